What follows belongs to an exercise in optimizing a design on an open flow for small area; a production flow would make more cautious choices.
At most, simulation tests tie the RTL to the original design; equivalence was not proved.
The runs stand in the order in which they began. Some may have run side by side, so a run need not build on the results above it, and the first need not be the original design.
The series may have gaps, and a smaller design here may also do less where the tests do not look.
Function not checked in run 2: the RTL went through the layout flow alone.
No activity file was given, so power comes from the tool's default toggle rates.

==> design/flow/design.v <==
module physics_core # (
      parameter	  WIDTH     = 75,      
      parameter	  HEIGHT    = 50      
   )    (
   input wire		    aclk,	     
   input wire		    aresetn,
   input wire [15:0]	ip_pc_paddle_1_X,
   input wire [15:0]	ip_pc_paddle_1_Y,
   input wire [15:0]    ip_pc_paddle_1_Z,
   input wire           ip_pc_paddle_1_valid,
   input wire [15:0]	ip_pc_paddle_2_X,
   input wire [15:0]	ip_pc_paddle_2_Y,
   input wire [15:0]    ip_pc_paddle_2_Z,
   input wire           ip_pc_paddle_2_valid,
   input wire [15:0]	iBall_X,
   input wire [15:0]	iBall_Y,
   input wire [15:0]	iBall_Z,
   output wire [15:0]	pc_gr_ball_X_p1,
   output wire [15:0]	pc_gr_ball_Y_p1,
   output wire [15:0]	pc_gr_ball_Z_p1,
   output wire [15:0]  pc_gr_paddle_1_X_p1,  
   output wire [15:0]  pc_gr_paddle_1_Y_p1, 
   output wire [15:0]  pc_gr_paddle_1_Z_p1, 
   output wire [15:0]  pc_gr_paddle_2_X_p1, 
   output wire [15:0]  pc_gr_paddle_2_Y_p1,  
   output wire [15:0]  pc_gr_paddle_2_Z_p1
);
parameter GRAVITY        = 10;    
parameter SCREEN_HEIGHT  = 480;
parameter SCREEN_WIDTH   = 640;
parameter BALL_RADIUS    = 16;
parameter [2:0] BALL_IDLE               = 3'd0,
                PADDLE_1_BALL_COLLISION = 3'd1,
                PADDLE_2_BALL_COLLISION = 3'd2,
                BALL_COLLISION          = 3'd3; 
reg [15:0]  ip_pc_paddle_1_X_p1; 
reg [15:0]  ip_pc_paddle_1_Y_p1; 
reg [15:0]  ip_pc_paddle_1_Z_p1;  
reg [15:0]  ip_pc_paddle_2_X_p1; 
reg [15:0]  ip_pc_paddle_2_Y_p1;  
reg [15:0]  ip_pc_paddle_2_Z_p1;
reg [15:0] paddle_1_velocity_X;
reg [15:0] paddle_1_velocity_Y;
reg [15:0] paddle_1_velocity_Z;
reg [15:0] paddle_2_velocity_X;
reg [15:0] paddle_2_velocity_Y;
reg [15:0] paddle_2_velocity_Z;
reg [15:0] ball_X_p1;
reg [15:0] ball_Y_p1;
reg [15:0] ball_Z_p1; 
reg [2:0] ball_state;
always @(posedge aclk) begin
   if (~aresetn) begin
      ball_X_p1	                <= 16'd0;
	  ball_Y_p1	                <= 16'd0;
	  ball_Z_p1	                <= 16'd0;
      ip_pc_paddle_1_X_p1	    <= 16'd0;
      ip_pc_paddle_1_Y_p1		<= 16'd0;
      ip_pc_paddle_1_Z_p1		<= 16'd0;
      ip_pc_paddle_2_X_p1	    <= 16'd0;
      ip_pc_paddle_2_Y_p1		<= 16'd0;
      ip_pc_paddle_2_Z_p1		<= 16'd0;
      paddle_1_velocity_X       <= 16'd0;
      paddle_1_velocity_Y       <= 16'd0;
      paddle_1_velocity_Z       <= 16'd0;
      paddle_2_velocity_X       <= 16'd0;
      paddle_2_velocity_Y       <= 16'd0;
      paddle_2_velocity_Z       <= 16'd0;
      ball_state                <= BALL_IDLE;
    end else begin
        case (ball_state)
            BALL_IDLE : begin
               if (ip_pc_paddle_1_valid) begin
	               ip_pc_paddle_1_X_p1	   <= ip_pc_paddle_1_X;   
	               ip_pc_paddle_1_Y_p1	   <= ip_pc_paddle_1_Y;
	               ip_pc_paddle_1_Z_p1	   <= ip_pc_paddle_1_Z;   
	           end
	           if (ip_pc_paddle_2_valid) begin
	               ip_pc_paddle_2_X_p1	   <= ip_pc_paddle_2_X;   
	               ip_pc_paddle_2_Y_p1	   <= ip_pc_paddle_2_Y;
	               ip_pc_paddle_2_Z_p1	   <= ip_pc_paddle_2_Z;  
	           end
	           paddle_1_velocity_X       <= 16'd0;
               paddle_1_velocity_Y       <= 16'd0;
               paddle_1_velocity_Z       <= 16'd0;
               paddle_2_velocity_X       <= 16'd0;
               paddle_2_velocity_Y       <= 16'd0;
               paddle_2_velocity_Z       <= 16'd0;
               ball_X_p1                 <= iBall_X;
	           ball_Y_p1                 <= iBall_Y;
	           ball_Z_p1                 <= iBall_Z;
	           if ( (ball_X_p1 < (ip_pc_paddle_1_X_p1 + WIDTH) ) && (ball_X_p1 > ip_pc_paddle_1_X_p1 ) && 
	                (ball_Y_p1 < (ip_pc_paddle_1_Y_p1 + HEIGHT)) && (ball_Y_p1 > ip_pc_paddle_1_Y_p1 ) && 
	                ((ball_Z_p1 - ip_pc_paddle_1_Z_p1) == BALL_RADIUS) ) begin
                   ball_state  <= PADDLE_1_BALL_COLLISION;
	           end else if ( (ball_X_p1 < (ip_pc_paddle_2_X_p1 + WIDTH) ) && (ball_X_p1 > ip_pc_paddle_2_X_p1 ) && 
	                         (ball_Y_p1 < (ip_pc_paddle_2_Y_p1 + HEIGHT)) && (ball_Y_p1 > ip_pc_paddle_2_Y_p1 ) && 
	                         ((ball_Z_p1 + BALL_RADIUS) == ip_pc_paddle_2_Z_p1) ) begin
                   ball_state  <= PADDLE_2_BALL_COLLISION;
               end else begin
                   ball_state  <= BALL_IDLE; 
               end
            end
            PADDLE_1_BALL_COLLISION : begin
                if (ip_pc_paddle_1_X > ip_pc_paddle_1_X_p1) begin
	               paddle_1_velocity_X   <= (ip_pc_paddle_1_X - ip_pc_paddle_1_X_p1);
	            end
	            if (ip_pc_paddle_1_Y > ip_pc_paddle_1_Y_p1) begin
	               paddle_1_velocity_Y   <= (ip_pc_paddle_1_Y - ip_pc_paddle_1_Y_p1);
	            end
	            if (ip_pc_paddle_1_Z > ip_pc_paddle_1_Z_p1) begin
	               paddle_1_velocity_Z   <= (ip_pc_paddle_1_Z - ip_pc_paddle_1_Z_p1);
	            end
	            ball_state  <= BALL_COLLISION;
	       end
	       PADDLE_2_BALL_COLLISION : begin
                if (ip_pc_paddle_2_X > ip_pc_paddle_2_X_p1) begin
	               paddle_2_velocity_X   <= (ip_pc_paddle_2_X - ip_pc_paddle_2_X_p1);
	            end
	            if (ip_pc_paddle_2_Y > ip_pc_paddle_2_Y_p1) begin
	               paddle_2_velocity_Y   <= (ip_pc_paddle_2_Y - ip_pc_paddle_2_Y_p1);
	            end
	            if (ip_pc_paddle_2_Z > ip_pc_paddle_2_Z_p1) begin
	               paddle_2_velocity_Z   <= (ip_pc_paddle_2_Z - ip_pc_paddle_2_Z_p1);
	            end
	            ball_state  <= BALL_COLLISION;
	        end
	        BALL_COLLISION : begin
	           if (ball_X_p1 >= 16'd640) begin	     
	               ball_X_p1       <= SCREEN_WIDTH >> 1;
	               ball_Y_p1       <= ball_Y_p1 + paddle_1_velocity_Y - GRAVITY;
	               ball_Z_p1       <= ball_Z_p1 + paddle_1_velocity_Z - GRAVITY;	         
                end else if (ball_Y_p1 >= 16'd480) begin	      
	               ball_X_p1       <= ball_X_p1 + paddle_1_velocity_X - GRAVITY;
	               ball_Y_p1       <= SCREEN_HEIGHT >> 1;
	               ball_Z_p1       <= ball_Z_p1 + paddle_1_velocity_Z - GRAVITY;
                end else if (ball_Y_p1 == 0) begin	          
	               ball_X_p1       <= ball_X_p1 + paddle_1_velocity_X - GRAVITY;
	               ball_Y_p1       <= SCREEN_HEIGHT >> 1;
	               ball_Z_p1       <= ball_Z_p1 + paddle_1_velocity_Z - GRAVITY;
                end else begin	 
	               ball_X_p1	   <= ball_X_p1 + paddle_1_velocity_X - GRAVITY;
	               ball_Y_p1	   <= ball_Y_p1 + paddle_1_velocity_Y - GRAVITY;
	               ball_Z_p1	   <= ball_Z_p1 + paddle_1_velocity_Z - GRAVITY;
	            end 
	           if ( (ball_X_p1 < (ip_pc_paddle_1_X_p1 + WIDTH) ) && (ball_X_p1 > ip_pc_paddle_1_X_p1 ) && 
	                (ball_Y_p1 < (ip_pc_paddle_1_Y_p1 + HEIGHT)) && (ball_Y_p1 > ip_pc_paddle_1_Y_p1 ) && 
	                ((ball_Z_p1 - ip_pc_paddle_1_Z_p1) == BALL_RADIUS) ) begin
                   ball_state  <= PADDLE_1_BALL_COLLISION;
	           end else if ( (ball_X_p1 < (ip_pc_paddle_2_X_p1 + WIDTH) ) && (ball_X_p1 > ip_pc_paddle_2_X_p1 ) && 
	                         (ball_Y_p1 < (ip_pc_paddle_2_Y_p1 + HEIGHT)) && (ball_Y_p1 > ip_pc_paddle_2_Y_p1 ) && 
	                         ((ball_Z_p1 + BALL_RADIUS) == ip_pc_paddle_2_Z_p1) ) begin
                   ball_state  <= PADDLE_2_BALL_COLLISION;
               end else begin
                   ball_state  <= BALL_IDLE; 
               end
	         end
        endcase
    end
end
assign pc_gr_ball_X_p1  = ball_X_p1;
assign pc_gr_ball_Y_p1  = ball_Y_p1;
assign pc_gr_ball_Z_p1  = ball_Z_p1;
assign pc_gr_paddle_1_X_p1  = ip_pc_paddle_1_X_p1;
assign pc_gr_paddle_1_Y_p1  = ip_pc_paddle_1_Y_p1;
assign pc_gr_paddle_1_Z_p1  = ip_pc_paddle_1_Z_p1;
assign pc_gr_paddle_2_X_p1  = ip_pc_paddle_2_X_p1;
assign pc_gr_paddle_2_Y_p1  = ip_pc_paddle_2_Y_p1;
assign pc_gr_paddle_2_Z_p1  = ip_pc_paddle_2_Z_p1;
endmodule
==> design/flow/run.sh <==
#!/bin/bash
# synth_recipe.tcl (not shown) runs the flow's synth.tcl, then flattens the netlist and writes it again
# the make line also repeats each setting of config.mk as NAME=value (left out here)
make -C /OpenROAD-flow-scripts/flow DESIGN_CONFIG=/design/flow/config.mk WORK_HOME=/design/flow/orfs CLKGATE_MAP_FILE= SYNTH_SCRIPT=/design/flow/synth_recipe.tcl finish
==> design/flow/config.mk <==
export PLATFORM = sky130hd
export DESIGN_NAME = physics_core
export DESIGN_NICKNAME = physics_core
export VERILOG_FILES = /design/flow/design.v
export SDC_FILE = /design/flow/constraint.sdc
export NUM_CORES = 4
export LEC_CHECK = 0
export CAP_MARGIN = 20
export CORE_MARGIN = 2
export CORE_UTILIZATION = 40
export SLEW_MARGIN = 20
==> design/flow/constraint.sdc <==
create_clock -name core_clock -period 10.0 [get_ports {aclk}]
set_input_delay 2.0000 -clock core_clock [delete_from_list [all_inputs] [get_ports {aclk}]]
set_output_delay 2.0000 -clock core_clock [all_outputs]
set_load 0.01 [all_outputs]
==> metrics.md, run 1 <==
| Metric | Value |
|---|---|
| Run status | `finished clean` |
| Setup TNS | `0 ns` |
| GP Congestion | `0.920` |
| Fill cell count | `4239` |
| GR Util met2 | `0.443` |
| NetSw | `2.07 mW` |
| R2R setup slack | `5.52 ns` |
| Fmax | `201 MHz` |
| Root Buffer | `clkbuf_16` |
| Standard-cell rows | `76` |
| Number of cells on the critical path | `13` |
| Worst skew pair latency | `0.51 ns` |
| Post-DR vias/cell | `5.55` |
| Worst-path cell chain | `clkdlybuf4s50_1, inv_1, ha_1, inv_1, fa_1, a21o_1, a21o_1, a211oi_2, o211ai_1, a311oi_2, or2_1, nand4b_1, a21oi_1` |
| Setup bufs post-CTS | `0` |
| Family with the most delay on the worst path | `compound AO/OA/AOI/OAI gates` |
| Vias | `17000` |
| Buffers added on ports | `291` |
| First-pass GRT wire length | `91000 microns` |
| Period minus WS final | `4.97 ns` |
| Power per cell area | `211 mW/mm^2` |
| Synth area leaders | `dfxtp_1 23%, ha_1 21%, a21oi_1 7.4%, nand2_1 6.1%, xnor2_1 5.8%` |
| Post-synth top cells | `285 x ha_1, 279 x nand2_1, 256 x inv_1` |
| R2R cell count | `14` |
| Slew at the pin with the worst max-slew slack | `1.10 ns` |
| Number of routed nets with antenna violations | `0` |
| Worst Path Required | `10.36 ns` |
| Buf/Inv on CP | `3` |
| Die area | `0.0448 sq mm` |
| Clock share of power | `0.153` |
| Die span in x | `212 microns` |
| WL/cell | `19.4 microns` |
| Internal | `2.41 mW` |
| CP peak stage delay | `0.60 ns` |
| Peak supply drop | `0.132 mV` |
| Clk_skew | `0.0108 ns` |
| Main synth FF type | `dfxtp_1` |
| Nets@finish | `2935` |
| Dpl ws | `4.51 ns` |
| Yosys reg bits | `194` |
| Global Route met1 Usage | `0.333` |
| Seq/Total Area, Yosys | `0.225` |
| Max Cap Viol | `0` |
| Share of cells above drive strength 1 | `0.0303` |
| Crit path DAT | `5.32 ns` |
| Hold crit path type | `reg -> reg` |
| IO Count | `292` |
| Slew margin rel. | `0.263` |
| Worst path slowest cell | `or2_1` |
| Initial antenna violation count | `10` |
| CP Capture Type | `flop` |
| Clk sinks | `194` |
| DP HPWL | `46600 microns` |
| Clock Tree Buf Depth | `2` |
| Reg power frac | `0.256` |
| Syn_nets | `2688` |
| Crit Path Class | `in -> reg` |
| Post-Synthesis Cells | `2249` |
| Placeable Area | `0.0428 sq mm` |
| GRT overflow | `0` |
| Hold violation count in the final report | `0` |
| Critical-path maximum fanout | `22` |
| Syn. warnings | `1` |
| Slew Viols, Final | `0` |
| # resized after CTS | `0` |
| Clock Pin Slew Worst Setup and Hold Paths | `0.08 ns` |
| PnR worst setup slack | `5.03 ns` |
| Worst setup path startpoint | `ip_pc_paddle_1_Z[0]` |
| Htree depth | `4` |
| Initial Util | `0.403` |
| Post-synthesis async set-or-reset flop share | `0` |
| Area Growth Syn to Fin | `23.1%` |
| Met3 Resource Use GR | `0.0598` |
| TritonRoute pass-1 iters | `5` |
| Drt total wl | `59200 microns` |
| Total global routing track utilization | `0.265` |
| CP Launch Type | `input port` |
| Netlist cell types | `79` |
| Die Y | `212 microns` |
| Largest net degree at the start of global routing | `109` |
| Cell leakage power | `8.58 nW` |
| R2r endpoint | `ball_state[1]` |
| # hold bufs at CTS | `0` |
| Gate power share | `0.590` |
| Synth Area per Inst | `7.67 sq um` |
| Total CTS buffers | `17` |
| Synthesized cell area | `0.0173 sq mm` |
| Top-count cell post-synth | `ha_1` |
| RR Startpoint | `ip_pc_paddle_1_X_p1[0]` |
| Crit path to | `paddle_1_velocity_Z[10]` |
| Vias in the first global route | `16600` |
| Grt peak-use layer | `met2` |
| Setup violators final | `0` |
| Final period util | `0.497` |
| CTS tree | `built` |
| Post-synth EDFFs | `0` |
| RSZ-0062 raised after global routing | `false` |
| Post-synth top area share | `0.225` |
| Sw Share | `0.462` |
| Initial detailed-routing violation count | `1020` |
| # DRC | `0` |
| Post-synth top area cell | `dfxtp_1` |
## worst min path at each step
stage	from	to	slack [ns]	cells past startpoint
2_1_floorplan	paddle_1_velocity_X[12]	paddle_1_velocity_X[12]	0.44	2
4_1_cts	paddle_1_velocity_Y[4]	paddle_1_velocity_Y[4]	0.47	2
3_5_place_dp	paddle_1_velocity_Y[6]	paddle_1_velocity_Y[6]	0.46	2
5_1_grt	paddle_1_velocity_X[6]	paddle_1_velocity_X[6]	0.48	2
6_report	paddle_1_velocity_Y[8]	paddle_1_velocity_Y[8]	0.46	2
3_3_place_gp	paddle_1_velocity_X[2]	paddle_1_velocity_X[2]	0.45	2
## per-stage QoR
step	total power [mW]	util	cells	hold WS [ns]	instance area, sq um
6_report	4.48	0.496	3059	0.463	21200
5_1_grt	4.86	0.496	3057	0.480	21200
4_1_cts	4.49	0.495	3051	0.468	21200
3_5_place_dp	3.78	0.482	3021	0.458	20600
3_3_place_gp	3.72	0.482	3021	0.450	20600
2_1_floorplan	2.88	-	2249	0.443	17300
## placed cells by master, fill, tap and decap left out, drive strengths merged, types with 12 or more instances in the layout
master	instances
nand3	76
xor2	29
dfxtp	194
xnor2	114
nor3	53
o21a	34
nor2b	27
a21o	36
a221oi	23
a31oi	15
nor2	93
nand2b	37
inv	257
nand2	279
nand4	37
and3	27
clkdlybuf4s50	291
a211oi	37
o211ai	16
o31ai	13
a21oi	255
clkbuf	21
ha	285
o21ai	70
nor4	14
or2	12
## sequential cells by signal, summed over array words and instances, names as in the netlist
signal and cells:
ball_Y_p1 16, paddle_1_velocity_X 16, paddle_1_velocity_Y 16, ip_pc_paddle_1_Y_p1 16
ball_Z_p1 16, ip_pc_paddle_1_X_p1 16, ip_pc_paddle_1_Z_p1 16, ball_state 2
paddle_1_velocity_Z 16, ball_X_p1 16, ip_pc_paddle_2_X_p1 16, ip_pc_paddle_2_Y_p1 16
ip_pc_paddle_2_Z_p1 16
## power groups by stage
stage / Clock [mW] / Combinational (mW) / Sequential (mW)
CTS: 0.705 / 2.63 / 1.15
global route: 0.730 / 2.96 / 1.17
detailed placement: 0 / 2.61 / 1.17
finish: 0.688 / 2.65 / 1.15
global placement: 0 / 2.56 / 1.16
floorplan: 0 / 1.79 / 1.09
## tightest hold or removal path: stages (launching register included)
cell     delay, ns
dfxtp_1       0.31
nand3_1       0.06
a21oi_1       0.05
## logic make-up after synthesis
group	count (synthesis)	share of synthesized area
adder cells (fa/ha/maj)	291	0.214
XOR/XNOR	143	0.0726
AO/OA/AOI/OAI	575	0.214
buffers and inverters	332	0.0731
AND/OR/NAND/NOR	708	0.199
flip-flops	194	0.225
multiplexers	6	0.00348
## final cells by class
class                   count  area, sq um  share of cell area
multi-input cells        1723        12100               0.571
repair buffers            302         3030               0.143
well taps                 546          683              0.0322
clock inverters             9         86.3             0.00406
clock buffers              21          450              0.0212
inverters                 258          973              0.0458
flip-flops and latches    194         3880               0.183
diodes                      6         15.0            0.000707
## routing by layer
metal	wire (microns)	share of wire
met3	3320	0.056
met2	27800	0.47
met1	26300	0.44
met4	1780	0.030
met5	52	0.00088
==> run 2: changes to the inputs <==
==> design/flow/design.v (replaced) <==
module physics_core (
   input wire           aclk,
   input wire           aresetn,
   input wire [15:0]    ip_pc_paddle_1_X,
   input wire [15:0]    ip_pc_paddle_1_Y,
   input wire [15:0]    ip_pc_paddle_1_Z,
   input wire           ip_pc_paddle_1_valid,
   input wire [15:0]    ip_pc_paddle_2_X,
   input wire [15:0]    ip_pc_paddle_2_Y,
   input wire [15:0]    ip_pc_paddle_2_Z,
   input wire           ip_pc_paddle_2_valid,
   input wire [15:0]    iBall_X,
   input wire [15:0]    iBall_Y,
   input wire [15:0]    iBall_Z,
   output wire [15:0]   pc_gr_ball_X_p1,
   output wire [15:0]   pc_gr_ball_Y_p1,
   output wire [15:0]   pc_gr_ball_Z_p1,
   output wire [15:0]   pc_gr_paddle_1_X_p1,
   output wire [15:0]   pc_gr_paddle_1_Y_p1,
   output wire [15:0]   pc_gr_paddle_1_Z_p1,
   output wire [15:0]   pc_gr_paddle_2_X_p1,
   output wire [15:0]   pc_gr_paddle_2_Y_p1,
   output wire [15:0]   pc_gr_paddle_2_Z_p1
);
localparam [1:0] S_IDLE = 2'd0, S_HIT1 = 2'd1, S_HIT2 = 2'd2, S_MOVE = 2'd3;
localparam [15:0] GRAVITY = 16'd10;
function [16:0] radd;
   input [15:0] a;
   input [15:0] b;
   input        ci;
   integer i;
   reg c;
   begin
      c = ci;
      for (i = 0; i < 16; i = i + 1) begin
         radd[i] = a[i] ^ b[i] ^ c;
         c = (a[i] & b[i]) | (a[i] & c) | (b[i] & c);
      end
      radd[16] = c;
   end
endfunction
reg [15:0] p1x, p1y, p1z, p2x, p2y, p2z;
reg [15:0] bx, by, bz;
reg [15:0] ux, uy, uz;
reg [1:0]  state;
wire idle    = (state == S_IDLE);
wire hit1_st = (state == S_HIT1);
wire [15:0] nax = ~(hit1_st ? ip_pc_paddle_1_X : bx);
wire [15:0] nay = ~(hit1_st ? ip_pc_paddle_1_Y : by);
wire [15:0] naz = ~(hit1_st ? ip_pc_paddle_1_Z : bz);
wire [16:0] e1x = radd(nax, p1x, 1'b0);
wire [16:0] e1y = radd(nay, p1y, 1'b0);
wire [16:0] e1z = radd(naz, p1z, 1'b0);
wire [16:0] e2x = radd(nax, p2x, 1'b0);
wire [16:0] e2y = radd(nay, p2y, 1'b0);
wire [16:0] d2z = radd(naz, p2z, 1'b1);
wire [15:0] d1x = ~e1x[15:0];
wire [15:0] d1y = ~e1y[15:0];
wire [15:0] d1z = ~e1z[15:0];
wire [15:0] d2x = ~e2x[15:0];
wire [15:0] d2y = ~e2y[15:0];
wire hit1 = !e1x[16] && (d1x >= 16'd1) && (d1x <= 16'd74) &&
            !e1y[16] && (d1y >= 16'd1) && (d1y <= 16'd49) &&
            !e1z[16] && (d1z == 16'd16);
wire hit2 = !e2x[16] && (d2x >= 16'd1) && (d2x <= 16'd74) &&
            !e2y[16] && (d2y >= 16'd1) && (d2y <= 16'd49) &&
             d2z[16] && (d2z[15:0] == 16'd16);
wire gx = !e1x[16] && (d1x != 16'd0);
wire gy = !e1y[16] && (d1y != 16'd0);
wire gz = !e1z[16] && (d1z != 16'd0);
wire [16:0] mx = radd(e1x[15:0], 16'd11, 1'b0);
wire [16:0] my = radd(e1y[15:0], 16'd11, 1'b0);
wire [16:0] mz = radd(e1z[15:0], 16'd11, 1'b0);
wire [16:0] nx = radd(nax, ux, 1'b0);
wire [16:0] ny = radd(nay, uy, 1'b0);
wire [16:0] nz = radd(naz, uz, 1'b0);
wire wall_x = (bx >= 16'd640);
wire wall_y = (by >= 16'd480) || (by == 16'd0);
wire [1:0] next_hit = hit1 ? S_HIT1 : hit2 ? S_HIT2 : S_IDLE;
always @(posedge aclk) begin
   if (!aresetn) begin
      p1x <= 16'd0; p1y <= 16'd0; p1z <= 16'd0;
      p2x <= 16'd0; p2y <= 16'd0; p2z <= 16'd0;
      bx  <= 16'd0; by  <= 16'd0; bz  <= 16'd0;
      state <= S_IDLE;
   end else begin
      case (state)
         S_IDLE: begin
            if (ip_pc_paddle_1_valid) begin
               p1x <= ip_pc_paddle_1_X;
               p1y <= ip_pc_paddle_1_Y;
               p1z <= ip_pc_paddle_1_Z;
            end
            if (ip_pc_paddle_2_valid) begin
               p2x <= ip_pc_paddle_2_X;
               p2y <= ip_pc_paddle_2_Y;
               p2z <= ip_pc_paddle_2_Z;
            end
            bx <= iBall_X; by <= iBall_Y; bz <= iBall_Z;
            state <= next_hit;
         end
         S_HIT1: state <= S_MOVE;
         S_HIT2: state <= S_MOVE;
         S_MOVE: begin
            bx <= wall_x ? 16'd320 : ~nx[15:0];
            by <= (!wall_x && wall_y) ? 16'd240 : ~ny[15:0];
            bz <= ~nz[15:0];
            state <= next_hit;
         end
      endcase
   end
end
always @(posedge aclk) begin
   if (idle) begin
      ux <= GRAVITY; uy <= GRAVITY; uz <= GRAVITY;
   end else if (hit1_st) begin
      if (gx) ux <= mx[15:0];
      if (gy) uy <= my[15:0];
      if (gz) uz <= mz[15:0];
   end
end
assign pc_gr_ball_X_p1 = bx;
assign pc_gr_ball_Y_p1 = by;
assign pc_gr_ball_Z_p1 = bz;
assign pc_gr_paddle_1_X_p1 = p1x;
assign pc_gr_paddle_1_Y_p1 = p1y;
assign pc_gr_paddle_1_Z_p1 = p1z;
assign pc_gr_paddle_2_X_p1 = p2x;
assign pc_gr_paddle_2_Y_p1 = p2y;
assign pc_gr_paddle_2_Z_p1 = p2z;
endmodule
==> design/flow/flow/run.sh (new file) <==
#!/bin/bash
# Own layout flow: ORFS as standard.sh runs it, with three changes to
# how the layout is made:
#  - synthesis maps logic with an area-oriented ABC script (flow/abc_area.script)
#    instead of ORFS's delay-oriented one; the rest of synthesis is unchanged,
#    so the registers, their names and cells are the standard synthesis's;
#  - the port buffers are the smallest buffer cell;
#  - the clock tree uses small clock buffers.
# Each tool's full output goes to the ORFS logs under orfs/logs and to
# make_*.log here.
set -euo pipefail
here=$(pwd)
rm -rf "$here/scripts_mod"
cp -r "$FLOW_HOME/scripts" "$here/scripts_mod"
cp "$here/flow/abc_area.script" "$here/scripts_mod/abc_speed.script"
source "$here/flow/knobs.sh"
bash standard.sh SCRIPTS_DIR="$here/scripts_mod" "${KNOBS[@]}" finish > make_finish.log 2>&1
==> design/flow/flow/abc_area.script (new file) <==
strash
dc2
dch
amap
topo
==> design/flow/flow/knobs.sh (new file) <==
KNOBS=(
  "BUFFER_PORTS_ARGS=-buffer_cell sky130_fd_sc_hd__buf_1"
  "CTS_BUF_LIST=sky130_fd_sc_hd__clkbuf_8"
  "CORE_UTILIZATION=60"
)
==> design/flow/standard.sh (new file) <==
#!/bin/bash
# synth_recipe.tcl (not shown) runs the flow's synth.tcl, then flattens the netlist and writes it again
# the make line also repeats each setting of config.mk as NAME=value (left out here)
make -C /OpenROAD-flow-scripts/flow DESIGN_CONFIG=/design/flow/config.mk WORK_HOME=/design/flow/orfs CLKGATE_MAP_FILE= SYNTH_SCRIPT=/design/flow/synth_recipe.tcl "${@:-finish}"
removed: design/flow/run.sh
==> run 2 against run 1 <==
Register-to-register slack got worse by 4.9 ns. Highest routed layer is now met4. Die area down 56%. Critical endpoint is now uz[7]. Clock-buffer cell count shrank 3. Largest cell class unchanged. Clock power fell by 26%.
==> metrics.md, run 2 <==
| Metric | Value |
|---|---|
| Run status | `finished clean (unchanged)` |
| Fmax | `103 MHz (was 201 MHz)` |
| Synth Area per Inst | `10.3 sq um (was 7.67 sq um)` |
| Total CTS buffers | `17 (unchanged)` |
| Max Cap Viol | `0 (unchanged)` |
| Fin Hold WS | `0.479 ns (was 0.463 ns)` |
| Clock Pin Slew Worst Setup and Hold Paths | `0.10 ns (was 0.08 ns)` |
| Power per cell area | `139 mW/mm^2 (was 211 mW/mm^2)` |
| Initial Util | `0.606 (was 0.403)` |
| Final period util | `0.967 (was 0.497)` |
| Top-count cell post-synth | `dfxtp_1 (was ha_1)` |
| Post-Synthesis Cells | `1091 (was 2249)` |
| First-pass GRT wire length | `54400 microns (was 91000 microns)` |
| Sequential Area | `0.00388 sq mm (unchanged)` |
| Slew at the pin with the worst max-slew slack | `1.10 ns (about the same)` |
| CP peak stage delay | `0.55 ns (was 0.60 ns)` |
| Hold crit path type | `reg -> reg (unchanged)` |
| GP Congestion | `0.920 (about the same)` |
| Slew margin rel. | `0.264 (was 0.263)` |
| Utilization after layout | `0.716 (was 0.496)` |
| Initial detailed-routing violation count | `752 (was 1020)` |
| Largest net degree at the start of global routing | `78 (was 109)` |
| Post-synth EDFFs | `0 (unchanged)` |
| CTS tree | `built (unchanged)` |
| IO Count | `292 (unchanged)` |
| Post-synthesis async set-or-reset flop share | `0 (unchanged)` |
| Crit path DAT | `10.05 ns (was 5.32 ns)` |
| Worst Path Required | `10.39 ns (was 10.36 ns)` |
| Sw Share | `0.337 (was 0.462)` |
| Seq/Total Area, Yosys | `0.345 (was 0.225)` |
| Setup violators final | `0 (unchanged)` |
| Synthesized cell area | `0.0113 sq mm (was 0.0173 sq mm)` |
| Vias in the first global route | `9914 (was 16600)` |
| Fill cell count | `1504 (was 4239)` |
| Total global routing track utilization | `0.355 (was 0.265)` |
| Critical-path maximum fanout | `16 (was 22)` |
| Yosys reg bits | `194 (unchanged)` |
| Most frequent CP cell | `fa_1` |
| Gate power share | `0.262 (was 0.590)` |
| Clk_skew | `0.0171 ns (was 0.0108 ns)` |
| Die Y | `141 microns (was 212 microns)` |
| Htree depth | `4 (unchanged)` |
| Post-synth top area share | `0.345 (was 0.225)` |
| Initial antenna violation count | `1 (was 10)` |
| Post-synth top area cell | `dfxtp_1 (unchanged)` |
| TritonRoute pass-1 iters | `5 (unchanged)` |
| # DRC | `0 (unchanged)` |
| Drt total wl | `34700 microns (was 59200 microns)` |
| Area Growth Syn to Fin | `18.1% (was 23.1%)` |
| CP Launch Type | `input port (unchanged)` |
| Total power | `1.85 mW (was 4.48 mW)` |
| Placed Cells | `1643 (was 3021)` |
| Placeable Area | `0.0186 sq mm (was 0.0428 sq mm)` |
| RSZ-0062 raised after global routing | `false (unchanged)` |
| Syn_nets | `1428 (was 2688)` |
| GRT overflow | `0 (unchanged)` |
| Number of routed nets with antenna violations | `0 (unchanged)` |
| Crit Path Class | `in -> reg (unchanged)` |
| Standard-cell rows | `50 (was 76)` |
| Commonest non-fill, non-tap cell in the layout | `buf_1 (was clkdlybuf4s50_1)` |
| Cell leakage power | `4.83 nW (was 8.58 nW)` |
| Nets@finish | `1765 (was 2935)` |
| Main synth FF type | `dfxtp_1 (unchanged)` |
| Clock Tree Buf Depth | `2 (unchanged)` |
| Worst skew pair latency | `0.48 ns (was 0.51 ns)` |
| Slew Viols, Final | `0 (unchanged)` |
| Synth area leaders | `dfxtp_1 34%, fa_1 23%, o221a_1 9.3%, ha_1 6.7%, clkinv_1 4.7% (was dfxtp_1 23%, ha_1 21%, a21oi_1 7.4%, nand2_1 6.1%, xnor2_1 5.8%)` |
| Syn. warnings | `1 (unchanged)` |
| Peak supply drop | `0.0941 mV (was 0.132 mV)` |
| Share of cells above drive strength 1 | `0.0486 (was 0.0303)` |
| Period minus WS final | `9.67 ns (was 4.97 ns)` |
| WL/cell | `20.7 microns (was 19.4 microns)` |
| Post-DR vias/cell | `6.09 (was 5.55)` |
| Non-filler cells, final | `1676 (was 3059)` |
| Die area | `0.0199 sq mm (was 0.0448 sq mm)` |
| Commonest non-fill, non-tap cells in the layout | `290 x buf_1, 194 x dfxtp_1, 138 x clkinv_1 (was 291 x clkdlybuf4s50_1, 284 x ha_1, 277 x nand2_1)` |
| DP HPWL | `25600 microns (was 46600 microns)` |
| Worst path slowest cell | `or4_1 (was or2_1)` |
| Root Buffer | `clkbuf_8 (was clkbuf_16)` |
| Netlist cell types | `34 (was 79)` |
| Vias | `10200 (was 17000)` |
| Multi-input gate area | `0.00689 sq mm (was 0.0121 sq mm)` |
| Reg power frac | `0.461 (was 0.256)` |
| Setup TNS | `0 ns (unchanged)` |
| Clk sinks | `194 (unchanged)` |
| CP Capture Type | `flop (unchanged)` |
| Clock share of power | `0.277 (was 0.153)` |
| Internal | `1.22 mW (was 2.41 mW)` |
| Hold violation count in the final report | `0 (unchanged)` |
| Die span in x | `141 microns (was 212 microns)` |
| Post-synth top cells | `194 x dfxtp_1, 140 x clkinv_1, 129 x fa_1 (was 285 x ha_1, 279 x nand2_1, 256 x inv_1)` |
| Buffers added on ports | `291 (unchanged)` |
| NetSw | `622 uW (was 2.07 mW)` |
run 2: cell types whose count changed after synthesis, moves of 43 or more:
cell and delta:
clkinv_1 +138, xnor2_1 -111, o221a_1 +93, fa_1 +123, clkbuf_1 -61, nand3_1 -60
nand2_1 -244, ha_1 -225, o22ai_1 +43, a21oi_1 -180, inv_1 -256
run 2: worst paths after layout:
check                           slack [ns]       end  cells after the start           startpoint
worst min register to register        0.48     uy[8]                      2                uy[8]
worst max register to register        0.61  state[1]                     30             state[0]
worst max-delay path                  0.33     uz[7]                     30  ip_pc_paddle_1_Z[0]
worst min-delay path                  0.48     uy[8]                      2                uy[8]
run 2: what timing repair did:
action                     4_1_cts  5_1_grt
hold buffers                     0        0
setup buffers                    0        0
setup endpoints to repair        0        1
resized for setup                0        4
run 2: kinds of logic after synthesis:
| family | share of synthesized area |
|---|---|
| AO/OA/AOI/OAI | 0.210 |
| AND/OR/NAND/NOR | 0.100 |
| flip-flops | 0.345 |
| adder cells (fa/ha/maj) | 0.296 |
| buffers and inverters | 0.0467 |
| XOR/XNOR | 0.00233 |
run 2: layer usage:
layer / vias up / GRT usage / wire (microns)
li1: 4647 / - / -
met1: 5003 / 0.495 / 14800
met2: 494 / 0.563 / 16000
met3: 61 / 0.0764 / 2990
met4: 0 / 0.105 / 928
met5: - / 0 / 0
run 2: cell type report:
class                           instances  share of cell area
Inverter                              140              0.0396
Timing Repair Buffer                  318               0.100
Multi-Input combinational cell        757               0.518
Antenna cell                            1            0.000188
Clock buffer                           18              0.0186
Clock inverter                         14             0.00978
Tap cell                              234              0.0220
Sequential cell                       194               0.292
run 2: stage by stage:
stage	setup slack (ns)	instance area (sq um)
floorplan	0.0114	11300
global placement	0.00237	12900
detailed placement	-0.204	12900
CTS	0.234	13300
global route	0.00571	13300
finish	0.332	13300
run 2: critical path: cells and delay by family:
family          cells  cell delay (ns)
compound gates      1             0.10
fa+ha+maj          16             6.02
buf+inv             7             0.71
simple gates        6             1.24
run 2: power by group through the flow:
| stage | clock [mW] | sequential [mW] | combinational (mW) |
|---|---|---|---|
| 4_1_cts | 0.514 | 0.850 | 0.481 |
| 5_1_grt | 0.542 | 0.857 | 0.546 |
| 3_3_place_gp | 0 | 0.868 | 0.463 |
| 2_1_floorplan | 0 | 0.876 | 0.278 |
| 3_5_place_dp | 0 | 0.868 | 0.475 |
| 6_report | 0.511 | 0.851 | 0.484 |
==> run 3: changes to the inputs <==
--- a/design/flow/design.v
+++ b/design/flow/design.v
@@ -50,25 +50,20 @@
 wire [15:0] naz = ~(hit1_st ? ip_pc_paddle_1_Z : bz);
-wire [16:0] e1x = radd(nax, p1x, 1'b0);
-wire [16:0] e1y = radd(nay, p1y, 1'b0);
-wire [16:0] e1z = radd(naz, p1z, 1'b0);
-wire [16:0] e2x = radd(nax, p2x, 1'b0);
-wire [16:0] e2y = radd(nay, p2y, 1'b0);
+wire [16:0] f1x = radd(nax, p1x, 1'b1);
+wire [16:0] f1y = radd(nay, p1y, 1'b1);
+wire [16:0] f1z = radd(naz, p1z, 1'b1);
+wire [16:0] f2x = radd(nax, p2x, 1'b1);
+wire [16:0] f2y = radd(nay, p2y, 1'b1);
 wire [16:0] d2z = radd(naz, p2z, 1'b1);
-wire [15:0] d1x = ~e1x[15:0];
-wire [15:0] d1y = ~e1y[15:0];
-wire [15:0] d1z = ~e1z[15:0];
-wire [15:0] d2x = ~e2x[15:0];
-wire [15:0] d2y = ~e2y[15:0];
-wire hit1 = !e1x[16] && (d1x >= 16'd1) && (d1x <= 16'd74) &&
-            !e1y[16] && (d1y >= 16'd1) && (d1y <= 16'd49) &&
-            !e1z[16] && (d1z == 16'd16);
-wire hit2 = !e2x[16] && (d2x >= 16'd1) && (d2x <= 16'd74) &&
-            !e2y[16] && (d2y >= 16'd1) && (d2y <= 16'd49) &&
+wire hit1 = !f1x[16] && (f1x[15:0] >= 16'd65462) &&
+            !f1y[16] && (f1y[15:0] >= 16'd65487) &&
+            !f1z[16] && (f1z[15:0] == 16'd65520);
+wire hit2 = !f2x[16] && (f2x[15:0] >= 16'd65462) &&
+            !f2y[16] && (f2y[15:0] >= 16'd65487) &&
              d2z[16] && (d2z[15:0] == 16'd16);
-wire gx = !e1x[16] && (d1x != 16'd0);
-wire gy = !e1y[16] && (d1y != 16'd0);
-wire gz = !e1z[16] && (d1z != 16'd0);
-wire [16:0] mx = radd(e1x[15:0], 16'd11, 1'b0);
-wire [16:0] my = radd(e1y[15:0], 16'd11, 1'b0);
-wire [16:0] mz = radd(e1z[15:0], 16'd11, 1'b0);
+wire gx = !f1x[16];
+wire gy = !f1y[16];
+wire gz = !f1z[16];
+wire [16:0] mx = radd(f1x[15:0], GRAVITY, 1'b0);
+wire [16:0] my = radd(f1y[15:0], GRAVITY, 1'b0);
+wire [16:0] mz = radd(f1z[15:0], GRAVITY, 1'b0);
 wire [16:0] nx = radd(nax, ux, 1'b0);
==> design/flow/flow/run.sh (replaced) <==
#!/bin/bash
# Own layout flow: ORFS as standard.sh runs it, with these changes to
# how the layout is made:
#  - synthesis maps logic with an area-oriented ABC script (flow/abc_area.script)
#    instead of ORFS's delay-oriented one;
#  - right after synthesis maps the full adders, flow/fafix.py picks each full
#    adder's polarity to save inverters (a full adder is self-dual);
#    the rest of synthesis is unchanged, so the registers, their names and
#    cells are the standard synthesis's;
#  - the port buffers are the smallest buffer cell;
#  - the clock tree uses small clock buffers; knobs in flow/knobs.sh.
# Each tool's full output goes to the ORFS logs under orfs/logs and to
# make_finish.log here.
set -euo pipefail
here=$(pwd)
rm -rf "$here/scripts_mod"
cp -r "$FLOW_HOME/scripts" "$here/scripts_mod"
cp "$here/flow/abc_area.script" "$here/scripts_mod/abc_speed.script"
python3 - "$here/scripts_mod/synth.tcl" <<'PY'
import sys
p = sys.argv[1]
s = open(p).read()
old = """  opt -fast -purge
  dont_use_after_adder_step"""
new = """  opt -fast -purge
  write_json $::env(RESULTS_DIR)/pre_fafix.json
  exec python3 $::env(FAFIX_PY) $::env(RESULTS_DIR)/pre_fafix.json $::env(RESULTS_DIR)/post_fafix.json $::env(DESIGN_NAME) >@ stdout
  delete $::env(DESIGN_NAME)
  read_json $::env(RESULTS_DIR)/post_fafix.json
  hierarchy -top $::env(DESIGN_NAME)
  opt_clean -purge
  dont_use_after_adder_step"""
assert s.count(old) == 1
open(p, 'w').write(s.replace(old, new))
PY
export FAFIX_PY="$here/flow/fafix.py"
source "$here/flow/knobs.sh"
bash standard.sh SCRIPTS_DIR="$here/scripts_mod" "${KNOBS[@]}" finish > make_finish.log 2>&1
==> design/flow/flow/abc_area.script (replaced) <==
strash
dch -f
amap
strash
dch -f
amap
topo
==> design/flow/flow/fafix.py (new file) <==
#!/usr/bin/env python3
"""Choose the polarity of each full-adder cell to save inverters.

A full adder is self-dual: fa(~a, ~b, ~c) = (~cout, ~sum). Yosys's extract_fa
fixes each adder's polarity on its own, which leaves inverters between the
cells of a carry chain and on their operands. This reads the netlist (Yosys
JSON) right after the adders are mapped, removes every $_NOT_ gate, picks for
each sky130 fa cell whether to build it on complemented signals (a local
search that minimises the inverters needed next to adder pins), and adds back
one $_NOT_ per signal that is needed in the polarity its driver does not give.
The function of the module is unchanged.
usage: fafix.py in.json out.json top
"""
import json, sys, random

FA = 'sky130_fd_sc_hd__fa_1'
HARD_IN = {  # cell type -> input pins whose inverters logic mapping cannot absorb
    'sky130_fd_sc_hd__fa_1': ('A', 'B', 'CIN'),
    'sky130_fd_sc_hd__ha_1': ('A', 'B'),
}
SOFT_W = 0.4

def main(inp, outp, top):
    d = json.load(open(inp))
    m = d['modules'][top]
    cells = m['cells']
    maxbit = 1
    for n in m['netnames'].values():
        for b in n['bits']:
            if isinstance(b, int): maxbit = max(maxbit, b)
    for c in cells.values():
        for bits in c['connections'].values():
            for b in bits:
                if isinstance(b, int): maxbit = max(maxbit, b)
    nots = {}  # Y bit -> A bit
    notcells = []
    for name, c in cells.items():
        if c['type'] == '$_NOT_':
            nots[c['connections']['Y'][0]] = c['connections']['A'][0]
            notcells.append(name)

    def lit(b):
        inv = 0
        seen = 0
        while isinstance(b, int) and b in nots:
            b = nots[b]; inv ^= 1; seen += 1
            if seen > 1000: raise SystemExit('NOT loop')
        if isinstance(b, str):  # constant
            if b in ('0', '1') and inv:
                return ('1' if b == '0' else '0', 0)
            return (b, 0) if not inv else (b, 1)
        return (b, inv)

    fas = [n for n, c in cells.items() if c['type'] == FA]
    fa_idx = {n: i for i, n in enumerate(fas)}
    # base bit -> driving fa index (its outputs)
    out_fa = {}
    for n in fas:
        for p in ('COUT', 'SUM'):
            out_fa[m['cells'][n]['connections'][p][0]] = fa_idx[n]
    # consumers: list of (cellname or None for port, pin/portname, index, base, inv, hard, fa_index or -1)
    cons = []
    for name, c in cells.items():
        if c['type'] == '$_NOT_':
            continue
        dirs = c.get('port_directions', {})
        for p, bits in c['connections'].items():
            if dirs.get(p, 'input') != 'input':
                continue
            for k, b in enumerate(bits):
                base, inv = lit(b)
                hard = p in HARD_IN.get(c['type'], ())
                cons.append((name, p, k, base, inv, hard, fa_idx.get(name, -1) if c['type'] == FA else -1))
    port_bits = []  # (original bit, base, inv) of output port bits
    pinned = set()
    for pname, pd in m['ports'].items():
        if pd['direction'] == 'output':
            for k, b in enumerate(pd['bits']):
                base, inv = lit(b)
                if isinstance(b, int) and b in out_fa:
                    pinned.add(out_fa[b])
                if isinstance(b, int) and b in nots:
                    port_bits.append((b, base, inv))
                    cons.append((None, pname, k, base, inv, True, -1))

    # per base: list of consumer indices
    by_base = {}
    for i, cn in enumerate(cons):
        if isinstance(cn[3], int):
            by_base.setdefault(cn[3], []).append(i)
    bases = list(by_base)
    pol = [0] * len(fas)
    # bases touched by each fa (its outputs and its inputs' bases)
    touch = [set() for _ in fas]
    for b in bases:
        if b in out_fa: touch[out_fa[b]].add(b)
        for i in by_base[b]:
            if cons[i][6] >= 0: touch[cons[i][6]].add(b)

    def base_cost(b):
        phys = pol[out_fa[b]] if b in out_fa else 0
        hard = soft = False
        for i in by_base[b]:
            _, _, _, _, inv, h, f = cons[i]
            need = inv ^ (pol[f] if f >= 0 else 0)
            if need != phys:
                if h: hard = True
                else: soft = True
        return 1.0 if hard else (SOFT_W if soft else 0.0)

    def local(f):
        return sum(base_cost(b) for b in touch[f])

    total0 = sum(base_cost(b) for b in bases)
    rnd = random.Random(1)
    improved = True
    it = 0
    while improved and it < 100:
        improved = False
        it += 1
        order = list(range(len(fas)))
        rnd.shuffle(order)
        for f in order:
            if f in pinned: continue
            before = local(f)
            pol[f] ^= 1
            after = local(f)
            if after < before - 1e-9:
                improved = True
            else:
                pol[f] ^= 1
    # try flipping pairs of neighbouring cells (carry chains)
    for _ in range(3):
        for f in range(len(fas)):
            for b in list(touch[f]):
                for i in by_base[b]:
                    g = cons[i][6]
                    if g < 0 or g == f or f in pinned or g in pinned: continue
                    s = touch[f] | touch[g]
                    before = sum(base_cost(x) for x in s)
                    pol[f] ^= 1; pol[g] ^= 1
                    after = sum(base_cost(x) for x in s)
                    if after >= before - 1e-9:
                        pol[f] ^= 1; pol[g] ^= 1
    total1 = sum(base_cost(b) for b in bases)

    # rebuild
    for n in notcells:
        del cells[n]
    inv_bit = {}
    newcells = {}
    def get_inv(b):
        if b not in inv_bit:
            nonlocal maxbit
            maxbit += 1
            nb = maxbit
            inv_bit[b] = nb
            newcells['$fafix$not$%d' % nb] = {
                'hide_name': 1, 'type': '$_NOT_', 'parameters': {}, 'attributes': {},
                'port_directions': {'A': 'input', 'Y': 'output'},
                'connections': {'A': [b], 'Y': [nb]}}
        return inv_bit[b]
    for (name, p, k, base, inv, hard, f) in cons:
        need = inv ^ (pol[f] if f >= 0 else 0)
        if isinstance(base, str):
            if base in ('0', '1'):
                v = base if not need else ('1' if base == '0' else '0')
            else:
                v = base  # x/z: leave
            bit = v
        else:
            phys = pol[out_fa[base]] if base in out_fa else 0
            bit = base if need == phys else get_inv(base)
        if name is None:
            # the port keeps its bit, which a NOT drove: drive it again
            b0 = m['ports'][p]['bits'][k]
            newcells['$fafix$portdrv$%d' % b0] = {
                'hide_name': 1, 'type': '$_BUF_', 'parameters': {}, 'attributes': {},
                'port_directions': {'A': 'input', 'Y': 'output'},
                'connections': {'A': [bit], 'Y': [b0]}}
        else:
            cells[name]['connections'][p][k] = bit
    cells.update(newcells)
    # netnames of NOT outputs that vanished: drop them; names on flipped fa
    # outputs now carry the complement, so drop those too (purely cosmetic)
    driven = set()
    for c in cells.values():
        for p, bits in c['connections'].items():
            if c.get('port_directions', {}).get(p) == 'output':
                driven.update(b for b in bits if isinstance(b, int))
    for pd in m['ports'].values():
        if pd['direction'] == 'input':
            driven.update(b for b in pd['bits'] if isinstance(b, int))
    flipped_out = set(b for b, f in out_fa.items() if pol[f])
    for nn in list(m['netnames']):
        if nn in m['ports']:
            continue
        bits = m['netnames'][nn]['bits']
        if any(isinstance(b, int) and (b not in driven or b in flipped_out) for b in bits):
            del m['netnames'][nn]
    json.dump({'creator': d.get('creator', ''), 'modules': {top: m}}, open(outp, 'w'))
    print('fafix: %d fa cells, %d flipped, %d NOT gates before, %d after, cost %.1f -> %.1f'
          % (len(fas), sum(pol), len(notcells), len(newcells), total0, total1))

if __name__ == '__main__':
    main(sys.argv[1], sys.argv[2], sys.argv[3])
==> design/flow/flow/knobs.sh (replaced) <==
KNOBS=(
  "BUFFER_PORTS_ARGS=-buffer_cell sky130_fd_sc_hd__buf_1"
  "CTS_BUF_LIST=sky130_fd_sc_hd__clkbuf_8"
  "CORE_UTILIZATION=70"
  "PLACE_DENSITY=0.75"
)
==> run 3 against run 2 <==
Cell count shrank 7.7%. Sequential share of layout area grew 2.0 points. Clock skew shrank 0.0084 ns. Fmax grew 2.8%. Via count grew 0.87%. Design area shrank 6.5%. Still clean. Synthesized cell count shrank 6.0%. Critical path depth shrank 4. Combinational power shrank 7.6%. Synthesized area shrank 6.3%. First-iteration DRC count grew 45%. Power grew 1.2%.
==> metrics.md, run 3 <==
| Metric | Value |
|---|---|
| Setup bufs post-CTS | `0 (unchanged)` |
| Diode count | `0 (was 1)` |
| Initial Util | `0.720 (was 0.606)` |
| Vias in the first global route | `10200 (was 9914)` |
| # hold bufs at CTS | `0 (unchanged)` |
| GRT overflow | `0 (unchanged)` |
| Yosys reg bits | `194 (unchanged)` |
| Post-synthesis async set-or-reset flop share | `0 (unchanged)` |
| Initial detailed-routing violation count | `1091 (was 752)` |
| Run status | `finished clean (unchanged)` |
| Syn_nets | `1356 (was 1428)` |
| Slew Viols, Final | `0 (unchanged)` |
| TritonRoute pass-1 iters | `6 (was 5)` |
| Die area | `0.0161 sq mm (was 0.0199 sq mm)` |
| CP Capture Type | `flop (unchanged)` |
| Drt total wl | `33600 microns (was 34700 microns)` |
| Worst path slowest cell | `fa_1 (was or4_1)` |
| Standard-cell rows | `44 (was 50)` |
| Nets@finish | `1681 (was 1765)` |
| Syn. warnings | `1 (unchanged)` |
| Clock share of power | `0.303 (was 0.277)` |
| RSZ-0062 raised after global routing | `false (unchanged)` |
| Post-Synthesis Cells | `1026 (was 1091)` |
| Vias | `10300 (was 10200)` |
| Non-filler cells, final | `1547 (was 1676)` |
| Gate power share | `0.239 (was 0.262)` |
| Root Buffer | `clkbuf_8 (unchanged)` |
| Cell leakage power | `4.51 nW (was 4.83 nW)` |
| DP HPWL | `23200 microns (was 25600 microns)` |
| Placed Area | `0.0120 sq mm (was 0.0129 sq mm)` |
| Initial antenna violation count | `0 (was 1)` |
| Worst Path Required | `10.35 ns (was 10.39 ns)` |
| Synthesized cell area | `0.0106 sq mm (was 0.0113 sq mm)` |
| Fin Hold WS | `0.480 ns (was 0.479 ns)` |
| Internal | `1.29 mW (was 1.22 mW)` |
| Seq/Total Area, Yosys | `0.368 (was 0.345)` |
| Commonest non-fill, non-tap cell in the layout | `buf_1 (unchanged)` |
| Total global routing track utilization | `0.426 (was 0.355)` |
| Setup TNS | `0 ns (unchanged)` |
| Placed Cells | `1516 (was 1643)` |
| Hold violation count in the final report | `0 (unchanged)` |
| Setup violators final | `0 (unchanged)` |
| Clk sinks | `194 (unchanged)` |
| Total power | `1.87 mW (was 1.85 mW)` |
| Synth area leaders | `dfxtp_1 37%, fa_1 25%, o22ai_1 8.4%, nor2_1 6.5%, ha_1 6.0% (was dfxtp_1 34%, fa_1 23%, o221a_1 9.3%, ha_1 6.7%, clkinv_1 4.7%)` |
| IO Count | `292 (unchanged)` |
| Post-synth top area cell | `dfxtp_1 (unchanged)` |
| Most frequent CP cell | `fa_1 (unchanged)` |
| Top-count cell post-synth | `dfxtp_1 (unchanged)` |
| CP Launch Type | `input port (unchanged)` |
| Buf/Inv on CP | `3 (was 7)` |
| Critical-path maximum fanout | `3 (was 16)` |
| Post-synth EDFFs | `0 (unchanged)` |
| WL/cell | `21.7 microns (was 20.7 microns)` |
| CTS tree | `built (unchanged)` |
| Final period util | `0.941 (was 0.967)` |
| Post-synth top area share | `0.368 (was 0.345)` |
| Htree depth | `4 (unchanged)` |
| Synth Area per Inst | `10.3 sq um (about the same)` |
| Commonest non-fill, non-tap cells in the layout | `291 x buf_1, 194 x dfxtp_1, 182 x nor2_1 (was 290 x buf_1, 194 x dfxtp_1, 138 x clkinv_1)` |
| Sw Share | `0.311 (was 0.337)` |
| R2R setup slack | `0.82 ns (was 0.61 ns)` |
| Crit Path Class | `in -> reg (unchanged)` |
| Cell area after layout | `0.0124 sq mm (was 0.0133 sq mm)` |
| First-pass GRT wire length | `52800 microns (was 54400 microns)` |
| Period minus WS final | `9.41 ns (was 9.67 ns)` |
| Die Y | `127 microns (was 141 microns)` |
| NetSw | `581 uW (was 622 uW)` |
| Clock Pin Slew Worst Setup and Hold Paths | `0.09 ns (was 0.10 ns)` |
| Post-synth top cells | `194 x dfxtp_1, 182 x nor2_1, 141 x o22ai_1 (was 194 x dfxtp_1, 140 x clkinv_1, 129 x fa_1)` |
| Die span in x | `127 microns (was 141 microns)` |
| GP Congestion | `0.908 (was 0.920)` |
| Total CTS buffers | `17 (unchanged)` |
| CP peak stage delay | `0.54 ns (was 0.55 ns)` |
| Post-DR vias/cell | `6.65 (was 6.09)` |
| Slew margin rel. | `0.280 (was 0.264)` |
| Clock Tree Buf Depth | `2 (unchanged)` |
| Family with the most delay on the worst path | `adder cells (unchanged)` |
| Number of routed nets with antenna violations | `0 (unchanged)` |
| Fill cell count | `941 (was 1504)` |
| Slew at the pin with the worst max-slew slack | `1.08 ns (was 1.10 ns)` |
| Reg power frac | `0.458 (was 0.461)` |
| Buffers added on ports | `291 (unchanged)` |
| Fmax | `106 MHz (was 103 MHz)` |
| Max Cap Viol | `0 (unchanged)` |
| Main synth FF type | `dfxtp_1 (unchanged)` |
| Placeable Area | `0.0146 sq mm (was 0.0186 sq mm)` |
| # resized after CTS | `0 (unchanged)` |
| Peak supply drop | `0.110 mV (was 0.0941 mV)` |
| Largest net degree at the start of global routing | `65 (was 78)` |
| Worst skew pair latency | `0.48 ns (about the same)` |
| Netlist cell types | `30 (was 34)` |
| Power per cell area | `150 mW/mm^2 (was 139 mW/mm^2)` |
| Crit path DAT | `9.76 ns (was 10.05 ns)` |
| # DRC | `0 (unchanged)` |
| Hold crit path type | `reg -> reg (unchanged)` |
| Clk_skew | `0.00867 ns (was 0.0171 ns)` |
| Share of cells above drive strength 1 | `0.0389 (was 0.0486)` |
| Area Growth Syn to Fin | `17.9% (was 18.1%)` |
==> run 3: changes by cell type after synthesis, moves of 9 or more <==
cell | before | now
a211oi_1 | 25 | 9
a21oi_1 | 75 | 50
a221oi_1 | 1 | 19
a22oi_1 | 0 | 43
a311oi_1 | 10 | 0
clkinv_1 | 140 | 54
ha_1 | 60 | 51
nand3_1 | 16 | 2
nor2_1 | 125 | 182
nor3_1 | 32 | 19
o221a_1 | 93 | 1
o22ai_1 | 48 | 141
or3_1 | 1 | 11
==> run 3: logic make-up (layout without fill, tap and decap cells) <==
family / after synthesis / in the layout / synth area share
fa+ha+maj: 182 / 182 / 0.309
compound gates: 323 / 323 / 0.193
flops: 194 / 194 / 0.368
simple gates: 273 / 273 / 0.110
buf+inv: 54 / 391 / 0.0192
==> run 3: tightest hold or removal path, stage by stage (launching register included) <==
cell and delay, ns:
dfxtp_1 0.32, clkinv_1 0.06, a21oi_1 0.05
==> run 3: path summary, 6_finish.rpt <==
path,start,to,cells after the start
setup / recovery,ip_pc_paddle_1_Z[0],state[1],26
hold / removal,p2x[0],p2x[0],2
setup reg to reg,state[1],state[1],29
hold reg to reg,p2x[0],p2x[0],2
==> run 3: power groups by stage <==
stage                     Clock [mW]  Sequential [mW]  Combinational (mW)
after detailed placement           0            0.872               0.426
after global placement             0            0.872               0.410
final                          0.566            0.856               0.447
after CTS                      0.559            0.855               0.439
after global routing           0.591            0.861               0.496
after floorplan                    0            0.878               0.255
==> run 3: routing by layer <==
layer  share of wire  GRT usage
met1            0.35      0.528
met2            0.48      0.700
met3            0.12      0.108
met4           0.051      0.215
met5               0          0
==> run 3: cell type report <==
class / count / area, sq um / share of cell area
Timing Repair Buffer: 306 / 1200 / 0.0968
Multi-Input combinational cell: 778 / 6480 / 0.521
Sequential cell: 194 / 3880 / 0.312
Clock inverter: 11 / 160 / 0.0129
Inverter: 54 / 206 / 0.0166
Clock buffer: 20 / 275 / 0.0221
Tap cell: 184 / 230 / 0.0185
==> run 3: stage by stage <==
stage	setup slack, ns	util
after floorplan	0.326	-
after global placement	0.304	0.819
after detailed placement	0.135	0.819
after CTS	0.624	0.849
after global routing	0.269	0.850
final	0.592	0.850
==> run 4: changes to the inputs <==
==> design/flow/flow/knobs.sh (replaced) <==
KNOBS=(
  "BUFFER_PORTS_ARGS=-buffer_cell sky130_fd_sc_hd__buf_1"
  "CTS_ARGS=-sink_clustering_enable -repair_clock_nets -buf_list sky130_fd_sc_hd__clkbuf_8 -dont_use_dummy_load"
  "CORE_UTILIZATION=70"
  "PLACE_DENSITY=0.75"
  "SLEW_MARGIN=5"
  "CAP_MARGIN=5"
)
==> run 4 against run 3 <==
Setup slack worse by 0.014 ns. Critical path depth stayed put. Via count is 0.93% lower. Power is 9.7% lower. Synthesized area stayed put. Wire length is 3.7% lower. Clock power is about 30% lower. Critical endpoint unchanged. Largest power group unchanged.
==> metrics.md, run 4 <==
| Metric | Value |
|---|---|
| Crit Path Class | `in -> reg (unchanged)` |
| Htree depth | `4 (unchanged)` |
| Drt total wl | `32300 microns (was 33600 microns)` |
| # DRC | `0 (unchanged)` |
| Initial antenna violation count | `1 (was 0)` |
| Final period util | `0.942 (was 0.941)` |
| Period minus WS final | `9.42 ns (was 9.41 ns)` |
| Diode count | `0 (unchanged)` |
| Clk_skew | `0.0215 ns (was 0.00867 ns)` |
| Root Buffer | `clkbuf_8 (unchanged)` |
| Setup bufs post-CTS | `0 (unchanged)` |
| GRT overflow | `0 (unchanged)` |
| Power per cell area | `138 mW/mm^2 (was 150 mW/mm^2)` |
| Syn_nets | `1356 (unchanged)` |
| Max Cap Viol | `0 (unchanged)` |
| RR Startpoint | `state[1] (unchanged)` |
| Fin Hold WS | `0.482 ns (was 0.480 ns)` |
| Slew margin rel. | `0.211 (was 0.280)` |
| Worst Path Required | `10.33 ns (was 10.35 ns)` |
| Top-count cell post-synth | `dfxtp_1 (unchanged)` |
| Die Y | `127 microns (unchanged)` |
| Share of cells above drive strength 1 | `0.0297 (was 0.0389)` |
| Buffers added on ports | `291 (unchanged)` |
| CP Launch Type | `input port (unchanged)` |
| Clock Tree Buf Depth | `2 (unchanged)` |
| Crit path DAT | `9.76 ns (about the same)` |
| Fmax | `106 MHz (about the same)` |
| R2R setup slack | `0.91 ns (was 0.82 ns)` |
| Nets@finish | `1681 (unchanged)` |
| Number of routed nets with antenna violations | `0 (unchanged)` |
| Post-synth top cells | `194 x dfxtp_1, 182 x nor2_1, 141 x o22ai_1 (unchanged)` |
| Clock Pin Slew Worst Setup and Hold Paths | `0.08 ns (was 0.09 ns)` |
| Initial detailed-routing violation count | `1039 (was 1091)` |
| Family with the most delay on the worst path | `adder cells (unchanged)` |
| Initial Util | `0.720 (unchanged)` |
| Worst Hold Path Cells | `2 (unchanged)` |
| Fill cell count | `990 (was 941)` |
| Worst skew pair latency | `0.47 ns (was 0.48 ns)` |
| Main synth FF type | `dfxtp_1 (unchanged)` |
| Total power | `1.69 mW (was 1.87 mW)` |
| Most frequent CP cell | `fa_1 (unchanged)` |
| Slew at the pin with the worst max-slew slack | `1.18 ns (was 1.08 ns)` |
| Setup violators final | `0 (unchanged)` |
| Run status | `finished clean (unchanged)` |
| Peak supply drop | `0.0927 mV (was 0.110 mV)` |
| Area Growth Syn to Fin | `16.0% (was 17.9%)` |
| Slew Viols, Final | `0 (unchanged)` |
| Synth Area per Inst | `10.3 sq um (unchanged)` |
| Critical-path maximum fanout | `3 (unchanged)` |
| Total CTS buffers | `17 (unchanged)` |
| # resized after CTS | `0 (unchanged)` |
| Worst path slowest cell | `fa_1 (unchanged)` |
| WL/cell | `21.1 microns (was 21.7 microns)` |
| Hold_sp | `p2x[0] (unchanged)` |
| Min-Delay Endpoint | `p2x[0] (unchanged)` |
| Post-synth EDFFs | `0 (unchanged)` |
| Die area | `0.0161 sq mm (unchanged)` |
| IO Count | `292 (unchanged)` |
| # hold bufs at CTS | `0 (unchanged)` |
| GP Congestion | `0.908 (unchanged)` |
| Buf/Inv on CP | `3 (unchanged)` |
| First-pass GRT wire length | `51500 microns (was 52800 microns)` |
| Synthesized cell area | `0.0106 sq mm (unchanged)` |
| Standard-cell rows | `44 (unchanged)` |
| Multi-input gate area | `0.00648 sq mm (about the same)` |
| Total global routing track utilization | `0.414 (was 0.426)` |
| Commonest non-fill, non-tap cell in the layout | `buf_1 (unchanged)` |
| Dpl ws | `0.135 ns (unchanged)` |
| CTS tree | `built (unchanged)` |
| Hold crit path type | `reg -> reg (unchanged)` |
| R2R cell count | `29 (unchanged)` |
| Seq/Total Area, Yosys | `0.368 (unchanged)` |
| TritonRoute pass-1 iters | `5 (was 6)` |
| Commonest non-fill, non-tap cells in the layout | `291 x buf_1, 194 x dfxtp_1, 182 x nor2_1 (unchanged)` |
| Placeable Area | `0.0146 sq mm (unchanged)` |
| Sequential Area | `0.00388 sq mm (unchanged)` |
| Syn. warnings | `1 (unchanged)` |
| Post-synth top area share | `0.368 (unchanged)` |
| Largest net degree at the start of global routing | `65 (unchanged)` |
| Die span in x | `127 microns (unchanged)` |
| Synth area leaders | `dfxtp_1 37%, fa_1 25%, o22ai_1 8.4%, nor2_1 6.5%, ha_1 6.0% (unchanged)` |
| Clk sinks | `194 (unchanged)` |
| Setup TNS | `0 ns (unchanged)` |
| Vias in the first global route | `10200 (about the same)` |
| Vias | `10200 (was 10300)` |
| RSZ-0062 raised after global routing | `false (unchanged)` |
| Hold violation count in the final report | `0 (unchanged)` |
| CP Capture Type | `flop (unchanged)` |
| Post-Synthesis Cells | `1026 (unchanged)` |
| Cell leakage power | `4.40 nW (was 4.51 nW)` |
| Post-synth top area cell | `dfxtp_1 (unchanged)` |
| CP peak stage delay | `0.55 ns (was 0.54 ns)` |
| DP HPWL | `23200 microns (unchanged)` |
| PnR worst setup slack | `0.577 ns (was 0.592 ns)` |
| Yosys reg bits | `194 (unchanged)` |
| Netlist cell types | `30 (unchanged)` |
| R2r endpoint | `state[1] (unchanged)` |
| Post-synthesis async set-or-reset flop share | `0 (unchanged)` |
| Post-DR vias/cell | `6.65 (about the same)` |
[run 4: routing by layer]
layer,track usage,up-vias,routed length (microns)
met3,0.120,146,3870
met1,0.510,4794,11800
met2,0.682,829,15300
met4,0.188,2,1360
met5,0.00310,-,13
li1,-,4427,-
[run 4: cell families after synthesis]
kind of cell    synth area share
flops                      0.368
simple gates               0.110
compound gates             0.193
buf+inv                   0.0192
fa+ha+maj                  0.309
[run 4: worst max-delay path by stage]
stage                        start        to  slack [ns]  depth (start not counted)
4_1_cts        ip_pc_paddle_1_Z[0]  state[1]        0.60                         26
5_1_grt        ip_pc_paddle_1_Z[0]  state[1]        0.26                         26
3_5_place_dp   ip_pc_paddle_1_Z[0]  state[1]        0.13                         26
2_1_floorplan  ip_pc_paddle_1_X[0]    ux[15]        0.33                         23
6_report       ip_pc_paddle_1_Z[0]  state[1]        0.58                         26
3_3_place_gp   ip_pc_paddle_1_Z[0]  state[1]        0.30                         26
[run 4: tightest hold or removal path, cell delays in order (launching register included)]
cell,delay [ns]
dfxtp_1,0.32
clkinv_1,0.07
a21oi_1,0.06
[run 4: area by class of cell]
cell class | instances | share of cell area
timing repair buffer | 306 | 0.0985
clock buffer | 17 | 0.0191
inverter | 54 | 0.0168
tap | 184 | 0.0188
sequential | 194 | 0.317
multi-input combinational | 778 | 0.529
[run 4: where the power goes]
group          total [mW]  internal, mW  switching [mW]
clock network       0.396         0.151           0.245
registers           0.855         0.810          0.0457
logic               0.437         0.185           0.251
[run 4: stage by stage]
| stage | utilization | std cells | area [sq um] |
|---|---|---|---|
| 6_report | 0.835 | 1533 | 12200 |
| 5_1_grt | 0.835 | 1533 | 12200 |
| 4_1_cts | 0.835 | 1533 | 12200 |
| 3_5_place_dp | 0.819 | 1516 | 12000 |
| 3_3_place_gp | 0.819 | 1516 | 12000 |
| 2_1_floorplan | - | 1026 | 10600 |
==> run 5: changes to the inputs <==
==> design/flow/flow/knobs.sh (replaced) <==
KNOBS=(
  "BUFFER_PORTS_ARGS=-buffer_cell sky130_fd_sc_hd__buf_1"
  "CTS_ARGS=-sink_clustering_enable -repair_clock_nets -buf_list sky130_fd_sc_hd__clkbuf_16 -sink_clustering_size 40 -sink_clustering_max_diameter 100 -dont_use_dummy_load"
  "CORE_UTILIZATION=70"
  "PLACE_DENSITY=0.75"
  "SLEW_MARGIN=5"
  "CAP_MARGIN=5"
)
==> run 5 against run 4 <==
Clock-buffer cell count unchanged. Core utilization increased by 1.3 points. Register-to-register slack about the same.
==> metrics.md, run 5 <==
| Metric | Value |
|---|---|
| Run status | `finished clean (unchanged)` |
| Worst path slowest cell | `fa_1 (unchanged)` |
| Diode count | `0 (unchanged)` |
| CTS tree | `built (unchanged)` |
| CP peak stage delay | `0.55 ns (about the same)` |
| Hold violation count in the final report | `0 (unchanged)` |
| DP HPWL | `23200 microns (unchanged)` |
| Clock Pin Slew Worst Setup and Hold Paths | `0.06 ns (was 0.08 ns)` |
| Slew margin rel. | `0.206 (was 0.211)` |
| WL/cell | `21.5 microns (was 21.1 microns)` |
| Nets@finish | `1681 (unchanged)` |
| Worst skew pair latency | `0.44 ns (was 0.47 ns)` |
| Synth area leaders | `dfxtp_1 37%, fa_1 25%, o22ai_1 8.4%, nor2_1 6.5%, ha_1 6.0% (unchanged)` |
| Post-synth top cells | `194 x dfxtp_1, 182 x nor2_1, 141 x o22ai_1 (unchanged)` |
| Top-count cell post-synth | `dfxtp_1 (unchanged)` |
| Syn. warnings | `1 (unchanged)` |
| Post-synth top area share | `0.368 (unchanged)` |
| Placed Area | `0.0120 sq mm (unchanged)` |
| Vias | `10300 (was 10200)` |
| TritonRoute pass-1 iters | `5 (unchanged)` |
| Fmax | `105 MHz (was 106 MHz)` |
| Placed Cells | `1516 (unchanged)` |
| Initial detailed-routing violation count | `938 (was 1039)` |
| Main synth FF type | `dfxtp_1 (unchanged)` |
| Clock Tree Buf Depth | `2 (unchanged)` |
| Family with the most delay on the worst path | `adder cells (unchanged)` |
| Total global routing track utilization | `0.418 (was 0.414)` |
| Most frequent CP cell | `fa_1 (unchanged)` |
| Synth Area per Inst | `10.3 sq um (unchanged)` |
| Non-filler cells, final | `1533 (unchanged)` |
| # hold bufs at CTS | `0 (unchanged)` |
| Clk sinks | `194 (unchanged)` |
| Fill cell count | `930 (was 990)` |
| Placeable Area | `0.0146 sq mm (unchanged)` |
| GRT overflow | `0 (unchanged)` |
| Power per cell area | `150 mW/mm^2 (was 138 mW/mm^2)` |
| Cell area after layout | `0.0124 sq mm (was 0.0122 sq mm)` |
| Reg power frac | `0.460 (was 0.507)` |
| Drt total wl | `33000 microns (was 32300 microns)` |
| Slew Viols, Final | `0 (unchanged)` |
| Period minus WS final | `9.51 ns (was 9.42 ns)` |
| NetSw | `569 uW (was 542 uW)` |
| Yosys reg bits | `194 (unchanged)` |
| Peak supply drop | `0.131 mV (was 0.0927 mV)` |
| Number of routed nets with antenna violations | `0 (unchanged)` |
| CP Capture Type | `flop (unchanged)` |
| Utilization after layout | `0.849 (was 0.835)` |
| # resized after CTS | `0 (unchanged)` |
| Syn_nets | `1356 (unchanged)` |
| Post-synthesis async set-or-reset flop share | `0 (unchanged)` |
| Total CTS buffers | `17 (unchanged)` |
| Final period util | `0.951 (was 0.942)` |
| Root Buffer | `clkbuf_16 (was clkbuf_8)` |
| Setup TNS | `0 ns (unchanged)` |
| Htree depth | `4 (unchanged)` |
| Buffers added on ports | `291 (unchanged)` |
| Crit Path Class | `in -> reg (unchanged)` |
| Synthesized cell area | `0.0106 sq mm (unchanged)` |
| Die Y | `127 microns (unchanged)` |
| Initial Util | `0.720 (unchanged)` |
| RSZ-0062 raised after global routing | `false (unchanged)` |
| Commonest non-fill, non-tap cell in the layout | `buf_1 (unchanged)` |
| First-pass GRT wire length | `52000 microns (was 51500 microns)` |
| Max Cap Viol | `0 (unchanged)` |
| Setup bufs post-CTS | `0 (unchanged)` |
| Standard-cell rows | `44 (unchanged)` |
| Dpl ws | `0.135 ns (unchanged)` |
| Slew at the pin with the worst max-slew slack | `1.19 ns (was 1.18 ns)` |
| # DRC | `0 (unchanged)` |
| Hold crit path type | `reg -> reg (unchanged)` |
| Gate power share | `0.238 (was 0.259)` |
| IO Count | `292 (unchanged)` |
| Post-synth top area cell | `dfxtp_1 (unchanged)` |
| Fin Hold WS | `0.476 ns (was 0.482 ns)` |
| Post-Synthesis Cells | `1026 (unchanged)` |
| Initial antenna violation count | `1 (unchanged)` |
| Netlist cell types | `30 (unchanged)` |
| Clock share of power | `0.302 (was 0.234)` |
| Largest net degree at the start of global routing | `65 (unchanged)` |
| Die span in x | `127 microns (unchanged)` |
| Setup violators final | `0 (unchanged)` |
| Cell leakage power | `4.49 nW (was 4.40 nW)` |
| Post-synth EDFFs | `0 (unchanged)` |
| Commonest non-fill, non-tap cells in the layout | `291 x buf_1, 194 x dfxtp_1, 182 x nor2_1 (unchanged)` |
| Area Growth Syn to Fin | `17.8% (was 16.0%)` |
| Vias in the first global route | `10300 (was 10200)` |
| Internal | `1.29 mW (was 1.15 mW)` |
| Die area | `0.0161 sq mm (unchanged)` |
| Worst Path Required | `10.30 ns (was 10.33 ns)` |
| Share of cells above drive strength 1 | `0.0297 (unchanged)` |
| Buf/Inv on CP | `3 (unchanged)` |
| Post-DR vias/cell | `6.70 (was 6.65)` |
| Clk_skew | `0.0174 ns (was 0.0215 ns)` |
| Seq/Total Area, Yosys | `0.368 (unchanged)` |
| CP Launch Type | `input port (unchanged)` |
| Sw Share | `0.306 (was 0.321)` |
| GP Congestion | `0.908 (unchanged)` |
| PnR worst setup slack | `0.494 ns (was 0.577 ns)` |
| Total power | `1.86 mW (was 1.69 mW)` |
| Crit path DAT | `9.80 ns (was 9.76 ns)` |
| Critical-path maximum fanout | `3 (unchanged)` |
[run 5: area by class of cell]
class | count | area [sq um] | area share
clock buffer | 17 | 425 | 0.0342
inverter | 54 | 205 | 0.0165
multi-input combinational | 778 | 6480 | 0.521
tap | 184 | 230 | 0.0185
timing repair buffer | 306 | 1200 | 0.0970
sequential | 194 | 3880 | 0.313
[run 5: tightest hold or removal path: cells and delay by family, from the launching register on]
kind / cells / cell delay (ns)
buf+inv: 1 / 0.06
flops: 1 / 0.31
compound gates: 1 / 0.05
[run 5: final timing paths]
check                       from       end  slack (ns)  depth (start not counted)
min reg2reg               p2x[0]    p2x[0]        0.48                          2
max          ip_pc_paddle_1_Z[0]  state[1]        0.49                         26
max reg2reg             state[1]  state[1]        0.90                         29
min                       p2x[0]    p2x[0]        0.48                          2
[run 5: metal layers]
layer  GRT usage  part of all wire  up-vias
met3       0.113              0.12      165
li1            -                 -     4432
met4       0.215             0.047        0
met1       0.509              0.36     4835
met5           0                 0        -
met2       0.689              0.47      833
[run 5: power groups by stage]
stage	registers [mW]	logic, mW	clock network [mW]
finish	0.856	0.444	0.563
CTS	0.855	0.435	0.557
global placement	0.872	0.410	0
detailed placement	0.872	0.426	0
global route	0.861	0.493	0.587
floorplan	0.878	0.255	0
[run 5: cells by family (layout without fill, tap and decap cells)]
family | after synthesis | in the layout | share of synthesized area
flip-flops | 194 | 194 | 0.368
AND/OR/NAND/NOR | 273 | 273 | 0.110
AO/OA/AOI/OAI | 323 | 323 | 0.193
buffers and inverters | 54 | 377 | 0.0192
adder cells (fa/ha/maj) | 182 | 182 | 0.309
==> run 6: changes to the inputs <==
==> design/flow/flow/knobs.sh (replaced) <==
KNOBS=(
  "BUFFER_PORTS_ARGS=-buffer_cell sky130_fd_sc_hd__buf_1"
  "CTS_ARGS=-sink_clustering_enable -repair_clock_nets -buf_list sky130_fd_sc_hd__clkbuf_8 -root_buf sky130_fd_sc_hd__clkbuf_16 -sink_clustering_size 30 -sink_clustering_max_diameter 60 -dont_use_dummy_load"
  "CORE_UTILIZATION=80"
  "PLACE_DENSITY=0.85"
  "SLEW_MARGIN=5"
  "CAP_MARGIN=5"
)
==> run 6 against run 5 <==
The run now fails in global routing. Synthesized area is the same. Synthesized cell count is the same.
==> metrics.md, run 6 <==
| Metric | Value |
|---|---|
| Htree depth | `4 (unchanged)` |
| Die span in x | `119 microns (was 127 microns)` |
| Setup bufs post-CTS | `0 (unchanged)` |
| Post-synthesis async set-or-reset flop share | `0 (unchanged)` |
| Netlist cell types | `30 (unchanged)` |
| Vias in the first global route | `13700` |
| Post-synth top area share | `0.368 (unchanged)` |
| DP HPWL | `28300 microns (was 23200 microns)` |
| Top-count cell post-synth | `dfxtp_1 (unchanged)` |
| Syn_nets | `1356 (unchanged)` |
| Stop err | `[ERROR GRT-0116] Global routing finished with congestion. Check the congestion regions in the DRC Viewer.` |
| IO Count | `292 (unchanged)` |
| Yosys reg bits | `194 (unchanged)` |
| Synthesized cell area | `0.0106 sq mm (unchanged)` |
| GRT overflow | `8` |
| Standard-cell rows | `41 (was 44)` |
| GP Congestion | `0.960 (was 0.908)` |
| # resized after CTS | `0 (unchanged)` |
| Largest net degree at the start of global routing | `65` |
| Clock Tree Buf Depth | `2 (unchanged)` |
| Run status | `did not finish (was finished clean)` |
| Buffers added on ports | `291 (unchanged)` |
| # hold bufs at CTS | `0 (unchanged)` |
| Total global routing track utilization | `0.723` |
| First-pass GRT wire length | `76800 microns` |
| Last stage | `global routing` |
| Syn. warnings | `1 (unchanged)` |
| Main synth FF type | `dfxtp_1 (unchanged)` |
| Clk sinks | `194 (unchanged)` |
| Synth area leaders | `dfxtp_1 37%, fa_1 25%, o22ai_1 8.4%, nor2_1 6.5%, ha_1 6.0% (unchanged)` |
| Seq/Total Area, Yosys | `0.368 (unchanged)` |
| Dpl ws | `-0.248 ns (was 0.135 ns)` |
| Root Buffer | `clkbuf_16 (unchanged)` |
| Post-synth top area cell | `dfxtp_1 (unchanged)` |
| Post-synth top cells | `194 x dfxtp_1, 182 x nor2_1, 141 x o22ai_1 (unchanged)` |
| Placed Area | `0.0120 sq mm (about the same)` |
| Total CTS buffers | `17 (unchanged)` |
| Synth Area per Inst | `10.3 sq um (unchanged)` |
| Die Y | `119 microns (was 127 microns)` |
| Post-Synthesis Cells | `1026 (unchanged)` |
| Post-synth EDFFs | `0 (unchanged)` |
| Initial Util | `0.829 (was 0.720)` |
[run 6: kinds of logic after synthesis]
group,after synthesis,share of synthesized area
AOI/OAI and AO/OA,323,0.193
and+or+nand+nor,273,0.110
DFF,194,0.368
adders and majority gates,182,0.309
buffers and inverters,54,0.0192
[run 6: worst max path at each step]
stage                        startpoint       end  slack (ns)
floorplan           ip_pc_paddle_1_X[0]    ux[15]        0.33
global placement    ip_pc_paddle_1_Z[0]  state[1]        0.33
detailed placement  ip_pc_paddle_1_Z[0]  state[1]       -0.25
CTS                 ip_pc_paddle_1_Z[0]  state[1]        0.02
[run 6: power groups by stage]
stage,Clock [mW],Combinational [mW],Sequential [mW]
2_1_floorplan,0,0.255,0.878
3_5_place_dp,0,0.457,0.872
3_3_place_gp,0,0.402,0.870
4_1_cts,0.401,0.492,0.856
[run 6: metal layers]
layer  track usage  GRT overflow
met1         0.758             0
met3         0.505             0
met2         0.941             2
met5        0.0221             0
met4         0.671             6
[run 6: through the flow]
step | instances | setup TNS, ns | hold slack [ns]
floorplan | 1026 | 0 | 0.476
global placement | 1505 | 0 | 0.455
detailed placement | 1505 | -0.351 | 0.450
CTS | 1522 | 0 | 0.484
==> run 7: changes to the inputs <==
--- a/design/flow/design.v
+++ b/design/flow/design.v
@@ -78,3 +78,2 @@
       p2x <= 16'd0; p2y <= 16'd0; p2z <= 16'd0;
-      bx  <= 16'd0; by  <= 16'd0; bz  <= 16'd0;
       state <= S_IDLE;
@@ -93,3 +92,2 @@
             end
-            bx <= iBall_X; by <= iBall_Y; bz <= iBall_Z;
             state <= next_hit;
@@ -98,8 +96,3 @@
          S_HIT2: state <= S_MOVE;
-         S_MOVE: begin
-            bx <= wall_x ? 16'd320 : ~nx[15:0];
-            by <= (!wall_x && wall_y) ? 16'd240 : ~ny[15:0];
-            bz <= ~nz[15:0];
-            state <= next_hit;
-         end
+         S_MOVE: state <= next_hit;
       endcase
@@ -107,10 +100,22 @@
 end
+wire move    = (state == S_MOVE);
+wire c_load  = aresetn & idle;
+wire c_hold  = aresetn & !idle & !move;
+wire c_mx    = aresetn & move & !wall_x;              
+wire c_my    = aresetn & move & !(!wall_x && wall_y);  
+wire c_mz    = aresetn & move;
+wire c_wx    = aresetn & move & wall_x;                
+wire c_wy    = aresetn & move & !wall_x && wall_y;     
 always @(posedge aclk) begin
-   if (idle) begin
-      ux <= GRAVITY; uy <= GRAVITY; uz <= GRAVITY;
-   end else if (hit1_st) begin
-      if (gx) ux <= mx[15:0];
-      if (gy) uy <= my[15:0];
-      if (gz) uz <= mz[15:0];
-   end
+   bx <= ({16{c_load}} & iBall_X) | ({16{c_mx}} & ~nx[15:0]) | ({16{c_hold}} & bx) | ({16{c_wx}} & 16'd320);
+   by <= ({16{c_load}} & iBall_Y) | ({16{c_my}} & ~ny[15:0]) | ({16{c_hold}} & by) | ({16{c_wy}} & 16'd240);
+   bz <= ({16{c_load}} & iBall_Z) | ({16{c_mz}} & ~nz[15:0]) | ({16{c_hold}} & bz);
+end
+wire c_ux = hit1_st & gx;
+wire c_uy = hit1_st & gy;
+wire c_uz = hit1_st & gz;
+always @(posedge aclk) begin
+   ux <= ({16{idle}} & GRAVITY) | ({16{c_ux}} & mx[15:0]) | ({16{!idle && !c_ux}} & ux);
+   uy <= ({16{idle}} & GRAVITY) | ({16{c_uy}} & my[15:0]) | ({16{!idle && !c_uy}} & uy);
+   uz <= ({16{idle}} & GRAVITY) | ({16{c_uz}} & mz[15:0]) | ({16{!idle && !c_uz}} & uz);
 end
==> design/flow/flow/knobs.sh (replaced) <==
KNOBS=(
  "BUFFER_PORTS_ARGS=-buffer_cell sky130_fd_sc_hd__buf_1"
  "CTS_ARGS=-sink_clustering_enable -repair_clock_nets -buf_list sky130_fd_sc_hd__clkbuf_8 -dont_use_dummy_load"
  "CORE_UTILIZATION=70"
  "PLACE_DENSITY=0.75"
  "SLEW_MARGIN=5"
  "CAP_MARGIN=5"
)
==> run 7 against run 6 <==
The run now finishes clean. Synthesized area down 3.7%. Synthesized cell count shrank 10%.
==> metrics.md, run 7 <==
| Metric | Value |
|---|---|
| Clock Pin Slew Worst Setup and Hold Paths | `0.09 ns` |
| RSZ-0062 raised after global routing | `false` |
| Post-synth top area share | `0.382 (was 0.368)` |
| Main synth FF type | `dfxtp_1 (unchanged)` |
| R2R setup slack | `0.86 ns` |
| Initial detailed-routing violation count | `969` |
| Slew Viols, Final | `0` |
| Mux share of post-synthesis cell area | `0 (unchanged)` |
| Family with the most delay on the worst path | `adder cells` |
| Sw Share | `0.322` |
| Nets@finish | `1576` |
| PnR worst setup slack | `0.634 ns` |
| Crit path DAT | `9.69 ns` |
| DP HPWL | `23300 microns (was 28300 microns)` |
| Clock share of power | `0.237` |
| Yosys reg bits | `194 (unchanged)` |
| GP Congestion | `0.933 (was 0.960)` |
| Main combinational cell family by area after synthesis | `adder cells (unchanged)` |
| Buffers added on ports | `291 (unchanged)` |
| # DRC | `0` |
| TritonRoute pass-1 iters | `5` |
| Root Buffer | `clkbuf_8 (was clkbuf_16)` |
| Largest net degree at the start of global routing | `93` |
| Critical-path maximum fanout | `3` |
| First-pass GRT wire length | `48900 microns` |
| Internal | `1.14 mW` |
| Standard-cell rows | `44 (was 41)` |
| Placed Area | `0.0116 sq mm (was 0.0120 sq mm)` |
| Initial Util | `0.707 (was 0.829)` |
| Peak supply drop | `0.102 mV` |
| Worst Path Required | `10.33 ns` |
| CP Launch Type | `input port` |
| Clk_skew | `0.0252 ns` |
| Run status | `finished clean (was did not finish)` |
| Post-Synthesis Cells | `920 (was 1026)` |
| Reg power frac | `0.509` |
| Period minus WS final | `9.37 ns` |
| Cell leakage power | `4.42 nW` |
| Setup bufs post-CTS | `0 (unchanged)` |
| Synth area leaders | `dfxtp_1 38%, fa_1 26%, o22ai_1 8.6%, ha_1 6.3%, nor2_1 4.4% (was dfxtp_1 37%, fa_1 25%, o22ai_1 8.4%, nor2_1 6.5%, ha_1 6.0%)` |
| WL/cell | `21.7 microns` |
| Syn. warnings | `1 (unchanged)` |
| CTS tree | `built` |
| Seq/Total Area, Yosys | `0.382 (was 0.368)` |
| Cell area after layout | `0.0119 sq mm` |
| Share of cells above drive strength 1 | `0.0314` |
| Vias in the first global route | `9104` |
| Clock Tree Buf Depth | `2 (unchanged)` |
| Fmax | `107 MHz` |
| Vias | `9365` |
| Synth Area per Inst | `11.0 sq um (was 10.3 sq um)` |
| Netlist cell types | `38 (was 30)` |
| Setup violators final | `0` |
| Total CTS buffers | `17 (unchanged)` |
| Die area | `0.0155 sq mm` |
| Max Cap Viol | `0` |
| Worst path slowest cell | `fa_1` |
| Top-count cell post-synth | `dfxtp_1 (unchanged)` |
| NetSw | `541 uW` |
| Number of routed nets with antenna violations | `0` |
| IO Count | `292 (unchanged)` |
| GRT overflow | `0` |
| Slew margin rel. | `0.240` |
| Worst skew pair latency | `0.49 ns` |
| Hold crit path type | `reg -> reg` |
| Clk sinks | `194 (unchanged)` |
| Total global routing track utilization | `0.406` |
| Final period util | `0.937` |
| Crit Path Class | `in -> reg` |
| Initial antenna violation count | `0` |
| Post-DR vias/cell | `6.56` |
| Setup TNS | `0 ns` |
| Syn_nets | `1250 (was 1356)` |
| Area Growth Syn to Fin | `16.7%` |
| CP peak stage delay | `0.54 ns` |
| Post-synthesis async set-or-reset flop share | `0 (unchanged)` |
| Post-synth EDFFs | `0 (unchanged)` |
| Compound-Gate Fraction of Synth Area | `0.195 (was 0.193)` |
| Post-synth top cells | `194 x dfxtp_1, 139 x o22ai_1, 131 x fa_1 (was 194 x dfxtp_1, 182 x nor2_1, 141 x o22ai_1)` |
| Post-Synth Adder-Cell Area | `0.321 (was 0.309)` |
| Diode count | `0` |
| Non-filler cells, final | `1428` |
| Total power | `1.68 mW` |
| Slew at the pin with the worst max-slew slack | `1.14 ns` |
| Hold violation count in the final report | `0` |
| Commonest non-fill, non-tap cells in the layout | `291 x buf_1, 194 x dfxtp_1, 139 x o22ai_1` |
| Die span in x | `124 microns (was 119 microns)` |
| Simple-gate share of the synthesized area | `0.0795 (was 0.110)` |
| Buf/Inv on CP | `3` |
| Synthesized cell area | `0.0102 sq mm (was 0.0106 sq mm)` |
| Placed Cells | `1411 (was 1505)` |
| Most frequent CP cell | `fa_1` |
| Post-synth top area cell | `dfxtp_1 (unchanged)` |
| CP Capture Type | `flop` |
| Placeable Area | `0.0144 sq mm` |
| Dpl ws | `0.158 ns (was -0.248 ns)` |
| Gate power share | `0.254` |
| Post-Synth XOR/XNOR Area | `0.000862 (was 0)` |
| Commonest non-fill, non-tap cell in the layout | `buf_1` |
| Power per cell area | `142 mW/mm^2` |
| Die Y | `124 microns (was 119 microns)` |
| Htree depth | `4 (unchanged)` |
| Drt total wl | `31000 microns` |
| # hold bufs at CTS | `0 (unchanged)` |
| # resized after CTS | `0 (unchanged)` |
-- run 7: worst min-delay path, stage by stage (launching register included) --
cell and delay (ns):
dfxtp_1 0.32, clkinv_1 0.06, a21oi_1 0.06
-- run 7: stage by stage --
stage / utilization / hold WS, ns
4_1_cts: 0.825 / 0.477
3_5_place_dp: 0.809 / 0.467
3_3_place_gp: 0.809 / 0.462
2_1_floorplan: - / 0.432
6_report: 0.825 / 0.482
5_1_grt: 0.825 / 0.505
-- run 7: worst paths after layout --
check,startpoint,end,cells after the start
worst max-delay path,ip_pc_paddle_1_Y[0],state[1],27
worst min-delay path,p2x[0],p2x[0],2
worst max register to register,state[1],state[1],30
worst min register to register,p2x[0],p2x[0],2
-- run 7: final cells by class --
cell class | instances | area [sq um]
timing repair buffer | 307 | 1210
sequential | 194 | 3880
clock buffer | 17 | 234
tap | 184 | 230
inverter | 56 | 211
fill | 912 | 2520
multi-input combinational | 670 | 6080
-- run 7: power by group through the flow --
stage	Combinational (mW)	Clock [mW]	Sequential (mW)
after floorplan	0.244	0	0.879
after CTS	0.422	0.394	0.855
after global placement	0.400	0	0.873
after detailed placement	0.416	0	0.873
after global routing	0.478	0.427	0.861
final	0.428	0.399	0.856
-- run 7: kinds of logic (layout without fill, tap and decap cells) --
family | count (synthesis) | in the layout
buf+inv | 56 | 380
xor+xnor | 1 | 1
fa+ha+maj | 182 | 182
simple gates | 189 | 189
compound gates | 298 | 298
flops | 194 | 194
-- run 7: layer usage --
| layer | part of all wire | track usage | vias up |
|---|---|---|---|
| met3 | 0.11 | 0.0889 | 112 |
| met2 | 0.48 | 0.654 | 707 |
| met5 | 0 | 0 | - |
| met4 | 0.039 | 0.171 | 0 |
| li1 | - | - | 4063 |
| met1 | 0.37 | 0.539 | 4483 |
==> run 8: changes to the inputs <==
--- a/design/flow/design.v
+++ b/design/flow/design.v
@@ -55,3 +55,4 @@
 wire [16:0] f2y = radd(nay, p2y, 1'b1);
-wire [16:0] d2z = radd(naz, p2z, 1'b1);
+wire [16:0] d2z = radd({4'h0, naz[15:4]}, {4'h0, p2z[15:4]}, 1'b0);
+wire        z2_lo_eq = (p2z[3:0] == bz[3:0]);
 wire hit1 = !f1x[16] && (f1x[15:0] >= 16'd65462) &&
@@ -61,3 +62,3 @@
             !f2y[16] && (f2y[15:0] >= 16'd65487) &&
-             d2z[16] && (d2z[15:0] == 16'd16);
+             z2_lo_eq && d2z[12] && (d2z[11:0] == 12'd0);
 wire gx = !f1x[16];
==> design/flow/flow/knobs.sh (replaced) <==
KNOBS=(
  "BUFFER_PORTS_ARGS=-buffer_cell sky130_fd_sc_hd__buf_1"
  "CTS_ARGS=-sink_clustering_enable -repair_clock_nets -buf_list sky130_fd_sc_hd__clkbuf_8 -dont_use_dummy_load"
  "CORE_UTILIZATION=75"
  "PLACE_DENSITY=0.8"
  "SLEW_MARGIN=5"
  "CAP_MARGIN=5"
)
==> run 8 against run 7 <==
Still clean. Power down 0.45%. Die area down 6.8%. Clock power down 2%. Core utilization up 7.0 points. Design area down 0.38%. Largest cell class unchanged.
==> metrics.md, run 8 <==
| Metric | Value |
|---|---|
| Run status | `finished clean (unchanged)` |
| Clk_skew | `0.0247 ns (was 0.0252 ns)` |
| Worst Path Required | `10.40 ns (was 10.33 ns)` |
| CP Launch Type | `input port (unchanged)` |
| Commonest non-fill, non-tap cells in the layout | `291 x buf_1, 194 x dfxtp_1, 138 x o22ai_1 (was 291 x buf_1, 194 x dfxtp_1, 139 x o22ai_1)` |
| Period minus WS final | `9.68 ns (was 9.37 ns)` |
| Nets@finish | `1569 (was 1576)` |
| Buffers added on ports | `291 (unchanged)` |
| Standard-cell rows | `42 (was 44)` |
| Drt total wl | `31400 microns (was 31000 microns)` |
| Cell leakage power | `4.39 nW (was 4.42 nW)` |
| Post-synthesis async set-or-reset flop share | `0 (unchanged)` |
| DP HPWL | `22800 microns (was 23300 microns)` |
| Placeable Area | `0.0132 sq mm (was 0.0144 sq mm)` |
| Clock Tree Buf Depth | `2 (unchanged)` |
| Syn. warnings | `1 (unchanged)` |
| Slew margin rel. | `0.247 (was 0.240)` |
| Total power | `1.68 mW (about the same)` |
| Hold violation count in the final report | `0 (unchanged)` |
| Main synth FF type | `dfxtp_1 (unchanged)` |
| Internal | `1.14 mW (about the same)` |
| Cell area after layout | `0.0118 sq mm (was 0.0119 sq mm)` |
| # resized after CTS | `0 (unchanged)` |
| IO Count | `292 (unchanged)` |
| Number of cells on the critical path | `26 (was 27)` |
| Family with the most delay on the worst path | `adder cells (unchanged)` |
| Hold crit path type | `reg -> reg (unchanged)` |
| Htree depth | `4 (unchanged)` |
| Gate power share | `0.256 (was 0.254)` |
| CP Capture Type | `flop (unchanged)` |
| Peak supply drop | `0.123 mV (was 0.102 mV)` |
| Post-synth top area share | `0.384 (was 0.382)` |
| Max Cap Viol | `0 (unchanged)` |
| Share of cells above drive strength 1 | `0.0306 (was 0.0314)` |
| Die area | `0.0144 sq mm (was 0.0155 sq mm)` |
| RSZ-0062 raised after global routing | `false (unchanged)` |
| Die span in x | `120 microns (was 124 microns)` |
| Power per cell area | `142 mW/mm^2 (about the same)` |
| Buf/Inv on CP | `3 (unchanged)` |
| Vias | `9640 (was 9365)` |
| Commonest non-fill, non-tap cell in the layout | `buf_1 (unchanged)` |
| Worst Hold Path Cells | `2 (unchanged)` |
| Hold_sp | `ux[0] (was p2x[0])` |
| # hold bufs at CTS | `0 (unchanged)` |
| Critical-path maximum fanout | `2 (was 3)` |
| Initial detailed-routing violation count | `1137 (was 969)` |
| Diode count | `0 (unchanged)` |
| NetSw | `535 uW (was 541 uW)` |
| Worst setup path startpoint | `ip_pc_paddle_1_X[0] (was ip_pc_paddle_1_Y[0])` |
| Initial Util | `0.767 (was 0.707)` |
| WL/cell | `22.2 microns (was 21.7 microns)` |
| Post-DR vias/cell | `6.80 (was 6.56)` |
| Area Growth Syn to Fin | `16.7% (about the same)` |
| Total CTS buffers | `17 (unchanged)` |
| Crit Path Class | `in -> reg (unchanged)` |
| Reg power frac | `0.510 (was 0.509)` |
| Fmax | `103 MHz (was 107 MHz)` |
| Number of routed nets with antenna violations | `0 (unchanged)` |
| Most frequent CP cell | `fa_1 (unchanged)` |
| Worst path slowest cell | `or4_1 (was fa_1)` |
| R2R cell count | `28 (was 30)` |
| Utilization after layout | `0.895 (was 0.825)` |
| Setup TNS | `0 ns (unchanged)` |
| Placed Area | `0.0116 sq mm (about the same)` |
| Initial antenna violation count | `0 (unchanged)` |
| Yosys reg bits | `194 (unchanged)` |
| Seq/Total Area, Yosys | `0.384 (was 0.382)` |
| Synthesized cell area | `0.0101 sq mm (was 0.0102 sq mm)` |
| Root Buffer | `clkbuf_8 (unchanged)` |
| GP Congestion | `0.922 (was 0.933)` |
| Sw Share | `0.319 (was 0.322)` |
| # DRC | `0 (unchanged)` |
| CTS tree | `built (unchanged)` |
| Post-synth EDFFs | `0 (unchanged)` |
| Post-synth top cells | `194 x dfxtp_1, 138 x o22ai_1, 127 x fa_1 (was 194 x dfxtp_1, 139 x o22ai_1, 131 x fa_1)` |
| Synth area leaders | `dfxtp_1 38%, fa_1 25%, o22ai_1 8.5%, ha_1 6.3%, nor2_1 4.3% (was dfxtp_1 38%, fa_1 26%, o22ai_1 8.6%, ha_1 6.3%, nor2_1 4.4%)` |
| Syn_nets | `1244 (was 1250)` |
| Fill cell count | `651 (was 912)` |
| Top-count cell post-synth | `dfxtp_1 (unchanged)` |
| Clk sinks | `194 (unchanged)` |
| Final period util | `0.968 (was 0.937)` |
| Clock Pin Slew Worst Setup and Hold Paths | `0.09 ns (about the same)` |
| CP peak stage delay | `0.52 ns (was 0.54 ns)` |
| First-pass GRT wire length | `49100 microns (was 48900 microns)` |
| Setup bufs post-CTS | `0 (unchanged)` |
| Largest net degree at the start of global routing | `72 (was 93)` |
| Vias in the first global route | `9460 (was 9104)` |
| Worst skew pair latency | `0.47 ns (was 0.49 ns)` |
| Clock share of power | `0.234 (was 0.237)` |
| Total global routing track utilization | `0.448 (was 0.406)` |
| Crit path DAT | `10.07 ns (was 9.69 ns)` |
| Synth Area per Inst | `11.0 sq um (about the same)` |
| Post-Synthesis Cells | `918 (was 920)` |
| TritonRoute pass-1 iters | `11 (was 5)` |
| Slew at the pin with the worst max-slew slack | `1.13 ns (was 1.14 ns)` |
| Netlist cell types | `35 (was 38)` |
| Die Y | `120 microns (was 124 microns)` |
| Post-synth top area cell | `dfxtp_1 (unchanged)` |
| RR Startpoint | `state[1] (unchanged)` |
| GRT overflow | `0 (unchanged)` |
| Setup violators final | `0 (unchanged)` |
| Slew Viols, Final | `0 (unchanged)` |
==> run 8: cell count changes after synthesis, sizes merged, moves of 3 or more <==
cell | previous run | this run
clkinv | 56 | 61
a22oi | 33 | 27
fa | 131 | 127
o21ai | 51 | 45
o221a | 0 | 3
o221ai | 7 | 14
or4 | 1 | 6
==> run 8: power by group through the flow <==
stage | Sequential (mW) | Combinational [mW] | Clock (mW)
3_3_place_gp | 0.869 | 0.392 | 0
5_1_grt | 0.859 | 0.475 | 0.426
3_5_place_dp | 0.870 | 0.413 | 0
4_1_cts | 0.853 | 0.420 | 0.390
2_1_floorplan | 0.878 | 0.239 | 0
6_report | 0.854 | 0.429 | 0.393
==> run 8: logic make-up (layout without fill, tap and decap cells) <==
logic type,Yosys count,in the layout,synth area share
adders and majority gates,178,178,0.314
DFF,194,194,0.384
buffers and inverters,61,384,0.0226
AOI/OAI and AO/OA,298,298,0.199
and+or+nand+nor,187,187,0.0798
==> run 8: per-stage QoR <==
stage	std cells	hold WS [ns]	setup slack, ns
CTS	1417	0.470	0.370
detailed placement	1400	0.455	-0.119
global route	1417	0.493	0.0965
global placement	1400	0.448	0.166
finish	1417	0.473	0.324
floorplan	918	0.432	0.428
==> run 8: worst paths after layout <==
path,slack [ns],to
setup / recovery,0.32,state[1]
hold / removal,0.47,ux[0]
setup reg to reg,0.69,state[1]
hold reg to reg,0.47,ux[0]
==> run 8: metal layers <==
layer  share of wire  track usage
met5               0            0
met4           0.054        0.218
met3            0.11        0.121
met2            0.48        0.719
met1            0.36        0.568
==> run 8: layout make-up <==
class / count / area, sq um / area share
sequential: 194 / 3880 / 0.329
multi-input combinational: 663 / 6020 / 0.510
timing repair buffer: 306 / 1220 / 0.103
clock buffer: 17 / 234 / 0.0198
tap: 176 / 220 / 0.0186
inverter: 61 / 229 / 0.0194
==> run 8: worst reg2reg max path, delay by kind of cell, from the launching register on <==
| family | cells | cell delay, ns |
|---|---|---|
| AOI/OAI and AO/OA | 1 | 0.17 |
| adders and majority gates | 17 | 7.13 |
| buffers and inverters | 4 | 0.63 |
| DFF | 1 | 0.32 |
| and+or+nand+nor | 6 | 0.95 |
==> run 9: changes to the inputs <==
==> design/flow/flow/knobs.sh (replaced) <==
KNOBS=(
  "BUFFER_PORTS_ARGS=-buffer_cell sky130_fd_sc_hd__buf_1"
  "CTS_ARGS=-sink_clustering_enable -repair_clock_nets -buf_list sky130_fd_sc_hd__clkbuf_8 -dont_use_dummy_load"
  "CORE_UTILIZATION=70"
  "PLACE_DENSITY=0.75"
  "SLEW_MARGIN=5"
  "CAP_MARGIN=5"
)
==> run 9 against run 8 <==
Still clean on timing, DRC and antenna. First-iteration DRC count fell by 3.2%. Synthesized cell count unchanged. Wire length fell by 0.44%. Clock skew fell by 0.00057 ns. Flip-flop and latch count did not move. Worst hold slack got worse by 0.0029 ns. Die area rose by 6.9%. Core utilization is 5.1 points lower. Critical endpoint unchanged. Largest power group unchanged. Highest routed layer unchanged.
==> metrics.md, run 9 <==
| Metric | Value |
|---|---|
| Run status | `finished clean (unchanged)` |
| Root Buffer | `clkbuf_8 (unchanged)` |
| Syn. warnings | `1 (unchanged)` |
| Hold_sp | `p1x[0] (was ux[0])` |
| Utilization after layout | `0.844 (was 0.895)` |
| Post-synth EDFFs | `0 (unchanged)` |
| Nets@finish | `1568 (was 1569)` |
| Peak supply drop | `0.135 mV (was 0.123 mV)` |
| Netlist cell types | `35 (unchanged)` |
| Slew margin rel. | `0.154 (was 0.247)` |
| Area Growth Syn to Fin | `16.7% (about the same)` |
| Main synth FF type | `dfxtp_1 (unchanged)` |
| Setup violators final | `0 (unchanged)` |
| Slew at the pin with the worst max-slew slack | `1.26 ns (was 1.13 ns)` |
| Die Y | `124 microns (was 120 microns)` |
| Post-synth top cells | `194 x dfxtp_1, 138 x o22ai_1, 127 x fa_1 (unchanged)` |
| Family with the most delay on the worst path | `adder cells (unchanged)` |
| PnR worst setup slack | `0.321 ns (was 0.324 ns)` |
| Total global routing track utilization | `0.406 (was 0.448)` |
| Standard-cell rows | `43 (was 42)` |
| Largest net degree at the start of global routing | `69 (was 72)` |
| Hold violation count in the final report | `0 (unchanged)` |
| Synth Area per Inst | `11.0 sq um (unchanged)` |
| Worst Path Required | `10.39 ns (was 10.40 ns)` |
| Dpl ws | `-0.0937 ns (was -0.119 ns)` |
| Seq/Total Area, Yosys | `0.384 (unchanged)` |
| Die span in x | `124 microns (was 120 microns)` |
| Setup bufs post-CTS | `0 (unchanged)` |
| Vias in the first global route | `9548 (was 9460)` |
| WL/cell | `22.0 microns (was 22.2 microns)` |
| RR Startpoint | `state[0] (was state[1])` |
| Cell leakage power | `4.39 nW (about the same)` |
| Hold crit path type | `reg -> reg (unchanged)` |
| CP peak stage delay | `0.50 ns (was 0.52 ns)` |
| Total CTS buffers | `17 (unchanged)` |
| Fill cell count | `860 (was 651)` |
| Worst path slowest cell | `or4_1 (unchanged)` |
| Post-synth top area cell | `dfxtp_1 (unchanged)` |
| Worst setup path startpoint | `ip_pc_paddle_1_X[0] (unchanged)` |
| Multi-input gate area | `0.00602 sq mm (unchanged)` |
| Synth area leaders | `dfxtp_1 38%, fa_1 25%, o22ai_1 8.5%, ha_1 6.3%, nor2_1 4.3% (unchanged)` |
| Slew Viols, Final | `0 (unchanged)` |
| Clk_skew | `0.0241 ns (was 0.0247 ns)` |
| Most frequent CP cell | `fa_1 (unchanged)` |
| CTS tree | `built (unchanged)` |
| Buffers added on ports | `291 (unchanged)` |
| Buf/Inv on CP | `3 (unchanged)` |
| Post-synth top area share | `0.384 (unchanged)` |
| Die area | `0.0154 sq mm (was 0.0144 sq mm)` |
| Worst skew pair latency | `0.47 ns (about the same)` |
| GRT overflow | `0 (unchanged)` |
| Sequential Area | `0.00388 sq mm (unchanged)` |
| Drt total wl | `31300 microns (was 31400 microns)` |
| Syn_nets | `1244 (unchanged)` |
| Yosys reg bits | `194 (unchanged)` |
| Number of routed nets with antenna violations | `0 (unchanged)` |
| Fin Hold WS | `0.470 ns (was 0.473 ns)` |
| Initial detailed-routing violation count | `1101 (was 1137)` |
| Initial Util | `0.723 (was 0.767)` |
| # DRC | `0 (unchanged)` |
| Max Cap Viol | `0 (unchanged)` |
| Crit Path Class | `in -> reg (unchanged)` |
| Commonest non-fill, non-tap cells in the layout | `291 x buf_1, 194 x dfxtp_1, 138 x o22ai_1 (unchanged)` |
| IO Count | `292 (unchanged)` |
| Synthesized cell area | `0.0101 sq mm (unchanged)` |
| Critical-path maximum fanout | `2 (unchanged)` |
| Htree depth | `4 (unchanged)` |
| Clk sinks | `194 (unchanged)` |
| Placeable Area | `0.0140 sq mm (was 0.0132 sq mm)` |
| Diode count | `0 (unchanged)` |
| Clock Pin Slew Worst Setup and Hold Paths | `0.08 ns (was 0.09 ns)` |
| GP Congestion | `0.884 (was 0.922)` |
| Initial antenna violation count | `0 (unchanged)` |
| RSZ-0062 raised after global routing | `false (unchanged)` |
| Commonest non-fill, non-tap cell in the layout | `buf_1 (unchanged)` |
| TritonRoute pass-1 iters | `6 (was 11)` |
| DP HPWL | `23000 microns (was 22800 microns)` |
| Clock Tree Buf Depth | `2 (unchanged)` |
| Post-DR vias/cell | `6.69 (was 6.80)` |
| Fmax | `103 MHz (about the same)` |
| Period minus WS final | `9.68 ns (about the same)` |
| CP Capture Type | `flop (unchanged)` |
| Crit path DAT | `10.07 ns (about the same)` |
| First-pass GRT wire length | `49700 microns (was 49100 microns)` |
| Share of cells above drive strength 1 | `0.0298 (was 0.0306)` |
| Vias | `9495 (was 9640)` |
| Post-Synthesis Cells | `918 (unchanged)` |
| Post-synthesis async set-or-reset flop share | `0 (unchanged)` |
| # hold bufs at CTS | `0 (unchanged)` |
| CP Launch Type | `input port (unchanged)` |
| # resized after CTS | `0 (unchanged)` |
| Final period util | `0.968 (about the same)` |
| Power per cell area | `142 mW/mm^2 (about the same)` |
| Top-count cell post-synth | `dfxtp_1 (unchanged)` |
run 9: cell counts after synthesis:
Identical to the previous run, type by type.
run 9: power breakdown:
| group | switching (mW) | leakage, nW | total (mW) | internal, mW |
|---|---|---|---|---|
| sequential | 0.0455 | 1.60 | 0.855 | 0.810 |
| combinational | 0.246 | 2.67 | 0.427 | 0.181 |
| clock | 0.245 | 0.122 | 0.396 | 0.151 |
run 9: layout make-up:
type	instances	share of cell area
Timing Repair Buffer	305	0.102
Sequential cell	194	0.329
Tap cell	180	0.0191
Clock buffer	17	0.0198
Inverter	61	0.0194
Multi-Input combinational cell	663	0.510
run 9: per-layer routing:
layer	track usage	part of all wire	vias up
met5	0	0	-
met4	0.163	0.047	0
met3	0.0990	0.11	132
met2	0.673	0.48	759
met1	0.518	0.36	4536
li1	-	-	4068
run 9: cell families (layout without fill, tap and decap cells):
group | Yosys count | in the layout | synth area share
fa+ha+maj | 178 | 178 | 0.314
buf+inv | 61 | 383 | 0.0226
simple gates | 187 | 187 | 0.0798
compound gates | 298 | 298 | 0.199
flops | 194 | 194 | 0.384
run 9: final timing paths:
check	cells after the start	to	slack (ns)
min	2	p1x[0]	0.47
max	26	state[1]	0.32
max reg2reg	26	state[1]	0.75
min reg2reg	2	p1x[0]	0.47
run 9: stage by stage:
step	instances	TNS (ns)	area [sq um]	power, mW
after floorplan	918	0	10100	1.12
after global placement	1403	0	11600	1.26
after detailed placement	1403	-0.0937	11600	1.29
after CTS	1420	0	11800	1.66
after global routing	1420	0	11800	1.75
final	1420	0	11800	1.68
run 9: worst reg2reg max path: stages, from the launching register on:
cell	delay (ns)
dfxtp_1	0.38
ha_2	0.70
o22ai_1	0.27
clkinv_1	0.12
ha_1	0.15
clkinv_1	0.07
fa_1	0.38
fa_1	0.39
fa_1	0.40
fa_1	0.40
fa_1	0.40
fa_1	0.41
fa_1	0.40
fa_1	0.39
fa_1	0.40
fa_1	0.40
fa_1	0.39
fa_1	0.39
fa_1	0.40
fa_1	0.39
fa_1	0.49
nand4_1	0.09
or4_1	0.50
or4_1	0.44
nor4_1	0.30
nor2_1	0.07
nor2_1	0.08
==> run 10: changes to the inputs <==
--- a/design/flow/design.v
+++ b/design/flow/design.v
@@ -24,3 +24,3 @@
 );
-localparam [1:0] S_IDLE = 2'd0, S_HIT1 = 2'd1, S_HIT2 = 2'd2, S_MOVE = 2'd3;
+localparam [1:0] S_IDLE = 2'd0, S_HIT1 = 2'd3, S_HIT2 = 2'd1, S_MOVE = 2'd2;
 localparam [15:0] GRAVITY = 16'd10;
==> run 10 against run 9 <==
Core utilization fell by 0.38 points. Clock-buffer cell count did not move. Flip-flop and latch count did not move. Non-clock buffer count did not move. Critical path type unchanged. Largest cell class unchanged. Highest routed layer is now met5.
==> metrics.md, run 10 <==
| Metric | Value |
|---|---|
| Reg power frac | `0.511 (was 0.509)` |
| Worst setup path startpoint | `ip_pc_paddle_1_Z[0] (was ip_pc_paddle_1_X[0])` |
| Min-Delay Endpoint | `p1x[0] (unchanged)` |
| Clk sinks | `194 (unchanged)` |
| Post-synth top cells | `194 x dfxtp_1, 144 x o22ai_1, 126 x fa_1 (was 194 x dfxtp_1, 138 x o22ai_1, 127 x fa_1)` |
| Clk_skew | `0.0324 ns (was 0.0241 ns)` |
| WL/cell | `22.0 microns (about the same)` |
| RR Startpoint | `state[0] (unchanged)` |
| Share of cells above drive strength 1 | `0.0292 (was 0.0298)` |
| Worst-path cell chain | `buf_1, o22ai_1, clkinv_1, ha_1, clkinv_1, fa_1, fa_1, fa_1, fa_1, fa_1, fa_1, fa_1, fa_1, fa_1, fa_1, fa_1, fa_1, fa_1, fa_1, fa_1, nand4_1, or4_1, nor4_1, o21a_1` |
| CP Capture Type | `flop (unchanged)` |
| Post-synth top area cell | `dfxtp_1 (unchanged)` |
| First-pass GRT wire length | `47400 microns (was 49700 microns)` |
| Slew margin rel. | `0.217 (was 0.154)` |
| Top-count cell post-synth | `dfxtp_1 (unchanged)` |
| R2R cell count | `26 (unchanged)` |
| Clock Pin Slew Worst Setup and Hold Paths | `0.09 ns (was 0.08 ns)` |
| Buf/Inv on CP | `3 (unchanged)` |
| Crit Path Class | `in -> reg (unchanged)` |
| DP HPWL | `22700 microns (was 23000 microns)` |
| Syn. warnings | `1 (unchanged)` |
| TritonRoute pass-1 iters | `6 (unchanged)` |
| Main synth FF type | `dfxtp_1 (unchanged)` |
| Largest net degree at the start of global routing | `92 (was 69)` |
| Initial antenna violation count | `1 (was 0)` |
| Setup violators final | `0 (unchanged)` |
| Total global routing track utilization | `0.415 (was 0.406)` |
| Hold_sp | `p1x[0] (unchanged)` |
| Fmax | `106 MHz (was 103 MHz)` |
| Placed Area | `0.0115 sq mm (was 0.0116 sq mm)` |
| Post-synth EDFFs | `0 (unchanged)` |
| Sw Share | `0.319 (was 0.320)` |
| Most frequent CP cell | `fa_1 (unchanged)` |
| CP peak stage delay | `0.54 ns (was 0.50 ns)` |
| Hold violation count in the final report | `0 (unchanged)` |
| Worst Path Required | `10.42 ns (was 10.39 ns)` |
| Total power | `1.67 mW (was 1.68 mW)` |
| Worst path slowest cell | `fa_1 (was or4_1)` |
| Vias | `9454 (was 9495)` |
| Post-DR vias/cell | `6.70 (was 6.69)` |
| Hold crit path type | `reg -> reg (unchanged)` |
| Cell leakage power | `4.30 nW (was 4.39 nW)` |
| Cell area after layout | `0.0118 sq mm (about the same)` |
| Post-synthesis async set-or-reset flop share | `0 (unchanged)` |
| Gate power share | `0.252 (was 0.255)` |
| Critical-path maximum fanout | `3 (was 2)` |
| Commonest non-fill, non-tap cells in the layout | `291 x buf_1, 194 x dfxtp_1, 144 x o22ai_1 (was 291 x buf_1, 194 x dfxtp_1, 138 x o22ai_1)` |
| Worst Hold Path Cells | `2 (unchanged)` |
| Run status | `finished clean (unchanged)` |
| Clock Tree Buf Depth | `2 (unchanged)` |
| Initial Util | `0.720 (was 0.723)` |
| Drt total wl | `31000 microns (was 31300 microns)` |
| Clock share of power | `0.236 (about the same)` |
| Die Y | `124 microns (about the same)` |
| GRT overflow | `0 (unchanged)` |
| Syn_nets | `1231 (was 1244)` |
| Placeable Area | `0.0140 sq mm (unchanged)` |
| Yosys reg bits | `194 (unchanged)` |
| Utilization after layout | `0.840 (was 0.844)` |
| Setup TNS | `0 ns (unchanged)` |
| R2r endpoint | `uy[3] (was state[1])` |
| CP Launch Type | `input port (unchanged)` |
| GP Congestion | `0.937 (was 0.884)` |
| Internal | `1.14 mW (about the same)` |
| Post-Synthesis Cells | `909 (was 918)` |
| Worst skew pair latency | `0.49 ns (was 0.47 ns)` |
| Synth Area per Inst | `11.1 sq um (was 11.0 sq um)` |
| Die span in x | `124 microns (about the same)` |
| Standard-cell rows | `43 (unchanged)` |
| RSZ-0062 raised after global routing | `false (unchanged)` |
| Final period util | `0.941 (was 0.968)` |
| Seq/Total Area, Yosys | `0.385 (was 0.384)` |
| Slew Viols, Final | `0 (unchanged)` |
| Number of routed nets with antenna violations | `0 (unchanged)` |
| Slew at the pin with the worst max-slew slack | `1.16 ns (was 1.26 ns)` |
| CTS tree | `built (unchanged)` |
| Synth area leaders | `dfxtp_1 39%, fa_1 25%, o22ai_1 8.9%, ha_1 6.0%, nor2_1 4.5% (was dfxtp_1 38%, fa_1 25%, o22ai_1 8.5%, ha_1 6.3%, nor2_1 4.3%)` |
| NetSw | `533 uW (was 537 uW)` |
| Crit path DAT | `9.83 ns (was 10.07 ns)` |
| Peak supply drop | `0.126 mV (was 0.135 mV)` |
| Post-synth top area share | `0.385 (was 0.384)` |
| Netlist cell types | `35 (unchanged)` |
| Period minus WS final | `9.41 ns (was 9.68 ns)` |
| Vias in the first global route | `8981 (was 9548)` |
| Root Buffer | `clkbuf_8 (unchanged)` |
| # hold bufs at CTS | `0 (unchanged)` |
| Area Growth Syn to Fin | `16.6% (was 16.7%)` |
| Total CTS buffers | `17 (unchanged)` |
| Setup bufs post-CTS | `0 (unchanged)` |
| # resized after CTS | `0 (unchanged)` |
| Nets@finish | `1555 (was 1568)` |
| Initial detailed-routing violation count | `985 (was 1101)` |
| Placed Cells | `1394 (was 1403)` |
| Htree depth | `4 (unchanged)` |
| Die area | `0.0154 sq mm (about the same)` |
| # DRC | `0 (unchanged)` |
| Non-filler cells, final | `1411 (was 1420)` |
| IO Count | `292 (unchanged)` |
| Diode count | `0 (unchanged)` |
| Max Cap Viol | `0 (unchanged)` |
| Synthesized cell area | `0.0101 sq mm (about the same)` |
| Fill cell count | `884 (was 860)` |
| R2R setup slack | `1.21 ns (was 0.75 ns)` |
| Commonest non-fill, non-tap cell in the layout | `buf_1 (unchanged)` |
| Family with the most delay on the worst path | `adder cells (unchanged)` |
| Buffers added on ports | `291 (unchanged)` |
| Power per cell area | `142 mW/mm^2 (about the same)` |
## run 10: worst max-delay path by stage
stage,end,slack [ns],cells after the start
final,state[0],0.59,24
after global routing,state[1],0.31,26
after CTS,state[0],0.64,24
after detailed placement,state[0],0.18,24
after global placement,state[0],0.40,24
after floorplan,uy[1],0.45,23
## run 10: cells by family after synthesis
kind of cell	count (synthesis)	share of synthesized area
flip-flops	194	0.385
AO/OA/AOI/OAI	308	0.208
adder cells (fa/ha/maj)	174	0.310
buffers and inverters	48	0.0179
AND/OR/NAND/NOR	185	0.0790
## run 10: per-stage QoR
step	worst slack [ns]	hold slack (ns)
global route	0.309	0.496
CTS	0.645	0.475
global placement	0.398	0.457
floorplan	0.445	0.442
finish	0.589	0.471
detailed placement	0.177	0.462
## run 10: tightest hold or removal path, cell delays in order (launching register included)
cell	delay, ns
dfxtp_1	0.32
clkinv_1	0.06
a21oi_1	0.05
## run 10: routing by layer
layer | global-route usage | wire length [microns] | vias up
met5 | 0 | 15 | -
met4 | 0.170 | 1200 | 2
met3 | 0.102 | 3300 | 110
met2 | 0.681 | 15000 | 700
met1 | 0.532 | 11500 | 4563
li1 | - | - | 4079
## run 10: layout make-up
cell class | instances | area, sq um | share of cell area
inverters | 48 | 181 | 0.0154
repair buffers | 305 | 1200 | 0.102
flip-flops and latches | 194 | 3880 | 0.330
multi-input cells | 667 | 6030 | 0.513
clock buffers | 17 | 234 | 0.0199
well taps | 180 | 225 | 0.0192
## run 10: power by group through the flow
stage	registers (mW)	clock network, mW	logic [mW]
2_1_floorplan	0.879	0	0.238
3_3_place_gp	0.871	0	0.389
3_5_place_dp	0.872	0	0.411
4_1_cts	0.854	0.395	0.417
5_1_grt	0.860	0.422	0.475
6_report	0.855	0.396	0.422

==> re-timing with driven ports <==
The flow's constraints put no driver on any port. The routed layouts listed below were extracted and timed again, unchanged, in two steps.
Step 1 assumes that a clkbuf_16 drives the clock port and a buf_2 every other input.
Step 2 times the ports against the registers' clock, not the clock port: input delays grow and output delays shrink by t, the midpoint of the rising clock arrivals with the driver on.
Slacks: ideal / step 1 / step 2; pairs: ideal / step 1.
run	shift t [ns]	slack for setup (ns)	hold WS [ns]	clock arrival spread, ns	pins driven straight from the clock port
run 1	0.557	5.032 / 5.066 / 4.509	0.463 / 0.463 / 0.463	0.012 / 0.012	1
run 2	0.518	0.332 / 0.353 / -0.165	0.479 / 0.479 / 0.479	0.017 / 0.017	1
run 3	0.519	0.592 / 0.606 / 0.087	0.480 / 0.480 / 0.480	0.010 / 0.010	1
run 4	0.504	0.577 / 0.591 / 0.087	0.482 / 0.482 / 0.482	0.024 / 0.025	1
run 5	0.477	0.494 / 0.513 / 0.036	0.476 / 0.476 / 0.476	0.017 / 0.018	1
run 7	0.517	0.634 / 0.652 / 0.135	0.482 / 0.482 / 0.482	0.026 / 0.026	1
run 8	0.501	0.324 / 0.340 / -0.161	0.473 / 0.473 / 0.473	0.026 / 0.026	1
run 9	0.495	0.321 / 0.338 / -0.157	0.470 / 0.470 / 0.470	0.024 / 0.024	1
run 10	0.516	0.589 / 0.599 / 0.084	0.471 / 0.471 / 0.471	0.032 / 0.033	1
With both steps, setup timing fails in run 2, run 8 and run 9, where it was met with ideal ports. The setup slack of run 1, which loses most, moves by +0.034 ns with the drivers and by -0.523 ns with both steps.
